What follows belongs to an exercise in optimizing a design on an open flow for small area; a production flow would make more cautious choices.
Where RTL was checked, it was by simulation tests only, not by an equivalence proof against the original.
Runs are listed by start time; runs that overlapped did not see each other's results, and the first one shown may already differ from the original design.
Not every run is shown, and edits may drop behaviour that the tests do not exercise.
For runs 6 and 8, only the layout was checked, not whether the RTL still works.
No driver is modelled on the clock port, so clocking that relies on it looks cheaper here than on a real chip.
No activity file was given, so power comes from the tool's default toggle rates.

[design/flow/design.v]
module sd_cmd_fsm(
    in_sd_clk,
    in_soft_reset,
    hrst_n,
    in_longresponse,
    in_response,
    in_command_ready,
    in_sd_dat,
    in_sd_cmd,
    current_state,
    has_send_bit,
    has_receive_bit,
    end_command,
    end_command_and_response,
    response_timeout
);
input       in_sd_clk;
input       in_soft_reset;  
input       hrst_n;
input       in_longresponse;
input       in_response;
input       in_command_ready;
input [3:0] in_sd_dat;
input       in_sd_cmd;
output [2:0]    current_state;
output [5:0]    has_send_bit;
output [7:0]    has_receive_bit;
output          end_command;
output          end_command_and_response;
output          response_timeout;
reg [2:0]   current_state;
reg [2:0]   next_state;
reg         send_bit_counter_en;
reg [5:0]   has_send_bit;
reg         receive_bit_counter_en;
reg [7:0]   has_receive_bit;
reg         resp_time_counter_en;
reg [6:0]   resp_time;
reg         end_command;
reg         end_command_and_response;
reg         response_timeout;
wire [7:0]  need_to_receive_bit;
wire        in_command_ready;
assign need_to_receive_bit = in_longresponse ? 8'd136 : 8'd47;   
always @(posedge in_sd_clk or negedge hrst_n) begin
    if(!hrst_n)
        current_state <= 3'd0;
    else if (!in_soft_reset)
        current_state <= 3'd0;
    else
        current_state <= next_state;
end
always @(*) begin
    case (current_state)
        3'd0:
            if (in_command_ready)
                next_state = 3'd1;
            else
                next_state = current_state;
        3'd1:
            if (in_sd_dat[0])
                next_state = 3'd2;
            else
                next_state = current_state;
        3'd2:
            if (has_send_bit != 47)
                next_state = 3'd2;
            else if (!in_response)
                next_state = 3'd0;
            else
                next_state = 3'd3;
        3'd3:
            if(resp_time == 7'b0111111)
                next_state = 3'd0;
            else if (!in_sd_cmd)
                next_state = 3'd4;
            else
                next_state = 3'd3;
        3'd4:
            if(has_receive_bit == (need_to_receive_bit - 1))
                next_state = 3'd0;
            else 
                next_state = 3'd4;
        default: next_state = 3'd0;
    endcase
end
always @(*) begin
    case (current_state)
        3'd0:
        begin
            send_bit_counter_en = 1'b0;
            receive_bit_counter_en = 1'b0;
            resp_time_counter_en = 1'b0;
            end_command_and_response = 1'b0;
            end_command = 1'b0;
            response_timeout =1'b0;
        end
        3'd1:
        begin
            send_bit_counter_en = 1'b0;
            receive_bit_counter_en = 1'b0;
            resp_time_counter_en = 1'b0;
            end_command_and_response = 1'b0;
            end_command = 1'b0;
            response_timeout =1'b0;
        end
        3'd2:
        begin
            send_bit_counter_en = 1'b1;
            receive_bit_counter_en = 1'b0;
            resp_time_counter_en = 1'b0;
            end_command_and_response = 1'b0;
            end_command = 1'b0;
            response_timeout =1'b0;
        end
        3'd3:
        begin
            end_command = 1'b1;
            send_bit_counter_en = 1'b0;
            receive_bit_counter_en = 1'b0;
            resp_time_counter_en = 1'b0;
            end_command_and_response = 1'b0;
            response_timeout =1'b0;
            if(resp_time == 7'b0111111)
                response_timeout = 1'b1;
            else if (!in_sd_cmd)
                resp_time_counter_en = 1'b0;
            else
                resp_time_counter_en = 1'b1;
        end
        3'd4:
        begin
            send_bit_counter_en = 1'b0;
            resp_time_counter_en = 1'b0;
            end_command = 1'b1;
            end_command_and_response = 1'b0;
            response_timeout = 1'b0;
            if(has_receive_bit == (need_to_receive_bit - 1))
                begin
                    end_command_and_response = 1'b1;
                    receive_bit_counter_en = 1'b0;
                end
            else
                receive_bit_counter_en = 1'b1;
        end
        default: 
        begin
            send_bit_counter_en = 1'b0;
            receive_bit_counter_en = 1'b0;
            resp_time_counter_en = 1'b0;
            end_command_and_response = 1'b0;
            end_command = 1'b0;
            response_timeout =1'b0;
        end
    endcase
end
always @(posedge in_sd_clk or negedge hrst_n) begin
    if(!hrst_n)
        has_send_bit <= 6'b0;
    else if(!in_soft_reset)
        has_send_bit <= 6'b0;
    else
    begin
        if(has_send_bit == 47)
            has_send_bit <= 6'b0;
        else if (send_bit_counter_en == 1'b1)
            has_send_bit <= has_send_bit + 1;
    end
end
always @(posedge in_sd_clk or negedge hrst_n) begin
    if(!hrst_n)
        has_receive_bit <= 8'b0;
    else if (!in_soft_reset)
        has_receive_bit <= 8'b0;
    else begin
        if(has_receive_bit == (need_to_receive_bit - 1))
            has_receive_bit <= 8'b0;
        else if (receive_bit_counter_en == 1'b1)
            has_receive_bit <= has_receive_bit + 1;
    end
end
always @(posedge in_sd_clk or negedge hrst_n) begin
    if(!hrst_n)
        resp_time <= 7'b0;
    else if (!in_soft_reset)
        resp_time <= 7'b0;
    else if( current_state == 3'd4)
            resp_time <= 7'b0;
    else if (resp_time == 63)
        resp_time <= 7'b0;
    else if (resp_time_counter_en == 1'b1)
        resp_time <= resp_time + 1;
end
endmodule
module sd_cmd_send_shift_regidter (
    in_sd_clk,               
    hrst_n,                  
    in_soft_reset,           
    in_current_state,        
    in_command_index,        
    in_command_argument,     
    in_has_send_bit,         
    out_sd_cmd,              
    out_cmd_dir              
);
input   in_sd_clk;
input   hrst_n;
input   in_soft_reset;
input [2:0]  in_current_state;
input [5:0]   in_command_index;
input [31:0]  in_command_argument;
input [5:0]  in_has_send_bit;
output   out_sd_cmd;
output   out_cmd_dir;
reg [7:0]   shift_r;
reg [6:0]   crc_reg;
reg [0:7]   cmd_for_send;
reg cmd_dir_pos;
reg sd_cmd_pos;
always @(posedge in_sd_clk or negedge hrst_n) begin
    if(!hrst_n)
        cmd_dir_pos <= 1'b0;
	else if (in_current_state == 3'd2)
		cmd_dir_pos <= 1'b1;
	else if (in_current_state == 3'd0)
		cmd_dir_pos <= 1'b0;
	else if (in_current_state == 3'd3)
		cmd_dir_pos <= 1'b0;
end
assign out_cmd_dir = cmd_dir_pos;
always @(*) begin
    cmd_for_send = 8'b0;
    if (in_current_state == 3'd2)
        begin
            case(in_has_send_bit)
                6'b0,6'b1,6'b10,6'b11,6'b100,6'b101,6'b110,6'b111:
                    cmd_for_send = {1'b0,1'b1,in_command_index};
                6'b001000,6'b001001,6'b001010,6'b001011,6'b001100,6'b001101,6'b001110,6'b001111:
                    cmd_for_send = {in_command_argument[31:24]};
                6'b010000,6'b010001,6'b010010,6'b010011,6'b010100,6'b010101,6'b010110,6'b010111:
                    cmd_for_send = {in_command_argument[23:16]};
                6'b011000,6'b011001,6'b011010,6'b011011,6'b011100,6'b011101,6'b011110,6'b011111:
                    cmd_for_send = {in_command_argument[15:8]};
                6'b100000,6'b100001,6'b100010,6'b100011,6'b100100,6'b100101,6'b100110,6'b100111:
                    cmd_for_send = {in_command_argument[7:0]};
            endcase
        end
end
always @(posedge in_sd_clk or negedge hrst_n) begin
    if(!hrst_n)
        begin
            sd_cmd_pos <= 1'b1;
            shift_r <= 8'b0;
        end
    else if(!in_soft_reset)
        begin
            sd_cmd_pos <= 1'b1;
            shift_r <= 8'b0;
        end
    else
        begin
            if(in_current_state == 3'd2)
                begin
                    if(in_has_send_bit[2:0] == 3'b0)
                        begin
                            case(in_has_send_bit)
                                6'b000000:
                                    {sd_cmd_pos,shift_r} <= {1'b0,1'b1,in_command_index,1'b0};
                                6'b001000:
                                    {sd_cmd_pos,shift_r} <= {in_command_argument[31:24],1'b0};
                                6'b010000:
                                    {sd_cmd_pos,shift_r} <= {in_command_argument[23:16],1'b0};
                                6'b011000:
                                    {sd_cmd_pos,shift_r} <= {in_command_argument[15:8],1'b0};
                                6'b100000:
                                    {sd_cmd_pos,shift_r} <= {in_command_argument[7:0],1'b0};
								6'b101000:
                                    {sd_cmd_pos,shift_r} <= {crc_reg,1'b1,1'b0};
                            endcase
                        end
                    else
                        {sd_cmd_pos,shift_r} <= {shift_r,1'b0};
                end
        end
end
assign out_sd_cmd = sd_cmd_pos;
always @(posedge in_sd_clk or negedge hrst_n) begin
    if(!hrst_n)
        crc_reg <= 7'b0;
    else if (!in_soft_reset)
        crc_reg <= 7'b0;
    else
        if((in_current_state == 3'd2) &&
            (in_has_send_bit >= 6'b0)            &&
            (in_has_send_bit < 6'd40))
        begin
            crc_reg[0] <= cmd_for_send[in_has_send_bit[2:0]]^crc_reg[6];
            crc_reg[1] <= crc_reg[0];
            crc_reg[2] <= crc_reg[1];
            crc_reg[3] <= cmd_for_send[in_has_send_bit[2:0]]^crc_reg[6]^crc_reg[2];
            crc_reg[4] <= crc_reg[3];
            crc_reg[5] <= crc_reg[4];
            crc_reg[6] <= crc_reg[5];
        end
        else
            crc_reg <= 7'b0;
end
endmodule
module sd_cmd_receive_shift_register(
    in_sd_clk           ,
    hrst_n              ,
    in_soft_reset       ,
    in_current_state    ,
    in_serial_cmd       ,
    in_has_receive_bit  ,
    in_long_response    ,
    out_cmd_receive_crc_error,
    response0   ,
    response1   ,
    response2   ,
    response3
);
input       in_sd_clk                  ;
input       hrst_n                     ;
input       in_soft_reset              ;
input [2:0] in_current_state           ;
input       in_serial_cmd              ;
input [7:0] in_has_receive_bit         ;
input       in_long_response           ;
output       out_cmd_receive_crc_error  ;
output [31:0] response0  ;
output [31:0] response1  ;
output [31:0] response2  ;
output [31:0] response3  ;
reg [31:0]  response0;
reg [31:0]  response1;
reg [31:0]  response2;
reg [31:0]  response3;
reg [6:0]   receive_crc_reg;
reg [6:0]   generate_crc_reg;
reg         out_cmd_receive_crc_error;
always @(posedge in_sd_clk or negedge hrst_n) begin
    if(!hrst_n)
        begin
            response0 <= 32'b0; 
            response1 <= 32'b0; 
            response2 <= 32'b0; 
            response3 <= 32'b0;
        end
    else if (!in_soft_reset)
        begin
            response0 <= 32'b0; 
            response1 <= 32'b0; 
            response2 <= 32'b0; 
            response3 <= 32'b0;
        end
    else if (in_current_state == 3'd2)
        begin
            response0 <= 32'b0; 
            response1 <= 32'b0; 
            response2 <= 32'b0; 
            response3 <= 32'b0;
        end
    else if (in_current_state == 3'd4)
        begin
            if(in_long_response)
                begin
                    if((in_has_receive_bit >= 7) && (in_has_receive_bit <=30))
                        response3 <= {response3[30:0],in_serial_cmd};
                    else if((in_has_receive_bit >= 31) && (in_has_receive_bit <= 62))
                        response2 <= {response2[30:0],in_serial_cmd};
                    else if((in_has_receive_bit >= 63) && (in_has_receive_bit <= 94))
                        response1 <= {response1[30:0],in_serial_cmd};
                    else if((in_has_receive_bit >= 95) && (in_has_receive_bit <= 126))
                        response0 <= {response0[30:0],in_serial_cmd};
                end
            else if((in_has_receive_bit >= 7) && (in_has_receive_bit <= 38))
                response0 <= {response0[30:0],in_serial_cmd};
        end
end
always @(posedge in_sd_clk or negedge hrst_n) begin
    if(!hrst_n)
        receive_crc_reg <= 7'b0;
    else if (!in_soft_reset)
        receive_crc_reg <= 7'b0;
    else if (in_current_state == 3'd2)
        receive_crc_reg <= 7'b0;
    else if (in_current_state == 3'd4)
        begin
            if (in_long_response)
                begin
                    if((in_has_receive_bit >= 127) && (in_has_receive_bit <= 133))
                        receive_crc_reg <= {receive_crc_reg[5:0],in_serial_cmd};
                end
            else begin
                 if((in_has_receive_bit >= 39) && (in_has_receive_bit <= 45))
                     receive_crc_reg <= {receive_crc_reg[5:0],in_serial_cmd};
             end
         end
end
always @(posedge in_sd_clk or negedge hrst_n) begin
    if(!hrst_n)
        generate_crc_reg <= 7'b0;
    else if (!in_soft_reset)
        generate_crc_reg <= 7'b0;
    else if(in_current_state == 3'd2)
        generate_crc_reg <= 7'b0;
    else if (in_current_state == 3'd4)
        begin
            if(in_long_response)
                begin
                    if((in_has_receive_bit >= 7) && (in_has_receive_bit <=126))
                        begin
                            generate_crc_reg[0] <= in_serial_cmd^generate_crc_reg[6];
                            generate_crc_reg[1] <= generate_crc_reg[0];
                            generate_crc_reg[2] <= generate_crc_reg[1];
                            generate_crc_reg[3] <= in_serial_cmd^generate_crc_reg[6]^generate_crc_reg[2];
                            generate_crc_reg[4] <= generate_crc_reg[3];
                            generate_crc_reg[5] <= generate_crc_reg[4];
                            generate_crc_reg[6] <= generate_crc_reg[5];
                        end
                end
            else
                begin
                    if((in_has_receive_bit >= 0) && (in_has_receive_bit <=38))
                        begin
                            generate_crc_reg[0] <= in_serial_cmd^generate_crc_reg[6];
                            generate_crc_reg[1] <= generate_crc_reg[0];
                            generate_crc_reg[2] <= generate_crc_reg[1];
                            generate_crc_reg[3] <= in_serial_cmd^generate_crc_reg[6]^generate_crc_reg[2];
                            generate_crc_reg[4] <= generate_crc_reg[3];
                            generate_crc_reg[5] <= generate_crc_reg[4];
                            generate_crc_reg[6] <= generate_crc_reg[5];
                        end
                end
        end
end
always @(posedge in_sd_clk or negedge hrst_n) begin
    if (!hrst_n)
        out_cmd_receive_crc_error <= 1'b0;
    else if (!in_soft_reset)
        out_cmd_receive_crc_error <= 1'b0;
    else if (in_current_state == 3'd2)
        out_cmd_receive_crc_error <= 1'b0;
    else if (in_current_state == 3'd4)
        begin
            if (in_long_response)
                begin 
                    if(in_has_receive_bit == 134)
                        out_cmd_receive_crc_error <= !(generate_crc_reg == receive_crc_reg);
                end
            else if (in_has_receive_bit == 46)
                out_cmd_receive_crc_error <= !(generate_crc_reg == receive_crc_reg);
        end
end
endmodule
module sd_cmd_engine (
    input         clk,
    input         rst_n,
    input         soft_rst_n,
    input         command_ready,
    input         response_expected,
    input         long_response,
    input  [5:0]  command_index,
    input  [31:0] command_argument,
    input         sd_cmd_in,
    input         sd_dat0_in,
    output        sd_cmd_out,
    output        sd_cmd_oe,
    output        cmd_sending,
    output [31:0] response0,
    output [31:0] response1,
    output [31:0] response2,
    output [31:0] response3,
    output        resp_crc_err,
    output        end_command,
    output        end_command_and_response,
    output        response_timeout
);
wire [2:0] current_state;
wire [5:0] has_send_bit;
wire [7:0] has_receive_bit;
assign cmd_sending = (current_state == 3'd2);
sd_cmd_fsm u_fsm (
    .in_sd_clk                (clk),
    .in_soft_reset            (soft_rst_n),
    .hrst_n                   (rst_n),
    .in_longresponse          (long_response),
    .in_response              (response_expected),
    .in_command_ready         (command_ready),
    .in_sd_dat                ({3'b111, sd_dat0_in}),
    .in_sd_cmd                (sd_cmd_in),
    .current_state            (current_state),
    .has_send_bit             (has_send_bit),
    .has_receive_bit          (has_receive_bit),
    .end_command              (end_command),
    .end_command_and_response (end_command_and_response),
    .response_timeout         (response_timeout)
);
sd_cmd_send_shift_regidter u_send (
    .in_sd_clk           (clk),
    .hrst_n              (rst_n),
    .in_soft_reset       (soft_rst_n),
    .in_current_state    (current_state),
    .in_command_index    (command_index),
    .in_command_argument (command_argument),
    .in_has_send_bit     (has_send_bit),
    .out_sd_cmd          (sd_cmd_out),
    .out_cmd_dir         (sd_cmd_oe)
);
sd_cmd_receive_shift_register u_recv (
    .in_sd_clk                 (clk),
    .hrst_n                    (rst_n),
    .in_soft_reset             (soft_rst_n),
    .in_current_state          (current_state),
    .in_serial_cmd             (sd_cmd_in),
    .in_has_receive_bit        (has_receive_bit),
    .in_long_response          (long_response),
    .out_cmd_receive_crc_error (resp_crc_err),
    .response0                 (response0),
    .response1                 (response1),
    .response2                 (response2),
    .response3                 (response3)
);
endmodule
[design/flow/run.sh]
#!/bin/bash
# synth_recipe.tcl (not shown) runs the flow's synth.tcl, then flattens the netlist and writes it again
# the make line also repeats each setting of config.mk as NAME=value (left out here)
make -C /OpenROAD-flow-scripts/flow DESIGN_CONFIG=/design/flow/config.mk WORK_HOME=/design/flow/orfs CLKGATE_MAP_FILE= SYNTH_SCRIPT=/design/flow/synth_recipe.tcl finish
[design/flow/config.mk]
export PLATFORM = sky130hd
export DESIGN_NAME = sd_cmd_engine
export DESIGN_NICKNAME = sd_cmd_engine
export VERILOG_FILES = /design/flow/design.v
export SDC_FILE = /design/flow/constraint.sdc
export NUM_CORES = 4
export LEC_CHECK = 0
export CAP_MARGIN = 20
export CORE_MARGIN = 2
export CORE_UTILIZATION = 40
export PLACE_DENSITY = 0.6
export SLEW_MARGIN = 20
[design/flow/constraint.sdc]
create_clock -name core_clock -period 10.0 [get_ports {clk}]
set_input_delay 2.0000 -clock core_clock [delete_from_list [all_inputs] [get_ports {clk}]]
set_output_delay 2.0000 -clock core_clock [all_outputs]
set_load 0.01 [all_outputs]
==> results of run 1 <==
## worst min-delay path by stage
stage,to,startpoint
5_1_grt,u_send.sd_cmd_pos,u_send.sd_cmd_pos
2_1_floorplan,u_send.shift_r[1],u_send.shift_r[1]
4_1_cts,u_send.sd_cmd_pos,u_send.sd_cmd_pos
6_report,u_send.crc_reg[6],u_send.crc_reg[5]
3_5_place_dp,u_send.crc_reg[4],u_send.crc_reg[3]
3_3_place_gp,u_send.crc_reg[6],u_send.crc_reg[5]
## kinds of logic after synthesis
kind of cell | count (synthesis)
AND/OR/NAND/NOR | 382
AO/OA/AOI/OAI | 234
flip-flops | 183
buffers and inverters | 151
multiplexers | 27
XOR/XNOR | 23
adder cells (fa/ha/maj) | 9
## per-stage QoR
step / utilization / std cells
floorplan: - / 1009
global placement: 0.499 / 1411
detailed placement: 0.499 / 1411
CTS: 0.526 / 1443
global route: 0.528 / 1444
finish: 0.528 / 1444
## critical path, cell delays in order
cell             delay (ps)
clkdlybuf4s50_1         580
nor4bb_1                380
nand2_1                  80
o21ai_0                  80
nand3_1                 180
nor2_1                  130
clkdlybuf4s50_1         550
## Yosys cell counts, types with 4 or more instances
| cell | instances | share of area |
|---|---|---|
| a21bo_2 | 4 | 0.0045 |
| a21oi_1 | 51 | 0.029 |
| a22o_1 | 8 | 0.0079 |
| a31oi_1 | 6 | 0.0042 |
| and2_1 | 6 | 0.0042 |
| and3_1 | 6 | 0.0042 |
| buf_1 | 5 | 0.0021 |
| buf_2 | 13 | 0.0073 |
| clkbuf_1 | 50 | 0.021 |
| dfrtp_1 | 182 | 0.51 |
| ha_1 | 9 | 0.013 |
| inv_1 | 80 | 0.034 |
| mux2_2 | 11 | 0.014 |
| mux2i_1 | 16 | 0.018 |
| nand2_1 | 168 | 0.071 |
| nand2b_1 | 8 | 0.0056 |
| nand3_1 | 82 | 0.046 |
| nand3b_1 | 4 | 0.0034 |
| nand4_1 | 12 | 0.0084 |
| nor2_1 | 46 | 0.019 |
| nor2b_1 | 8 | 0.0056 |
| nor3_1 | 14 | 0.0079 |
| nor3b_1 | 4 | 0.0034 |
| o21ai_0 | 127 | 0.071 |
| o21ai_1 | 5 | 0.0028 |
| o221ai_1 | 4 | 0.0039 |
| or3_1 | 6 | 0.0042 |
| xnor2_1 | 10 | 0.0098 |
| xor2_1 | 13 | 0.013 |
## routing by layer
metal | GRT usage | vias to the layer above | wire (µm)
met2 | 0.276 | 202 | 9490
met5 | 0 | - | 0
li1 | - | 3701 | -
met4 | 0.0529 | 0 | 352
met1 | 0.276 | 3519 | 10500
met3 | 0.0590 | 23 | 1620
## power by group
part	internal, mW	total (mW)	switching, mW
clock	0.336	0.663	0.327
combinational	0.0807	0.221	0.141
sequential	0.762	0.784	0.0225
## cells in the final DEF (no fill, tap or decap), drive strengths merged, types with 3 or more instances in the layout
cell           instances
ha                     9
mux2i                 16
nor3b                  4
buf                   12
or3                    6
a221oi                 3
a21oi                 52
xnor2                 10
nand4                 12
nor3                  14
o21ai                132
a31oi                  6
a32oi                  3
clkinv                 9
nand3                 83
nand2                168
a21bo                  4
and2                   7
nand3b                 5
nor2b                  8
a22o                   8
and3                   6
clkbuf                19
or2                    4
mux2                  11
nand2b                 8
o221ai                 4
xor2                  13
clkdlybuf4s50        179
nor4                   3
nor2                  46
inv                   87
dfrtp                182
## final cells by class
class / count / area (µm²)
fill: 2021 / 10300
sequential: 183 / 4580
multi-input combinational: 675 / 3760
timing repair buffer: 192 / 1920
clock buffer: 18 / 429
tap: 280 / 350
inverter: 82 / 320
clock inverter: 14 / 155
==> impl_metrics.env, run 1 <==
export IMPL_hold_slack_ps=481
export IMPL_r2r_end="u_send.crc_reg[3]"
export IMPL_p_total_mw=1.67
export IMPL_layout_drive_gt1_share=0.0627
export IMPL_setup_violations=0
export IMPL_reg2reg_from="u_fsm.has_send_bit[4]"
export IMPL_chipHeight_um=153
export IMPL_grt_max_degree=108
export IMPL_track_usage=0.191
export IMPL_start_util=0.408
export IMPL_post_cts_resized=0
export IMPL_synth_simple_gate_area_frac=0.201
export IMPL_startpoint="long_response"
export IMPL_first_global_vias=7041
export IMPL_wl_um=22000
export IMPL_rsz0062_at_grt="false"
export IMPL_synthMuxAreaShare=0.0319
export IMPL_maxCapViolations=0
export IMPL_path_class="in -> out"
export IMPL_cts_tree="yes"
export IMPL_core_um2=21800
export IMPL_synthArstFlopShare=1.00
export IMPL_num_rows=54
export IMPL_die_area_um2=23500
export IMPL_overflow=0
export IMPL_port_buffers=180
export IMPL_syn_avg_cell_area_um2=8.83
export IMPL_vias_per_cell=5.16
export IMPL_r2r_worst_path_cells=8
export IMPL_ant_nets=0
export IMPL_vdd_drop_max_v=0.000123
export IMPL_tightest_slew_ps=1010
export IMPL_drcViolationCount=0
export IMPL_grt_pass1_wl_um=37000
export IMPL_yosys_warnings=3
export IMPL_synthXorXnorAreaFrac=0.0226
export IMPL_synth_edf_count=0
export IMPL_ys_seq_elements=183
export IMPL_cts_buffer_depth=2
export IMPL_vias=7445
export IMPL_antenna_found_initial=0
export IMPL_skew_ps=20.5
export IMPL_worst_setup_path_end_kind="primary output"
export IMPL_period_share=0.597
export IMPL_cp_start_kind="primary input"
export IMPL_endpoint="end_command_and_response"
export IMPL_avgRoutedWirePerCell_um=15.2
export IMPL_reg2reg_setup_slack_ps=6790
export IMPL_cp_required_ps=8000
export IMPL_cts_htree_levels=4
export IMPL_clockRootBuffer="clkbuf_16"
export IMPL_dr_first_iter_drc_count=462
export IMPL_cts_sinks=183
export IMPL_powerDensity_nw_per_um2=145
export IMPL_seq_area_frac_synth=0.514
export IMPL_slew_viol_final=0
export IMPL_nNetsFinal=1206
export IMPL_holdCritPathClass="reg -> reg"
export IMPL_maxSlewHeadroom=0.330
export IMPL_synth_top_family_by_area="simple AND/OR/NAND/NOR gates"
export IMPL_clk_pin_slew_worst_paths_ps=70
export IMPL_status="timing/DRC/antenna clean"
export IMPL_setup_slack_ps=4030
export IMPL_post_cts_hold_buffer_count=0
export IMPL_cts_buffers=17
export IMPL_crit_arrival_ps=3970
export IMPL_hpwl_um=14500
export IMPL_max_freq_mhz=168
export IMPL_synth_compound_area_frac=0.150
export IMPL_hold_violations=0
export IMPL_clock_latency_ps=430
export IMPL_fin_tns_setup_ps=0
export IMPL_first_pass_iters=4
export IMPL_fin_crit_ps=5970
export IMPL_synthToLayoutAreaGrowth_pct=29.2
export IMPL_design_area_um2=11500
export IMPL_synthesis_area_um2=8910
export IMPL_p_leak_nw=4.66
export IMPL_die_width_um=153
export IMPL_place_ws_ps=4040
export IMPL_crit_fanout=7
export IMPL_ys_types=65
export IMPL_synth_ff_type="dfrtp_1"
export IMPL_num_io_pins=181
export IMPL_antennaDiodeCount=0
export IMPL_synth_cells=1009
export IMPL_postCtsSetupBuffers=0
export IMPL_dpl_cell_area_um2=10900
export IMPL_synthAdderAreaFrac=0.0126
export IMPL_globalplace_congestion=0.845
export IMPL_hold_depth=1
==> inputs of run 2 (changes only) <==
==> design/flow/design.v (replaced) <==
module sd_cmd_engine (
    input         clk,
    input         rst_n,
    input         soft_rst_n,
    input         command_ready,
    input         response_expected,
    input         long_response,
    input  [5:0]  command_index,
    input  [31:0] command_argument,
    input         sd_cmd_in,
    input         sd_dat0_in,
    output        sd_cmd_out,
    output        sd_cmd_oe,
    output        cmd_sending,
    output [31:0] response0,
    output [31:0] response1,
    output [31:0] response2,
    output [31:0] response3,
    output        resp_crc_err,
    output        end_command,
    output        end_command_and_response,
    output        response_timeout
);
reg        st_send, st_resp, st_c;
reg        oe;
reg  [7:0] cnt;
reg  [6:0] crc;
reg [119:0] resp;
wire idle      = !st_send && !st_resp;
wire wait_send = idle && st_c;
wire wait_recv = st_resp && !st_c;
wire receiving = st_resp && st_c;
wire send_last = (cnt[5:0] == 6'd47);
wire timeout   = wait_recv && (cnt[5:0] == 6'd63);
wire recv_last = long_response ? (cnt == 8'd135) : (cnt == 8'd46);
always @(posedge clk or negedge rst_n) begin
    if (!rst_n) begin
        st_send <= 1'b0;
        st_resp <= 1'b0;
        st_c    <= 1'b0;
    end else if (!soft_rst_n) begin
        st_send <= 1'b0;
        st_resp <= 1'b0;
        st_c    <= 1'b0;
    end else if (st_send) begin
        if (send_last) begin
            st_send <= 1'b0;
            st_resp <= response_expected;
        end
    end else if (!st_resp) begin
        if (!st_c) begin
            st_c <= command_ready;
        end else if (sd_dat0_in) begin
            st_c    <= 1'b0;
            st_send <= 1'b1;
        end
    end else if (!st_c) begin
        if (timeout)
            st_resp <= 1'b0;
        else if (!sd_cmd_in)
            st_c <= 1'b1;
    end else if (recv_last) begin
        st_resp <= 1'b0;
        st_c    <= 1'b0;
    end
end
always @(posedge clk or negedge rst_n) begin
    if (!rst_n)
        oe <= 1'b0;
    else
        oe <= st_send;
end
always @(posedge clk) begin
    if (idle || (st_send && send_last) || (wait_recv && !sd_cmd_in))
        cnt <= 8'd0;
    else
        cnt <= cnt + 8'd1;
end
wire [39:0] frame = {2'b01, command_index, command_argument};
wire        send_bit = (cnt[5:0] >= 6'd1 && cnt[5:0] <= 6'd40) ? frame[6'd40 - cnt[5:0]] : crc[6];
assign sd_cmd_out  = !st_send || send_bit;
assign sd_cmd_oe   = oe;
assign cmd_sending = st_send;
wire recv_crc_win = long_response ? (cnt >= 8'd7 && cnt <= 8'd133) : (cnt <= 8'd45);
wire crc_in  = st_send ? send_bit : sd_cmd_in;
wire crc_fb  = crc_in ^ crc[6];
always @(posedge clk) begin
    if (wait_send)
        crc <= 7'd0;
    else if (st_send || (receiving && recv_crc_win))
        crc <= {crc[5:3], crc[2] ^ crc_fb, crc[1:0], crc_fb};
end
assign resp_crc_err = |crc;
wire shift_en = receiving && (cnt >= 8'd7) && (long_response ? (cnt <= 8'd126) : (cnt <= 8'd38));
always @(posedge clk) begin
    if (shift_en)
        resp <= {resp[118:96], resp[95] & long_response,
                 resp[94:64],  resp[63] & long_response,
                 resp[62:32],  resp[31] & long_response,
                 resp[30:0],   sd_cmd_in};
end
assign response0 = resp[31:0];
assign response1 = resp[63:32];
assign response2 = resp[95:64];
assign response3 = {8'd0, resp[119:96]};
assign end_command              = st_resp;
assign end_command_and_response = receiving && recv_last;
assign response_timeout         = timeout;
endmodule
==> run 2 against run 1 <==
  * Still clean
  * Power fell by 14%
  * Clock skew decreased by 14 ps
  * Worst setup slack got worse by 390 ps
  * Worst hold slack lost 37 ps
  * Cell count fell by 52%
  * Largest power group is now the clock network
  * Highest routed layer unchanged
==> impl_metrics.env, run 2 <==
export IMPL_ys_seq_elements=139
export IMPL_cts_sinks=139
export IMPL_hpwl_um=7980
export IMPL_yosys_warnings=1
export IMPL_rsz0062_at_grt="false"
export IMPL_largest_registers="resp: 120 flops, cnt: 8 flops, crc: 7 flops"
export IMPL_cp_slowest_stage_delay_ps=540
export IMPL_clk_pin_slew_worst_paths_ps=60
export IMPL_slew_viol_final=0
export IMPL_maxSlewHeadroom=0.414
export IMPL_hold_violations=0
export IMPL_num_rows=42
export IMPL_ant_nets=0
export IMPL_wl_um=11000
export IMPL_final_common_cell="clkdlybuf4s50_1"
export IMPL_cts_buffer_depth=2
export IMPL_largest_register_ffs=120
export IMPL_synth_top_area_cell="edfxtp_1"
export IMPL_cts_tree="yes"
export IMPL_holdCritPathClass="reg -> reg"
export IMPL_worst_path_max_delay_cell="clkdlybuf4s50_1"
export IMPL_crit_path_cell_trace="clkdlybuf4s50_1 > mux4_1 > mux2_4 > o311a_4 > a211oi_1 > o21ai_0 > clkdlybuf4s50_1"
export IMPL_ys_types=59
export IMPL_postCtsSetupBuffers=0
export IMPL_antennaDiodeCount=0
export IMPL_tightest_slew_ps=880
export IMPL_powerDensity_nw_per_um2=183
export IMPL_grtUsageMet2=0.242
export IMPL_synthAdderAreaFrac=0.00946
export IMPL_cp_start_kind="primary input"
export IMPL_synth_simple_gate_area_frac=0.0845
export IMPL_clock_latency_ps=410
export IMPL_synthToLayoutAreaGrowth_pct=47.8
export IMPL_max_freq_mhz=157
export IMPL_synth_compound_area_frac=0.0520
export IMPL_start_util=0.404
export IMPL_dpl_cell_area_um2=7170
export IMPL_design_area_um2=7820
export IMPL_p_leak_nw=2.71
export IMPL_vias_per_cell=4.89
export IMPL_vias=3367
export IMPL_cts_buffers=17
export IMPL_setup_violations=0
export IMPL_seq_area_frac_synth=0.757
export IMPL_status="timing/DRC/antenna clean"
export IMPL_critPathTopFamily="buffers and inverters"
export IMPL_nNetsFinal=550
export IMPL_top_register="resp"
export IMPL_skew_ps=6.97
export IMPL_core_um2=13100
export IMPL_crit_fanout=3
export IMPL_grt_busiest_layer="met2"
export IMPL_globalplace_congestion=0.756
export IMPL_period_share=0.636
export IMPL_synth_edf_count=120
export IMPL_crit_arrival_ps=4360
export IMPL_synthArstFlopShare=0.0288
export IMPL_path_common_cell="clkdlybuf4s50_1"
export IMPL_final_cell_mix="172 x clkdlybuf4s50_1, 120 x edfxtp_1, 23 x nor2_1"
export IMPL_first_pass_iters=6
export IMPL_synth_top_family_by_area="simple AND/OR/NAND/NOR gates"
export IMPL_avgRoutedWirePerCell_um=16.0
export IMPL_die_area_um2=14200
export IMPL_post_cts_hold_buffer_count=0
export IMPL_cp_buffers_inverters=2
export IMPL_first_global_vias=3169
export IMPL_drcViolationCount=0
export IMPL_synthTopCellsByArea="edfxtp_1 68%, dfxtp_1 5.7%, mux4_2 3.0%, dfrtp_1 1.9%, nor2_1 1.6%"
export IMPL_fin_crit_ps=6360
export IMPL_synthMuxAreaShare=0.0577
export IMPL_layout_drive_gt1_share=0.0975
export IMPL_yosys_top_cells_count="120 x edfxtp_1, 23 x nor2_1, 17 x nand2_1"
export IMPL_fin_tns_setup_ps=0
export IMPL_track_usage=0.159
export IMPL_post_cts_resized=0
export IMPL_syn_avg_cell_area_um2=16.6
export IMPL_synth_most_common_cell="edfxtp_1"
export IMPL_grt_pass1_wl_um=17000
export IMPL_worst_setup_path_end_kind="primary output"
export IMPL_synth_cells=318
export IMPL_num_io_pins=181
export IMPL_port_buffers=172
export IMPL_clockRootBuffer="clkbuf_16"
export IMPL_synth_ff_type="edfxtp_1"
export IMPL_yosysTopAreaCellShare=0.681
export IMPL_postLayoutCoreUtil=0.598
export IMPL_synthesis_area_um2=5290
export IMPL_vdd_drop_max_v=0.000116
export IMPL_cp_required_ps=8000
export IMPL_maxCapViolations=0
export IMPL_antenna_found_initial=0
export IMPL_gr_usage_met3=0.0603
export IMPL_grtUsageMet1=0.211
export IMPL_path_class="in -> out"
export IMPL_cts_htree_levels=4
export IMPL_dr_first_iter_drc_count=243
export IMPL_dp_cells=657
export IMPL_grt_max_degree=73
export IMPL_n_fill_cell=1018
export IMPL_synthXorXnorAreaFrac=0.0132
export IMPL_die_width_um=119
export IMPL_stdcell_count=689
export IMPL_chipHeight_um=119
export IMPL_overflow=0
==> run 2: changes by cell type in the layout (fill, tap and decap cells not counted), moves of 9 or more <==
| cell | change |
|---|---|
| a21oi_1 | -42 |
| inv_1 | -75 |
| dfxtp_1 | +15 |
| edfxtp_1 | +120 |
| nand2_1 | -151 |
| nand3_1 | -75 |
| nor2_1 | -22 |
| o21ai_0 | -121 |
| buf_4 | -9 |
| dfrtp_1 | -178 |
| nand4_1 | -10 |
| mux2_2 | -11 |
==> run 2: worst reg2reg max path, cell delays in order (launching register included) <==
cell      delay (ps)
dfxtp_1          820
ha_1             370
nand2_1          120
a311oi_1         300
nand2_1          120
a21oi_4          120
buf_4            510
buf_4            800
==> run 2: worst paths after layout <==
kind | startpoint | end | slack, ps | cells past startpoint
max | command_argument[13] | sd_cmd_out | 3640 | 7
min | resp[107] | resp[108] | 440 | 0
max reg2reg | cnt[0] | resp[67] | 6420 | 7
min reg2reg | resp[107] | resp[108] | 440 | 0
max in group asynchronous | rst_n | st_send | 8020 | 1
min in group asynchronous | rst_n | oe | 1800 | 1
==> run 2: logic make-up after synthesis <==
group / count (synthesis)
adder cells (fa/ha/maj): 4
other: 1
buffers and inverters: 24
XOR/XNOR: 8
flip-flops: 139
AO/OA/AOI/OAI: 38
multiplexers: 18
AND/OR/NAND/NOR: 86
==> run 2: metrics by stage <==
stage,hold slack (ps),setup WS [ps],power (mW)
after global routing,455,3540,1.49
after CTS,447,3630,1.45
after detailed placement,433,3640,0.778
final,445,3640,1.43
after global placement,432,3650,0.777
after floorplan,433,1360,0.737
==> run 2: power breakdown <==
part           total (mW)  switching [mW]  internal [mW]
registers           0.647          0.0162          0.631
clock network       0.670           0.226          0.444
logic               0.117          0.0489         0.0677
total                1.43           0.291           1.14
==> run 2: final cells by class <==
type	count	area, µm²	area share
flip-flops and latches	139	4000	0.512
repair buffers	174	1740	0.222
multi-input cells	162	1190	0.152
clock buffers	22	484	0.0619
well taps	176	220	0.0282
clock inverters	10	163	0.0208
inverters	6	22.5	0.00288
==> run 2: routing by layer <==
layer  share of wire  routed length, µm
met2            0.46               5110
met5               0                  0
met3           0.071                785
met4           0.010                115
met1            0.46               5030
==> inputs of run 3 (changes only) <==
--- a/design/flow/design.v
+++ b/design/flow/design.v
@@ -76,8 +76,17 @@
     else
         cnt <= cnt + 8'd1;
 end
-wire [39:0] frame = {2'b01, command_index, command_argument};
-wire        send_bit = (cnt[5:0] >= 6'd1 && cnt[5:0] <= 6'd40) ? frame[6'd40 - cnt[5:0]] : crc[6];
+wire [63:0] line = {{16{crc[6]}}, {7{crc[6]}}, command_argument[0], command_argument[1], command_argument[2],
+                    command_argument[3], command_argument[4], command_argument[5], command_argument[6],
+                    command_argument[7], command_argument[8], command_argument[9], command_argument[10],
+                    command_argument[11], command_argument[12], command_argument[13], command_argument[14],
+                    command_argument[15], command_argument[16], command_argument[17], command_argument[18],
+                    command_argument[19], command_argument[20], command_argument[21], command_argument[22],
+                    command_argument[23], command_argument[24], command_argument[25], command_argument[26],
+                    command_argument[27], command_argument[28], command_argument[29], command_argument[30],
+                    command_argument[31], command_index[0], command_index[1], command_index[2],
+                    command_index[3], command_index[4], command_index[5], 1'b1, 1'b0, crc[6]};
+wire        send_bit = line[cnt[5:0]];
 assign sd_cmd_out  = !st_send || send_bit;
 assign sd_cmd_oe   = oe;
 assign cmd_sending = st_send;
--- a/design/flow/config.mk
+++ b/design/flow/config.mk
@@ -7,6 +7,7 @@
 export LEC_CHECK = 0
 export CAP_MARGIN = 20
 export CORE_MARGIN = 2
-export CORE_UTILIZATION = 40
-export PLACE_DENSITY = 0.6
+export CORE_UTILIZATION = 60
+export CTS_BUF_LIST = sky130_fd_sc_hd__clkbuf_4
+export PLACE_DENSITY = 0.75
 export SLEW_MARGIN = 20
==> run 3 against run 2 <==
  * Sequential share of layout area grew 3.1 points
  * Worst setup slack got worse by 71 ps
  * Sequential power is 2% lower
  * Cell count down 12%
  * Area after synthesis down 0.62%
  * Fmax shrank 1.1%
  * Synthesized cell count shrank 1.9%
==> impl_metrics.env, run 3 <==
export IMPL_status="timing/DRC/antenna clean"
export IMPL_largest_registers="resp: 120 flops, cnt: 8 flops, crc: 7 flops"
export IMPL_cts_htree_levels=4
export IMPL_drcViolationCount=0
export IMPL_top_register="resp"
export IMPL_fin_tns_setup_ps=0
export IMPL_gr_usage_met3=0.0712
export IMPL_worst_path_max_delay_cell="clkdlybuf4s50_1"
export IMPL_vias=3479
export IMPL_synth_cells=312
export IMPL_postCtsSetupBuffers=0
export IMPL_cp_slowest_stage_delay_ps=490
export IMPL_cp_start_kind="primary input"
export IMPL_synth_ff_type="edfxtp_1"
export IMPL_first_pass_iters=4
export IMPL_crit_arrival_ps=4430
export IMPL_cts_buffer_depth=2
export IMPL_cts_buffers=17
export IMPL_avgRoutedWirePerCell_um=20.2
export IMPL_post_cts_resized=0
export IMPL_final_cell_mix="172 x clkdlybuf4s50_1, 120 x edfxtp_1, 26 x nor2_1"
export IMPL_wl_um=12300
export IMPL_synth_edf_count=120
export IMPL_slew_viol_final=0
export IMPL_nNetsFinal=538
export IMPL_crit_path_cell_trace="clkdlybuf4s50_1 > mux4_2 > and2_1 > a2111oi_0 > a311oi_1 > a211o_1 > clkdlybuf4s50_1"
export IMPL_track_usage=0.259
export IMPL_yosysTopAreaCellShare=0.686
export IMPL_clock_latency_ps=530
export IMPL_largest_register_ffs=120
export IMPL_synth_top_area_cell="edfxtp_1"
export IMPL_multi_input_area_um2=1130
export IMPL_overflow=0
export IMPL_num_rows=34
export IMPL_synthTopCellsByArea="edfxtp_1 69%, dfxtp_1 5.7%, mux4_2 2.1%, dfrtp_1 1.9%, nor2_1 1.9%"
export IMPL_die_width_um=97.6
export IMPL_n_fill_cell=413
export IMPL_yosys_warnings=1
export IMPL_synthesis_area_um2=5260
export IMPL_powerDensity_nw_per_um2=149
export IMPL_grtUsageMet1=0.346
export IMPL_period_share=0.643
export IMPL_grtUsageMet2=0.417
export IMPL_yosys_top_cells_count="120 x edfxtp_1, 26 x nor2_1, 15 x dfxtp_1"
export IMPL_final_common_cell="clkdlybuf4s50_1"
export IMPL_rsz0062_at_grt="false"
export IMPL_die_area_um2=9520
export IMPL_ys_types=55
export IMPL_antenna_found_initial=0
export IMPL_layout_drive_gt1_share=0.100
export IMPL_hold_violations=0
export IMPL_skew_ps=19.0
export IMPL_synth_most_common_cell="edfxtp_1"
export IMPL_clk_pin_slew_worst_paths_ps=130
export IMPL_num_io_pins=181
export IMPL_setup_violations=0
export IMPL_cp_required_ps=8000
export IMPL_hpwl_um=8060
export IMPL_tightest_slew_ps=826
export IMPL_max_freq_mhz=156
export IMPL_ant_nets=0
export IMPL_holdCritPathClass="reg -> reg"
export IMPL_fin_crit_ps=6430
export IMPL_dr_first_iter_drc_count=338
export IMPL_cts_tree="yes"
export IMPL_synthArstFlopShare=0.0288
export IMPL_vias_per_cell=5.72
export IMPL_ys_seq_elements=139
export IMPL_port_buffers=172
export IMPL_globalplace_congestion=0.853
export IMPL_antennaDiodeCount=0
export IMPL_grt_pass1_wl_um=18500
export IMPL_crit_fanout=2
export IMPL_grt_max_degree=62
export IMPL_first_global_vias=3289
export IMPL_seq_area_um2=4000
export IMPL_hold_slack_ps=455
export IMPL_cts_sinks=139
export IMPL_vdd_drop_max_v=0.000126
export IMPL_start_util=0.612
export IMPL_postLayoutCoreUtil=0.857
export IMPL_core_um2=8590
export IMPL_post_cts_hold_buffer_count=0
export IMPL_path_common_cell="clkdlybuf4s50_1"
export IMPL_chipHeight_um=97.6
export IMPL_synthToLayoutAreaGrowth_pct=40.2
export IMPL_seq_area_frac_synth=0.762
export IMPL_worst_setup_path_end_kind="primary output"
export IMPL_clockRootBuffer="clkbuf_4"
export IMPL_path_class="in -> out"
export IMPL_syn_avg_cell_area_um2=16.8
export IMPL_maxSlewHeadroom=0.449
export IMPL_grt_busiest_layer="met2"
export IMPL_p_leak_nw=2.49
export IMPL_maxCapViolations=0
[run 3: changes by cell type in the layout (fill, tap and decap cells not counted), moves of 3 or more]
cell | previous run | this run
nand4_1 | 2 | 5
nor4_1 | 4 | 1
clkbuf_4 | 0 | 18
inv_1 | 5 | 8
mux2_2 | 0 | 4
clkinv_4 | 1 | 4
clkbuf_8 | 4 | 0
nor2_1 | 23 | 26
clkbuf_16 | 17 | 0
nand3_1 | 7 | 4
nand2_1 | 17 | 6
xor2_1 | 6 | 2
[run 3: where the power goes]
group | internal [mW] | switching, mW
sequential | 0.624 | 0.00736
combinational | 0.0347 | 0.0208
clock | 0.202 | 0.208
[run 3: critical path: cells and delay by family]
kind | cells | cell delay (ps)
AO/OA/AOI/OAI | 3 | 900
buffers and inverters | 2 | 910
multiplexers | 1 | 450
AND/OR/NAND/NOR | 1 | 170
[run 3: cells by family after synthesis]
family / count (synthesis) / share of synthesized area
compound gates: 38 / 0.0517
xor+xnor: 6 / 0.0100
fa+ha+maj: 4 / 0.00952
buf+inv: 32 / 0.0321
flops: 139 / 0.762
mux: 21 / 0.0628
other cells: 1 / 0.000713
simple gates: 71 / 0.0714
[run 3: metal layers]
layer | share of wire | wire length [µm]
met1 | 0.40 | 4920
met2 | 0.51 | 6220
met3 | 0.077 | 945
met4 | 0.016 | 202
met5 | 0 | 0
[run 3: metrics by stage]
stage / setup slack, ps / instances / total power, mW / area [µm²]
floorplan: 2880 / 319 / 0.672 / 5300
global route: 3440 / 608 / 1.13 / 7370
CTS: 3560 / 608 / 1.10 / 7360
finish: 3570 / 608 / 1.10 / 7370
global placement: 3640 / 577 / 0.697 / 7030
detailed placement: 3570 / 577 / 0.699 / 7030
[run 3: cell type report]
class / instances / area share
sequential: 139 / 0.543
timing repair buffer: 174 / 0.236
inverter: 8 / 0.00408
clock buffer: 18 / 0.0183
tap: 108 / 0.0183
clock inverter: 13 / 0.0262
multi-input combinational: 148 / 0.154
[run 3: worst paths after layout]
| check | endpoint | from | cells after the start | slack, ps |
|---|---|---|---|---|
| worst max-delay path | sd_cmd_out | command_argument[22] | 7 | 3570 |
| worst min-delay path | resp[73] | resp[72] | 0 | 460 |
| worst max register to register | resp[26] | cnt[1] | 5 | 6420 |
| worst min register to register | resp[73] | resp[72] | 0 | 460 |
| max in group asynchronous | st_resp | rst_n | 1 | 8160 |
| min in group asynchronous | st_c | rst_n | 1 | 1660 |
==> inputs of run 4 (changes only) <==
--- a/design/flow/design.v
+++ b/design/flow/design.v
@@ -21,18 +21,20 @@
     output        end_command_and_response,
     output        response_timeout
 );
-reg        st_send, st_resp, st_c;
-reg        oe;
-reg  [7:0] cnt;
-reg  [6:0] crc;
+reg         st_send, st_resp, st_c;
+reg         oe;
+reg   [7:0] cnt;
+reg   [6:0] crc;
 reg [119:0] resp;
 wire idle      = !st_send && !st_resp;
 wire wait_send = idle && st_c;
 wire wait_recv = st_resp && !st_c;
 wire receiving = st_resp && st_c;
-wire send_last = (cnt[5:0] == 6'd47);
-wire timeout   = wait_recv && (cnt[5:0] == 6'd63);
-wire recv_last = long_response ? (cnt == 8'd135) : (cnt == 8'd46);
+wire send_last  = cnt[5] && cnt[4];
+wire timeout    = wait_recv && cnt[6];
+wire short_last = cnt[5] && (&cnt[3:0]);
+wire long_last  = cnt[7] && cnt[3];
+wire recv_last  = long_response ? long_last : short_last;
 always @(posedge clk or negedge rst_n) begin
     if (!rst_n) begin
         st_send <= 1'b0;
@@ -55,7 +57,7 @@
             st_send <= 1'b1;
         end
     end else if (!st_c) begin
-        if (timeout)
+        if (cnt[6])
             st_resp <= 1'b0;
         else if (!sd_cmd_in)
             st_c <= 1'b1;
@@ -72,11 +74,11 @@
 end
 always @(posedge clk) begin
     if (idle || (st_send && send_last) || (wait_recv && !sd_cmd_in))
-        cnt <= 8'd0;
+        cnt <= 8'd1;
     else
         cnt <= cnt + 8'd1;
 end
-wire [63:0] line = {{16{crc[6]}}, {7{crc[6]}}, command_argument[0], command_argument[1], command_argument[2],
+wire [63:0] line = {{22{crc[6]}}, command_argument[0], command_argument[1], command_argument[2],
                     command_argument[3], command_argument[4], command_argument[5], command_argument[6],
                     command_argument[7], command_argument[8], command_argument[9], command_argument[10],
                     command_argument[11], command_argument[12], command_argument[13], command_argument[14],
@@ -85,22 +87,22 @@
                     command_argument[23], command_argument[24], command_argument[25], command_argument[26],
                     command_argument[27], command_argument[28], command_argument[29], command_argument[30],
                     command_argument[31], command_index[0], command_index[1], command_index[2],
-                    command_index[3], command_index[4], command_index[5], 1'b1, 1'b0, crc[6]};
-wire        send_bit = line[cnt[5:0]];
+                    command_index[3], command_index[4], command_index[5], 1'b1, 1'b0, crc[6], crc[6]};
+wire send_bit = line[cnt[5:0]];
 assign sd_cmd_out  = !st_send || send_bit;
 assign sd_cmd_oe   = oe;
 assign cmd_sending = st_send;
-wire recv_crc_win = long_response ? (cnt >= 8'd7 && cnt <= 8'd133) : (cnt <= 8'd45);
+wire crc_win = long_response ? ((|cnt[7:3]) && !(cnt[7] && (cnt[3] || (&cnt[2:0])))) : !short_last;
 wire crc_in  = st_send ? send_bit : sd_cmd_in;
 wire crc_fb  = crc_in ^ crc[6];
 always @(posedge clk) begin
     if (wait_send)
         crc <= 7'd0;
-    else if (st_send || (receiving && recv_crc_win))
+    else if (st_send || (receiving && crc_win))
         crc <= {crc[5:3], crc[2] ^ crc_fb, crc[1:0], crc_fb};
 end
 assign resp_crc_err = |crc;
-wire shift_en = receiving && (cnt >= 8'd7) && (long_response ? (cnt <= 8'd126) : (cnt <= 8'd38));
+wire shift_en = receiving && !cnt[7] && (|cnt[6:3]) && !(!long_response && cnt[5] && cnt[3]);
 always @(posedge clk) begin
     if (shift_en)
         resp <= {resp[118:96], resp[95] & long_response,
==> design/flow/flow/run.sh (new file) <==
#!/bin/bash
# Layout flow: the standard flow (standard.sh, unchanged synthesis), with
#  - port buffers of the smallest buffer cell (buf_1) instead of buffer_ports' default pick,
#  - clock tree built from clkbuf_4 cells and without dummy balancing loads.
# make's full output goes to make_finish.log; each ORFS step keeps its own log under orfs/logs/.
set -euo pipefail
export BUFFER_PORTS_ARGS="-buffer_cell sky130_fd_sc_hd__buf_1"
export CTS_ARGS="-sink_clustering_enable -repair_clock_nets -dont_use_dummy_load -buf_list \"sky130_fd_sc_hd__clkbuf_4 sky130_fd_sc_hd__clkbuf_8\""
bash standard.sh finish > make_finish.log 2>&1
==> design/flow/standard.sh (new file) <==
#!/bin/bash
# synth_recipe.tcl (not shown) runs the flow's synth.tcl, then flattens the netlist and writes it again
# the make line also repeats each setting of config.mk as NAME=value (left out here)
make -C /OpenROAD-flow-scripts/flow DESIGN_CONFIG=/design/flow/config.mk WORK_HOME=/design/flow/orfs CLKGATE_MAP_FILE= SYNTH_SCRIPT=/design/flow/synth_recipe.tcl "${@:-finish}"
--- a/design/flow/config.mk
+++ b/design/flow/config.mk
@@ -8,6 +8,5 @@
 export CAP_MARGIN = 20
 export CORE_MARGIN = 2
 export CORE_UTILIZATION = 60
-export CTS_BUF_LIST = sky130_fd_sc_hd__clkbuf_4
 export PLACE_DENSITY = 0.75
 export SLEW_MARGIN = 20
removed: design/flow/run.sh
==> run 4 against run 3 <==
  * Largest power group unchanged
  * Sequential share of layout area is 12 points higher
  * Worst hold slack worse by 20 ps
  * Non-clock buffer count stayed put
  * Die area is 3.4% lower
  * Via count is 13% lower
  * Area after synthesis is 3.6% lower
  * Still clean
  * Power is 11% lower
==> impl_metrics.env, run 4 <==
export IMPL_status="timing/DRC/antenna clean"
export IMPL_skew_ps=28.4
export IMPL_die_area_um2=9200
export IMPL_fin_tns_setup_ps=0
export IMPL_cp_start_kind="primary input"
export IMPL_avgRoutedWirePerCell_um=17.0
export IMPL_ant_nets=0
export IMPL_synth_most_common_cell="edfxtp_1"
export IMPL_holdPathEnd="resp[89]"
export IMPL_r2r_worst_path_cells=5
export IMPL_rsz0062_at_grt="false"
export IMPL_num_rows=33
export IMPL_hold_depth=0
export IMPL_layout_drive_gt1_share=0.0784
export IMPL_drcViolationCount=0
export IMPL_hold_violations=0
export IMPL_largest_registers="resp: 120 flops, cnt: 8 flops, crc: 7 flops"
export IMPL_yosysTopAreaCellShare=0.711
export IMPL_hpwl_um=6950
export IMPL_final_cell_mix="172 x buf_1, 120 x edfxtp_1, 18 x nor2_1"
export IMPL_globalplace_congestion=0.742
export IMPL_clock_latency_ps=430
export IMPL_fin_crit_ps=5440
export IMPL_holdCritPathClass="reg -> reg"
export IMPL_setup_violations=0
export IMPL_worst_setup_path_end_kind="primary output"
export IMPL_maxCapViolations=0
export IMPL_wl_um=9560
export IMPL_vdd_drop_max_v=0.000120
export IMPL_syn_avg_cell_area_um2=18.1
export IMPL_cts_tree="yes"
export IMPL_p_leak_nw=1.96
export IMPL_synthToLayoutAreaGrowth_pct=18.6
export IMPL_multi_input_area_um2=967
export IMPL_ys_types=52
export IMPL_first_pass_iters=4
export IMPL_yosys_warnings=1
export IMPL_cp_required_ps=8000
export IMPL_overflow=0
export IMPL_synth_top_area_cell="edfxtp_1"
export IMPL_port_buffers=172
export IMPL_core_um2=8220
export IMPL_reg2reg_setup_slack_ps=7160
export IMPL_antennaDiodeCount=0
export IMPL_first_global_vias=2699
export IMPL_synth_cells=280
export IMPL_crit_arrival_ps=3440
export IMPL_seq_area_um2=4000
export IMPL_crit_fanout=3
export IMPL_synth_edf_count=120
export IMPL_min_from="resp[88]"
export IMPL_synth_ff_type="edfxtp_1"
export IMPL_tightest_slew_ps=942
export IMPL_cts_buffers=17
export IMPL_track_usage=0.210
export IMPL_hold_slack_ps=435
export IMPL_ys_seq_elements=139
export IMPL_slew_viol_final=0
export IMPL_max_freq_mhz=184
export IMPL_n_fill_cell=545
export IMPL_seq_area_frac_synth=0.790
export IMPL_grt_max_degree=81
export IMPL_grt_pass1_wl_um=13800
export IMPL_nNetsFinal=509
export IMPL_cts_htree_levels=4
export IMPL_cts_sinks=139
export IMPL_maxSlewHeadroom=0.372
export IMPL_post_cts_hold_buffer_count=0
export IMPL_period_share=0.544
export IMPL_largest_register_ffs=120
export IMPL_final_common_cell="buf_1"
export IMPL_synthTopCellsByArea="edfxtp_1 71%, dfxtp_1 5.9%, dfrtp_1 2.0%, mux2_2 1.8%, mux4_2 1.8%"
export IMPL_path_class="in -> out"
export IMPL_clk_pin_slew_worst_paths_ps=60
export IMPL_cts_buffer_depth=2
export IMPL_dr_first_iter_drc_count=152
export IMPL_postCtsSetupBuffers=0
export IMPL_antenna_found_initial=0
export IMPL_top_register="resp"
export IMPL_num_io_pins=181
export IMPL_powerDensity_nw_per_um2=163
export IMPL_clockRootBuffer="clkbuf_8"
export IMPL_synthArstFlopShare=0.0288
export IMPL_synthesis_area_um2=5070
export IMPL_startpoint="command_argument[28]"
export IMPL_r2r_end="resp[25]"
export IMPL_yosys_top_cells_count="120 x edfxtp_1, 18 x nor2_1, 15 x dfxtp_1"
export IMPL_reg2reg_from="cnt[3]"
export IMPL_chipHeight_um=95.9
export IMPL_vias=3014
export IMPL_vias_per_cell=5.34
export IMPL_start_util=0.617
export IMPL_post_cts_resized=0
export IMPL_die_width_um=95.9
-- run 4: cell count changes after synthesis, moves of 4 or more --
cell     change
nor2_1       -8
a21oi_1      -6
nand2_1      +6
inv_1        -5
nand4_1      -5
o21ai_0      -5
mux2_2       +4
-- run 4: cells by family after synthesis --
logic type,Yosys count,share of synthesized area
adders and majority gates,2,0.00494
other,1,0.000740
DFF,139,0.790
buffers and inverters,22,0.0267
and+or+nand+nor,55,0.0536
xor gates and xnor gates,10,0.0173
AOI/OAI and AO/OA,29,0.0449
muxes,22,0.0617
-- run 4: routing by layer --
| layer | vias up | wire [µm] | global-route usage |
|---|---|---|---|
| met5 | - | 0 | 0 |
| met2 | 122 | 4640 | 0.330 |
| met1 | 1479 | 4100 | 0.281 |
| met4 | 0 | 139 | 0.0857 |
| met3 | 15 | 683 | 0.0572 |
| li1 | 1398 | - | - |
-- run 4: through the flow --
stage | setup WS (ps) | std cells | utilization | instance area [µm²] | total power [mW]
2_1_floorplan | 2530 | 287 | - | 5100 | 0.667
3_3_place_gp | 4580 | 547 | 0.703 | 5770 | 0.674
3_5_place_dp | 4550 | 547 | 0.703 | 5770 | 0.676
4_1_cts | 4550 | 564 | 0.731 | 6010 | 0.989
5_1_grt | 4470 | 564 | 0.731 | 6010 | 1.01
6_report | 4560 | 564 | 0.731 | 6010 | 0.978
-- run 4: how the worst max path moves through the flow --
stage / to / slack, ps
floorplan: resp[0] / 2530
global placement: sd_cmd_out / 4580
detailed placement: sd_cmd_out / 4550
CTS: sd_cmd_out / 4550
global route: sd_cmd_out / 4470
finish: sd_cmd_out / 4560
-- run 4: final cells by class --
cell class / instances / area share
flip-flops and latches: 139 / 0.666
multi-input cells: 126 / 0.161
repair buffers: 174 / 0.110
clock buffers: 17 / 0.0389
well taps: 105 / 0.0219
inverters: 3 / 0.00187
-- run 4: worst max-delay path: stages --
cell and delay, ps:
buf_1 70, mux4_1 490, mux2i_1 170, o21bai_1 120, o31ai_4 340, nand2_1 110, buf_1 140
-- run 4: power breakdown --
group / switching, mW / total (mW) / internal, mW
registers: 0.00611 / 0.629 / 0.623
clock network: 0.166 / 0.315 / 0.149
logic: 0.0159 / 0.0341 / 0.0182
total: 0.188 / 0.978 / 0.791
==> inputs of run 5 (changes only) <==
--- a/design/flow/flow/run.sh
+++ b/design/flow/flow/run.sh
@@ -5,5 +5,5 @@
 # make's full output goes to make_finish.log; each ORFS step keeps its own log under orfs/logs/.
 set -euo pipefail
 export BUFFER_PORTS_ARGS="-buffer_cell sky130_fd_sc_hd__buf_1"
-export CTS_ARGS="-sink_clustering_enable -repair_clock_nets -dont_use_dummy_load -buf_list \"sky130_fd_sc_hd__clkbuf_4 sky130_fd_sc_hd__clkbuf_8\""
+export CTS_ARGS="-sink_clustering_enable -repair_clock_nets -dont_use_dummy_load -buf_list sky130_fd_sc_hd__clkbuf_4 -sink_clustering_size 10"
 bash standard.sh finish > make_finish.log 2>&1
==> run 5 against run 4 <==
  * Via count decreased by 0.40%
  * Register-to-register slack about the same
  * Cell count unchanged
  * Sequential cell count unchanged
  * Sequential share of layout area increased by 1.2 points
  * Largest cell class unchanged
  * Combinational power about the same
  * Critical path depth unchanged
  * Non-clock buffer count unchanged
  * Sequential power about the same
  * Global-route usage about the same
  * Clock power decreased by 26%
  * Die area unchanged
==> impl_metrics.env, run 5 <==
export IMPL_crit_fanout=3
export IMPL_synth_ff_type="edfxtp_1"
export IMPL_largest_registers="resp: 120 flops, cnt: 8 flops, crc: 7 flops"
export IMPL_synthToLayoutAreaGrowth_pct=16.5
export IMPL_skew_ps=41.1
export IMPL_layout_drive_gt1_share=0.0784
export IMPL_hold_violations=0
export IMPL_fin_crit_ps=5440
export IMPL_dr_first_iter_drc_count=121
export IMPL_setup_violations=0
export IMPL_core_um2=8220
export IMPL_cp_required_ps=8000
export IMPL_crit_arrival_ps=3440
export IMPL_tightest_slew_ps=944
export IMPL_rsz0062_at_grt="false"
export IMPL_cts_tree="yes"
export IMPL_p_leak_nw=1.92
export IMPL_setup_slack_ps=4560
export IMPL_vias=3002
export IMPL_crit_path_cell_trace="buf_1 > mux4_1 > mux2i_1 > o21bai_1 > o31ai_4 > nand2_1 > buf_1"
export IMPL_fin_tns_setup_ps=0
export IMPL_track_usage=0.210
export IMPL_reg2reg_from="cnt[3]"
export IMPL_post_cts_hold_buffer_count=0
export IMPL_max_freq_mhz=184
export IMPL_maxCapViolations=0
export IMPL_start_util=0.617
export IMPL_wl_um=9540
export IMPL_maxSlewHeadroom=0.371
export IMPL_status="timing/DRC/antenna clean"
export IMPL_yosys_top_cells_count="120 x edfxtp_1, 18 x nor2_1, 15 x dfxtp_1"
export IMPL_cp_slowest_stage_delay_ps=490
export IMPL_cts_buffers=17
export IMPL_clk_pin_slew_worst_paths_ps=120
export IMPL_die_width_um=95.9
export IMPL_min_from="resp[61]"
export IMPL_final_common_cell="buf_1"
export IMPL_grt_max_degree=81
export IMPL_ys_types=52
export IMPL_vdd_drop_max_v=0.000118
export IMPL_p_total_uw=894
export IMPL_synthTopCellsByArea="edfxtp_1 71%, dfxtp_1 5.9%, dfrtp_1 2.0%, mux2_2 1.8%, mux4_2 1.8%"
export IMPL_antenna_found_initial=0
export IMPL_ys_seq_elements=139
export IMPL_synth_most_common_cell="edfxtp_1"
export IMPL_powerDensity_nw_per_um2=152
export IMPL_period_share=0.544
export IMPL_drcViolationCount=0
export IMPL_holdCritPathClass="reg -> reg"
export IMPL_globalplace_congestion=0.742
export IMPL_synthArstFlopShare=0.0288
export IMPL_overflow=0
export IMPL_antennaDiodeCount=0
export IMPL_cts_sinks=139
export IMPL_cp_start_kind="primary input"
export IMPL_grt_pass1_wl_um=13800
export IMPL_clock_latency_ps=500
export IMPL_port_buffers=172
export IMPL_yosysTopAreaCellShare=0.711
export IMPL_first_global_vias=2689
export IMPL_num_rows=33
export IMPL_avgRoutedWirePerCell_um=16.9
export IMPL_die_area_um2=9200
export IMPL_syn_avg_cell_area_um2=18.1
export IMPL_top_register="resp"
export IMPL_synth_edf_count=120
export IMPL_startpoint="command_argument[28]"
export IMPL_cts_buffer_depth=2
export IMPL_post_cts_resized=0
export IMPL_place_ws_ps=4550
export IMPL_cts_htree_levels=4
export IMPL_seq_area_frac_synth=0.790
export IMPL_stdcell_count=564
export IMPL_clockRootBuffer="clkbuf_4"
export IMPL_largest_register_ffs=120
export IMPL_yosys_warnings=1
export IMPL_final_cell_mix="172 x buf_1, 120 x edfxtp_1, 18 x nor2_1"
export IMPL_first_pass_iters=4
export IMPL_postCtsSetupBuffers=0
export IMPL_path_common_cell="buf_1"
export IMPL_chipHeight_um=95.9
export IMPL_path_class="in -> out"
export IMPL_slew_viol_final=0
export IMPL_num_io_pins=181
export IMPL_worst_setup_path_end_kind="primary output"
export IMPL_hold_slack_ps=431
export IMPL_hpwl_um=6950
export IMPL_synth_top_area_cell="edfxtp_1"
export IMPL_nNetsFinal=509
export IMPL_worst_path_max_delay_cell="mux4_1"
export IMPL_ant_nets=0
export IMPL_vias_per_cell=5.32
export IMPL_dp_cells=547
export IMPL_synthesis_area_um2=5070
export IMPL_synth_cells=280
## run 5: cell counts after synthesis
Identical to the previous run, type by type.
## run 5: cell type report
class	count	area (µm²)
Inverter	3	11.3
Sequential cell	139	4000
Tap cell	105	131
Multi-Input combinational cell	126	967
Clock buffer	17	128
Fill cell	563	2310
Timing Repair Buffer	174	661
## run 5: worst paths after layout
kind,end,slack (ps),cells after the start
worst max-delay path,sd_cmd_out,4560,7
worst min-delay path,resp[62],430,0
worst max register to register,resp[110],7150,5
worst min register to register,resp[62],430,0
max in group asynchronous,oe,8440,1
min in group asynchronous,st_resp,1330,1
## run 5: cells by family (layout without fill, tap and decap cells)
family / Yosys count / after routing / share of synthesized area
compound gates: 29 / 29 / 0.0449
xor+xnor: 10 / 10 / 0.0173
fa+ha+maj: 2 / 2 / 0.00494
buf+inv: 22 / 194 / 0.0267
flops: 139 / 139 / 0.790
mux: 22 / 22 / 0.0617
other cells: 1 / 8 / 0.000740
simple gates: 55 / 55 / 0.0536
## run 5: critical path, delay by kind of cell
family | cells | cell delay, ps
compound gates | 2 | 460
simple gates | 1 | 110
buf+inv | 2 | 210
mux | 2 | 670
## run 5: layer usage
metal	routed length, µm	share of wire	track usage	up-vias
li1	-	-	-	1407
met1	4020	0.42	0.280	1459
met2	4690	0.49	0.329	130
met3	774	0.081	0.0720	6
met4	58	0.0061	0.0679	0
met5	0	0	0	-
## run 5: power breakdown
part	internal, mW	switching [mW]	leakage (nW)
Clock	0.0779	0.154	0.0782
Combinational	0.0182	0.0159	0.588
Sequential	0.622	0.00609	1.25
Total	0.718	0.176	1.92
## run 5: stage by stage
step,util,instance area (µm²)
5_1_grt,0.718,5900
6_report,0.718,5900
4_1_cts,0.718,5900
2_1_floorplan,-,5100
3_5_place_dp,0.703,5770
3_3_place_gp,0.703,5770
==> inputs of run 6 (changes only) <==
--- a/design/flow/design.v
+++ b/design/flow/design.v
@@ -1,3 +1,38 @@
+module sd_send_mux (
+    input  [5:0]  c,
+    input  [39:0] f,
+    input         crc6,
+    output        y
+);
+wire [12:0] g;
+wire [2:0]  h;
+sd_and2 u_g0 (.a(c[1]), .b(c[0]), .y(g[0]));           
+genvar k;
+generate
+    for (k = 1; k <= 9; k = k + 1) begin : l1
+        sd_mux4 u (.d({f[41-4*k-3], f[41-4*k-2], f[41-4*k-1], f[41-4*k]}), .s(c[1:0]), .y(g[k]));
+    end
+endgenerate
+sd_mux4 u_g10 (.d({crc6, crc6, f[0], f[1]}), .s(c[1:0]), .y(g[10]));
+sd_mux4 u_h0 (.d(g[3:0]), .s(c[3:2]), .y(h[0]));
+sd_mux4 u_h1 (.d(g[7:4]), .s(c[3:2]), .y(h[1]));
+sd_mux4 u_h2 (.d({crc6, g[10:8]}), .s(c[3:2]), .y(h[2]));
+sd_mux4 u_y  (.d({crc6, h[2:0]}), .s(c[5:4]), .y(y));
+endmodule
+module sd_mux4 (
+    input  [3:0] d,
+    input  [1:0] s,
+    output       y
+);
+assign y = d[s];
+endmodule
+module sd_and2 (
+    input  a,
+    input  b,
+    output y
+);
+assign y = a & b;
+endmodule
 module sd_cmd_engine (
     input         clk,
     input         rst_n,
@@ -78,17 +113,8 @@
     else
         cnt <= cnt + 8'd1;
 end
-wire [63:0] line = {{22{crc[6]}}, command_argument[0], command_argument[1], command_argument[2],
-                    command_argument[3], command_argument[4], command_argument[5], command_argument[6],
-                    command_argument[7], command_argument[8], command_argument[9], command_argument[10],
-                    command_argument[11], command_argument[12], command_argument[13], command_argument[14],
-                    command_argument[15], command_argument[16], command_argument[17], command_argument[18],
-                    command_argument[19], command_argument[20], command_argument[21], command_argument[22],
-                    command_argument[23], command_argument[24], command_argument[25], command_argument[26],
-                    command_argument[27], command_argument[28], command_argument[29], command_argument[30],
-                    command_argument[31], command_index[0], command_index[1], command_index[2],
-                    command_index[3], command_index[4], command_index[5], 1'b1, 1'b0, crc[6], crc[6]};
-wire send_bit = line[cnt[5:0]];
+wire send_bit;
+sd_send_mux u_mux (.c(cnt[5:0]), .f({2'b01, command_index, command_argument}), .crc6(crc[6]), .y(send_bit));
 assign sd_cmd_out  = !st_send || send_bit;
 assign sd_cmd_oe   = oe;
 assign cmd_sending = st_send;
--- a/design/flow/flow/run.sh
+++ b/design/flow/flow/run.sh
@@ -5,5 +5,5 @@
 # make's full output goes to make_finish.log; each ORFS step keeps its own log under orfs/logs/.
 set -euo pipefail
 export BUFFER_PORTS_ARGS="-buffer_cell sky130_fd_sc_hd__buf_1"
-export CTS_ARGS="-sink_clustering_enable -repair_clock_nets -dont_use_dummy_load -buf_list sky130_fd_sc_hd__clkbuf_4 -sink_clustering_size 10"
+export CTS_ARGS="-sink_clustering_enable -repair_clock_nets -dont_use_dummy_load -buf_list sky130_fd_sc_hd__clkbuf_8 -sink_clustering_size 25 -sink_clustering_max_diameter 100"
 bash standard.sh finish > make_finish.log 2>&1
--- a/design/flow/config.mk
+++ b/design/flow/config.mk
@@ -10,3 +10,5 @@
 export CORE_UTILIZATION = 60
 export PLACE_DENSITY = 0.75
 export SLEW_MARGIN = 20
+export SYNTH_HIERARCHICAL = 1
+export SYNTH_MINIMUM_KEEP_SIZE = 0
==> run 6 against run 5 <==
  * Still clean on timing, DRC and antenna
  * Non-clock buffer count did not move
  * Die area shrank 2.1%
  * Synthesized cell count fell by 14%
  * Clock-buffer cell count unchanged
  * Worst setup slack got worse by 350 ps
  * Sequential cell count unchanged
  * Wire length decreased by 0.69%
  * Cell count shrank 5.7%
  * Via count down 5.2%
==> impl_metrics.env, run 6 <==
export IMPL_status="timing/DRC/antenna clean"
export IMPL_worst_path_max_delay_cell="mux4_2"
export IMPL_worst_setup_path_end_kind="primary output"
export IMPL_hpwl_um=6740
export IMPL_skew_ps=31.6
export IMPL_clk_pin_slew_worst_paths_ps=80
export IMPL_antenna_found_initial=0
export IMPL_vias=2846
export IMPL_antennaDiodeCount=0
export IMPL_synthToLayoutAreaGrowth_pct=19.6
export IMPL_vdd_drop_max_v=0.0000840
export IMPL_final_cell_mix="172 x buf_1, 120 x edfxtp_1, 17 x clkbuf_8"
export IMPL_crit_path_cell_trace="buf_1 > mux4_2 > mux4_2 > mux4_2 > nand2b_1 > buf_1"
export IMPL_start_util=0.612
export IMPL_syn_avg_cell_area_um2=20.6
export IMPL_maxSlewHeadroom=0.453
export IMPL_grt_max_degree=70
export IMPL_top_register="resp"
export IMPL_largest_registers="resp: 120 flops, cnt: 8 flops, crc: 7 flops"
export IMPL_clock_latency_ps=430
export IMPL_chipHeight_um=94.9
export IMPL_fin_crit_ps=5780
export IMPL_die_area_um2=9000
export IMPL_cp_required_ps=8000
export IMPL_p_leak_nw=1.87
export IMPL_path_depth=6
export IMPL_reg2reg_setup_slack_ps=6860
export IMPL_p_sw_uw=190
export IMPL_min_from="resp[1]"
export IMPL_cp_start_kind="primary input"
export IMPL_num_io_pins=181
export IMPL_crit_arrival_ps=3780
export IMPL_nNetsFinal=477
export IMPL_final_common_cell="buf_1"
export IMPL_multi_input_area_um2=888
export IMPL_cts_htree_levels=4
export IMPL_hold_violations=0
export IMPL_r2r_end="crc[3]"
export IMPL_layout_drive_gt1_share=0.0984
export IMPL_track_usage=0.214
export IMPL_hold_depth=0
export IMPL_grt_pass1_wl_um=13800
export IMPL_seq_area_um2=4000
export IMPL_tightest_slew_ps=821
export IMPL_cts_buffers=17
export IMPL_ant_nets=0
export IMPL_globalplace_congestion=0.759
export IMPL_port_buffers=172
export IMPL_powerDensity_nw_per_um2=166
export IMPL_post_cts_resized=0
export IMPL_n_fill_cell=547
export IMPL_synth_cells=241
export IMPL_overflow=0
export IMPL_rsz0062_at_grt="false"
export IMPL_netSwitchingFraction=0.193
export IMPL_seqPwrFrac=0.641
export IMPL_setup_violations=0
export IMPL_cp_slowest_stage_delay_ps=480
export IMPL_cts_tree="yes"
export IMPL_max_freq_mhz=173
export IMPL_stdcell_count=532
export IMPL_period_share=0.578
export IMPL_slew_viol_final=0
export IMPL_drcViolationCount=0
export IMPL_power_frac_clock=0.322
export IMPL_cts_sinks=139
export IMPL_fin_tns_setup_ps=0
export IMPL_cts_buffer_depth=2
export IMPL_p_int_uw=795
export IMPL_maxCapViolations=0
export IMPL_num_rows=33
export IMPL_avgRoutedWirePerCell_um=17.8
export IMPL_wl_um=9470
export IMPL_r2r_worst_path_cells=7
export IMPL_first_pass_iters=4
export IMPL_reg2reg_from="cnt[0]"
export IMPL_core_um2=8090
export IMPL_holdPathEnd="resp[2]"
export IMPL_path_common_cell="mux4_2"
export IMPL_crit_fanout=2
export IMPL_largest_register_ffs=120
export IMPL_dr_first_iter_drc_count=159
export IMPL_path_class="in -> out"
export IMPL_dp_cells=515
export IMPL_synthesis_area_um2=4960
export IMPL_combPwrFrac=0.037
export IMPL_first_global_vias=2677
export IMPL_yosys_warnings=7
export IMPL_holdCritPathClass="reg -> reg"
export IMPL_postCtsSetupBuffers=0
export IMPL_post_cts_hold_buffer_count=0
export IMPL_critPathTopFamily="multiplexers"
export IMPL_die_width_um=94.9
export IMPL_vias_per_cell=5.35
export IMPL_clockRootBuffer="clkbuf_8"
export IMPL_cp_buffers_inverters=2
[run 6: worst max-delay path by stage]
stage	slack (ps)	to	start
after floorplan	2710	resp[0]	long_response
after global placement	4220	sd_cmd_out	command_argument[11]
after detailed placement	4210	sd_cmd_out	command_argument[11]
after CTS	4210	sd_cmd_out	command_argument[11]
after global routing	4160	sd_cmd_out	command_argument[22]
final	4220	sd_cmd_out	command_argument[14]
[run 6: final cells by class]
class,count,share of cell area
Clock buffer,17,0.0395
Tap cell,105,0.0222
Multi-Input combinational cell,94,0.150
Inverter,3,0.00190
Sequential cell,139,0.675
Timing Repair Buffer,174,0.111
[run 6: power groups by stage]
stage,registers (mW),clock network [mW],logic (mW)
4_1_cts,0.631,0.326,0.0368
2_1_floorplan,0.641,0,0.0292
5_1_grt,0.631,0.350,0.0406
3_5_place_dp,0.643,0,0.0365
6_report,0.631,0.317,0.0367
3_3_place_gp,0.643,0,0.0358
[run 6: per-layer routing]
metal	global-route usage	up-vias	part of all wire
met5	0	-	0
met4	0.0737	0	0.0097
met3	0.0742	12	0.088
met2	0.319	134	0.48
met1	0.300	1396	0.42
li1	-	1304	-
[run 6: per-stage QoR]
step	util	power, mW	area [µm²]	hold slack [ps]	setup slack, ps
floorplan	-	0.670	4990	465	2710
global placement	0.704	0.679	5700	429	4220
detailed placement	0.704	0.680	5700	431	4210
CTS	0.733	0.994	5930	436	4210
global route	0.733	1.02	5930	448	4160
finish	0.733	0.984	5930	439	4220
==> inputs of run 7 (changes only) <==
--- a/design/flow/design.v
+++ b/design/flow/design.v
@@ -1,3 +1,47 @@
+module sd_cnt_next (
+    input  [7:0] c,
+    input        clr_n,
+    output [7:0] n
+);
+wire [7:0] t;    
+wire [7:0] s;    
+assign t[1] = c[0];
+genvar i;
+generate
+    for (i = 1; i < 7; i = i + 1) begin : ha
+        sd_ha u (.a(c[i]), .b(t[i]), .s(s[i]), .co(t[i+1]));
+    end
+endgenerate
+sd_xor2 u_x7 (.a(c[7]), .b(t[7]), .y(s[7]));
+sd_nand2 u_n0 (.a(clr_n), .b(c[0]), .y(n[0]));
+generate
+    for (i = 1; i < 8; i = i + 1) begin : clr
+        sd_and2 u (.a(clr_n), .b(s[i]), .y(n[i]));
+    end
+endgenerate
+endmodule
+module sd_ha (
+    input  a,
+    input  b,
+    output s,
+    output co
+);
+assign {co, s} = a + b;
+endmodule
+module sd_xor2 (
+    input  a,
+    input  b,
+    output y
+);
+assign y = a ^ b;
+endmodule
+module sd_nand2 (
+    input  a,
+    input  b,
+    output y
+);
+assign y = !(a & b);
+endmodule
 module sd_send_mux (
     input  [5:0]  c,
     input  [39:0] f,
@@ -32,6 +76,44 @@
     output y
 );
 assign y = a & b;
+endmodule
+module sd_crc_next (
+    input  [6:0] r,
+    input        sel,
+    input        d1,
+    input        d0,
+    input        shift,
+    input        hold,
+    output [6:0] n
+);
+wire din, fb, f3;
+sd_mux2 u_in (.a0(d0), .a1(d1), .s(sel), .y(din));
+sd_xor2 u_fb (.a(din), .b(r[6]), .y(fb));
+sd_xor2 u_f3 (.a(r[2]), .b(fb), .y(f3));
+sd_a22o u_n0 (.a1(shift), .a2(fb),   .b1(hold), .b2(r[0]), .y(n[0]));
+sd_a22o u_n1 (.a1(shift), .a2(r[0]), .b1(hold), .b2(r[1]), .y(n[1]));
+sd_a22o u_n2 (.a1(shift), .a2(r[1]), .b1(hold), .b2(r[2]), .y(n[2]));
+sd_a22o u_n3 (.a1(shift), .a2(f3),   .b1(hold), .b2(r[3]), .y(n[3]));
+sd_a22o u_n4 (.a1(shift), .a2(r[3]), .b1(hold), .b2(r[4]), .y(n[4]));
+sd_a22o u_n5 (.a1(shift), .a2(r[4]), .b1(hold), .b2(r[5]), .y(n[5]));
+sd_a22o u_n6 (.a1(shift), .a2(r[5]), .b1(hold), .b2(r[6]), .y(n[6]));
+endmodule
+module sd_mux2 (
+    input  a0,
+    input  a1,
+    input  s,
+    output y
+);
+assign y = s ? a1 : a0;
+endmodule
+module sd_a22o (
+    input  a1,
+    input  a2,
+    input  b1,
+    input  b2,
+    output y
+);
+assign y = (a1 & a2) | (b1 & b2);
 endmodule
 module sd_cmd_engine (
     input         clk,
@@ -107,26 +189,24 @@
     else
         oe <= st_send;
 end
-always @(posedge clk) begin
-    if (idle || (st_send && send_last) || (wait_recv && !sd_cmd_in))
-        cnt <= 8'd1;
-    else
-        cnt <= cnt + 8'd1;
-end
+wire       cnt_clr_n = !(idle || (st_send && send_last) || (wait_recv && !sd_cmd_in));
+wire [7:0] cnt_next;
+sd_cnt_next u_cnt (.c(cnt), .clr_n(cnt_clr_n), .n(cnt_next));
+always @(posedge clk)
+    cnt <= cnt_next;
 wire send_bit;
 sd_send_mux u_mux (.c(cnt[5:0]), .f({2'b01, command_index, command_argument}), .crc6(crc[6]), .y(send_bit));
 assign sd_cmd_out  = !st_send || send_bit;
 assign sd_cmd_oe   = oe;
 assign cmd_sending = st_send;
 wire crc_win = long_response ? ((|cnt[7:3]) && !(cnt[7] && (cnt[3] || (&cnt[2:0])))) : !short_last;
-wire crc_in  = st_send ? send_bit : sd_cmd_in;
-wire crc_fb  = crc_in ^ crc[6];
-always @(posedge clk) begin
-    if (wait_send)
-        crc <= 7'd0;
-    else if (st_send || (receiving && crc_win))
-        crc <= {crc[5:3], crc[2] ^ crc_fb, crc[1:0], crc_fb};
-end
+wire       crc_shift = st_send || (receiving && crc_win);
+wire       crc_hold  = !crc_shift && !wait_send;
+wire [6:0] crc_next;
+sd_crc_next u_crc (.r(crc), .sel(st_send), .d1(send_bit), .d0(sd_cmd_in),
+                   .shift(crc_shift), .hold(crc_hold), .n(crc_next));
+always @(posedge clk)
+    crc <= crc_next;
 assign resp_crc_err = |crc;
 wire shift_en = receiving && !cnt[7] && (|cnt[6:3]) && !(!long_response && cnt[5] && cnt[3]);
 always @(posedge clk) begin
==> design/flow/flow/run.sh (replaced) <==
#!/bin/bash
# Layout flow: the standard flow (standard.sh, unchanged synthesis), with
#  - port buffers of the smallest buffer cell (buf_1) instead of buffer_ports' default pick,
#  - one tie cell for the constant outputs (no per-pin tie copies),
#  - a clock tree of clkbuf_4 cells without dummy balancing loads; after CTS,
#    cts_fix.tcl upsizes the clock buffers whose loads see a high slew.
# make's full output goes to make_finish.log; each ORFS step keeps its own log under orfs/logs/.
set -euo pipefail
here=$(pwd)
export BUFFER_PORTS_ARGS="-buffer_cell sky130_fd_sc_hd__buf_1"
export SKIP_REPAIR_TIE_FANOUT=1
export CTS_ARGS="-sink_clustering_enable -repair_clock_nets -dont_use_dummy_load -buf_list sky130_fd_sc_hd__clkbuf_4"
export POST_CTS_TCL="$here/flow/cts_fix.tcl"
bash standard.sh finish > make_finish.log 2>&1
==> design/flow/flow/cts_fix.tcl (new file) <==
# Upsize clock-tree buffers whose output slew (placement estimate) is high,
# so every flip-flop clock pin stays well inside the slew limit.
estimate_parasitics -placement
set n_up 0
foreach inst [get_cells *] {
  if {[get_property $inst ref_name] eq "sky130_fd_sc_hd__clkbuf_4"} {
    set worst 0
    foreach pin [get_pins -of_objects [get_nets -of_objects [get_pins -of_objects $inst -filter "direction == output"]]] {
      set s [get_property $pin slew_max]
      if {$s > $worst} { set worst $s }
    }
    if {$worst > 0.105} {
      replace_cell $inst [get_lib_cells */sky130_fd_sc_hd__clkbuf_8]
      incr n_up
    }
  }
}
puts "clock buffers upsized: $n_up"
detailed_placement
check_placement -verbose
==> run 7 against run 6 <==
  * Still clean
  * Via count fell by 2.5%
  * Power fell by 7.4%
  * Worst hold slack got worse by 11 ps
  * Clock-buffer cell count did not move
  * Non-clock buffer count did not move
  * Combinational power rose by 9.0%
  * Sequential power barely moved
  * Global-route usage fell by 1.5 points
  * Synthesized cell count fell by 2.5%
  * Die area fell by 0.61%
  * Largest cell class unchanged
  * Largest power group unchanged
  * Highest routed layer unchanged
==> impl_metrics.env, run 7 <==
export IMPL_status="timing/DRC/antenna clean"
export IMPL_synthesis_area_um2=4920
export IMPL_hpwl_um=6220
export IMPL_ant_nets=0
export IMPL_crit_fanout=2
export IMPL_first_global_vias=2452
export IMPL_p_leak_nw=1.88
export IMPL_worst_path_max_delay_cell="mux4_2"
export IMPL_track_usage=0.198
export IMPL_p_int_uw=736
export IMPL_place_ws_ps=4220
export IMPL_vdd_drop_max_v=0.000101
export IMPL_setup_violations=0
export IMPL_clk_pin_slew_worst_paths_ps=100
export IMPL_antennaDiodeCount=0
export IMPL_final_cell_mix="172 x buf_1, 120 x edfxtp_1, 15 x clkbuf_4, 15 x dfxtp_1, 14 x mux4_2"
export IMPL_overflow=0
export IMPL_nNetsFinal=469
export IMPL_met2_length_um=3880
export IMPL_period_share=0.579
export IMPL_design_area_um2=5780
export IMPL_largest_register_ffs=120
export IMPL_clock_latency_ps=390
export IMPL_synthToLayoutAreaGrowth_pct=17.3
export IMPL_cts_tree="yes"
export IMPL_maxSlewHeadroom=0.426
export IMPL_combPwrFrac=0.044
export IMPL_first_pass_iters=4
export IMPL_n_fill_cell=563
export IMPL_netSwitchingFraction=0.193
export IMPL_cp_required_ps=8000
export IMPL_skew_ps=21.4
export IMPL_fin_crit_ps=5790
export IMPL_maxCapViolations=0
export IMPL_worst_setup_path_end_kind="primary output"
export IMPL_grt_max_degree=74
export IMPL_chipHeight_um=94.6
export IMPL_largest_registers="resp: 120 flops, cnt: 8 flops, crc: 7 flops"
export IMPL_cts_sinks=139
export IMPL_slew_viol_final=0
export IMPL_globalplace_congestion=0.810
export IMPL_start_util=0.609
export IMPL_tightest_slew_ps=862
export IMPL_num_rows=33
export IMPL_port_buffers=172
export IMPL_max_freq_mhz=173
export IMPL_synth_cells=235
export IMPL_cp_slowest_stage_delay_ps=480
export IMPL_cp_start_kind="primary input"
export IMPL_avgRoutedWirePerCell_um=16.6
export IMPL_dr_max_layer_used="met4"
export IMPL_core_um2=8090
export IMPL_holdCritPathClass="reg -> reg"
export IMPL_setup_slack_ps=4210
export IMPL_die_width_um=94.6
export IMPL_antenna_found_initial=0
export IMPL_grt_pass1_wl_um=12800
export IMPL_final_common_cell="buf_1"
export IMPL_drcViolationCount=0
export IMPL_powerDensity_nw_per_um2=158
export IMPL_crit_arrival_ps=3790
export IMPL_path_common_cell="mux4_2"
export IMPL_crit_path_cell_trace="buf_1 > mux4_2 > mux4_2 > mux4_2 > nand2b_1 > buf_1"
export IMPL_wl_met1_um=3940
export IMPL_dr_first_iter_drc_count=93
export IMPL_top_register="resp"
export IMPL_met3_length_um=768
export IMPL_hold_violations=0
export IMPL_seqPwrFrac=0.695
export IMPL_yosys_warnings=7
export IMPL_path_class="in -> out"
export IMPL_syn_avg_cell_area_um2=21.0
export IMPL_vias=2775
export IMPL_power_frac_clock=0.261
export IMPL_rsz0062_at_grt="false"
export IMPL_vias_per_cell=5.34
export IMPL_layout_drive_gt1_share=0.0916
export IMPL_hold_slack_ps=427
export IMPL_wl_um=8660
export IMPL_num_io_pins=181
export IMPL_p_total_uw=911
export IMPL_p_sw_uw=175
export IMPL_dpl_cell_area_um2=5640
export IMPL_fin_tns_setup_ps=0
export IMPL_die_area_um2=8950
==> run 7: cell count changes in the layout (fill, tap and decap cells not counted), moves of 3 or more <==
| cell | delta |
|---|---|
| clkbuf_4 | +15 |
| nor2_1 | -9 |
| inv_1 | -3 |
| ha_1 | +4 |
| conb_1 | -7 |
| a21oi_1 | +4 |
| xnor2_1 | -4 |
| clkbuf_8 | -15 |
| and2_1 | +7 |
==> run 7: metal layers <==
metal  vias up  GRT usage
li1       1291          -
met1      1342      0.290
met3         6     0.0774
met5         -          0
met2       136      0.280
met4         0     0.0652
==> run 7: power groups by stage <==
stage / Combinational (mW) / Clock [mW] / Sequential [mW]
3_5_place_dp: 0.0401 / 0 / 0.646
2_1_floorplan: 0.0321 / 0 / 0.643
5_1_grt: 0.0443 / 0.272 / 0.634
6_report: 0.0400 / 0.238 / 0.633
3_3_place_gp: 0.0391 / 0 / 0.646
==> run 7: metrics by stage <==
stage	instances	util
after floorplan	235	-
after global placement	503	0.696
after detailed placement	503	0.696
after global routing	520	0.714
final	520	0.714
==> run 7: layout make-up <==
class | count | area [µm²] | area share
clock buffers | 17 | 140 | 0.0243
multi-input cells | 85 | 840 | 0.145
flip-flops and latches | 139 | 4000 | 0.693
well taps | 105 | 131 | 0.0227
repair buffers | 174 | 661 | 0.114
==> run 7: final timing paths <==
path	from	to	slack, ps	cells past startpoint
setup / recovery	command_argument[10]	sd_cmd_out	4210	6
min in group asynchronous	rst_n	st_send	1420	1
setup reg to reg	cnt[0]	crc[3]	6700	7
hold / removal	resp[49]	resp[50]	430	0
max in group asynchronous	rst_n	st_resp	8380	1
hold reg to reg	resp[49]	resp[50]	430	0
==> run 7: worst max-delay path, delay by kind of cell <==
family	cells	cell delay, ps
buffers and inverters	2	220
and+or+nand+nor	1	160
muxes	3	1410
==> inputs of run 8 (changes only) <==
--- a/design/flow/design.v
+++ b/design/flow/design.v
@@ -86,9 +86,9 @@
     input        hold,
     output [6:0] n
 );
-wire din, fb, f3;
-sd_mux2 u_in (.a0(d0), .a1(d1), .s(sel), .y(din));
-sd_xor2 u_fb (.a(din), .b(r[6]), .y(fb));
+wire din_n, fb, f3;
+sd_mux2i u_in (.a0(d0), .a1(d1), .s(sel), .y(din_n));
+sd_xnor2 u_fb (.a(din_n), .b(r[6]), .y(fb));
 sd_xor2 u_f3 (.a(r[2]), .b(fb), .y(f3));
 sd_a22o u_n0 (.a1(shift), .a2(fb),   .b1(hold), .b2(r[0]), .y(n[0]));
 sd_a22o u_n1 (.a1(shift), .a2(r[0]), .b1(hold), .b2(r[1]), .y(n[1]));
@@ -98,13 +98,20 @@
 sd_a22o u_n5 (.a1(shift), .a2(r[4]), .b1(hold), .b2(r[5]), .y(n[5]));
 sd_a22o u_n6 (.a1(shift), .a2(r[5]), .b1(hold), .b2(r[6]), .y(n[6]));
 endmodule
-module sd_mux2 (
+module sd_mux2i (
     input  a0,
     input  a1,
     input  s,
     output y
 );
-assign y = s ? a1 : a0;
+assign y = !(s ? a1 : a0);
+endmodule
+module sd_xnor2 (
+    input  a,
+    input  b,
+    output y
+);
+assign y = !(a ^ b);
 endmodule
 module sd_a22o (
     input  a1,
@@ -166,10 +173,10 @@
             st_send <= 1'b0;
             st_resp <= response_expected;
         end
+    end else if (command_ready) begin
+        st_c <= 1'b1;
     end else if (!st_resp) begin
-        if (!st_c) begin
-            st_c <= command_ready;
-        end else if (sd_dat0_in) begin
+        if (st_c && sd_dat0_in) begin
             st_c    <= 1'b0;
             st_send <= 1'b1;
         end
==> run 8 against run 7 <==
  * Clock-buffer cell count unchanged
  * Via count up 1.7%
  * Register-to-register slack better by 100 ps
  * Area after synthesis down 0.46%
  * Combinational power up 31%
  * Fmax down 0.28%
  * Sequential share of layout area down 0.12 points
  * Clock power up 5%
  * Sequential power up 0.6%
  * Critical path depth unchanged
  * Critical endpoint unchanged
==> impl_metrics.env, run 8 <==
export IMPL_status="timing/DRC/antenna clean"
export IMPL_seq_area_um2=4000
export IMPL_track_usage=0.215
export IMPL_overflow=0
export IMPL_maxSlewHeadroom=0.416
export IMPL_max_freq_mhz=172
export IMPL_rsz0062_at_grt="false"
export IMPL_synthesis_area_um2=4900
export IMPL_reg2reg_from="cnt[0]"
export IMPL_setup_violations=0
export IMPL_layout_drive_gt1_share=0.0995
export IMPL_setup_slack_ps=4190
export IMPL_core_um2=7810
export IMPL_synthToLayoutAreaGrowth_pct=18.0
export IMPL_period_share=0.581
export IMPL_port_buffers=172
export IMPL_dr_first_iter_drc_count=168
export IMPL_num_io_pins=181
export IMPL_start_util=0.628
export IMPL_final_common_cell="buf_1"
export IMPL_drcViolationCount=0
export IMPL_dp_cells=497
export IMPL_path_class="in -> out"
export IMPL_crit_path_cell_trace="buf_1 > mux4_2 > mux4_2 > mux4_2 > nand2b_1 > buf_1"
export IMPL_wl_um=9260
export IMPL_startpoint="command_argument[10]"
export IMPL_nNetsFinal=466
export IMPL_hold_slack_ps=430
export IMPL_clock_latency_ps=390
export IMPL_n_fill_cell=526
export IMPL_place_ws_ps=4200
export IMPL_antenna_found_initial=0
export IMPL_chipHeight_um=94.4
export IMPL_gr_usage_met3=0.0790
export IMPL_cp_required_ps=8000
export IMPL_grt_max_degree=76
export IMPL_syn_avg_cell_area_um2=21.1
export IMPL_first_pass_iters=4
export IMPL_cts_tree="yes"
export IMPL_slew_viol_final=0
export IMPL_top_register="resp"
export IMPL_die_width_um=94.4
export IMPL_p_leak_nw=1.88
export IMPL_yosys_warnings=7
export IMPL_final_cell_mix="172 x buf_1, 120 x edfxtp_1, 15 x dfxtp_1"
export IMPL_worst_setup_path_end_kind="primary output"
export IMPL_clk_pin_slew_worst_paths_ps=90
export IMPL_largest_register_ffs=120
export IMPL_antennaDiodeCount=0
export IMPL_cp_start_kind="primary input"
export IMPL_holdCritPathClass="reg -> reg"
export IMPL_grt_pass1_wl_um=13700
export IMPL_fin_crit_ps=5810
export IMPL_avgRoutedWirePerCell_um=18.0
export IMPL_vdd_drop_max_v=0.0000956
export IMPL_critPathTopFamily="multiplexers"
export IMPL_num_rows=32
export IMPL_crit_fanout=2
export IMPL_skew_ps=27.6
export IMPL_stdcell_count=514
export IMPL_p_total_uw=938
export IMPL_tightest_slew_ps=876
export IMPL_grt_busiest_layer="met1"
export IMPL_vias_per_cell=5.49
export IMPL_powerDensity_nw_per_um2=162
export IMPL_cp_buffers_inverters=2
export IMPL_cp_slowest_stage_delay_ps=490
export IMPL_globalplace_congestion=0.737
export IMPL_crit_arrival_ps=3810
export IMPL_hpwl_um=6690
export IMPL_die_area_um2=8910
export IMPL_cts_sinks=139
export IMPL_maxCapViolations=0
export IMPL_ant_nets=0
export IMPL_first_global_vias=2616
export IMPL_grtUsageMet1=0.314
export IMPL_fin_tns_setup_ps=0
export IMPL_multi_input_area_um2=833
export IMPL_vias=2821
export IMPL_min_from="resp[15]"
export IMPL_hold_violations=0
export IMPL_synth_cells=232
export IMPL_largest_registers="resp: 120 flops, cnt: 8 flops, crc: 7 flops"
export IMPL_worst_path_max_delay_cell="mux4_2"
export IMPL_grtUsageMet2=0.313
export IMPL_path_common_cell="mux4_2"
==> run 8: per-stage QoR <==
stage | area (µm²) | utilization
finish | 5790 | 0.741
global route | 5790 | 0.741
detailed placement | 5630 | 0.721
global placement | 5630 | 0.721
floorplan | 4910 | -
==> run 8: final cells by class <==
| cell class | count | area share |
|---|---|---|
| clock buffers | 17 | 0.0264 |
| inverters | 2 | 0.00130 |
| multi-input cells | 80 | 0.144 |
| flip-flops and latches | 139 | 0.692 |
| well taps | 102 | 0.0221 |
| repair buffers | 174 | 0.114 |
==> run 8: layer usage <==
metal	vias to the layer above	wire, µm
li1	1288	-
met1	1402	4120
met2	127	4440
met3	4	658
met4	0	38
met5	-	0
==> run 8: path summary, 6_finish.rpt <==
kind,endpoint,slack (ps),cells past startpoint
max,sd_cmd_out,4190,6
min in group asynchronous,st_send,1430,1
max reg2reg,crc[3],6800,7
min reg2reg,resp[16],430,0
min,resp[16],430,0
max in group asynchronous,st_resp,8380,1
==> run 8: power breakdown <==
part           total (mW)  switching [mW]  internal (mW)
clock network       0.249           0.153         0.0962
logic              0.0526          0.0200         0.0327
registers           0.637          0.0123          0.624
total               0.938           0.185          0.753
==> inputs of run 9 (changes only) <==
--- a/design/flow/design.v
+++ b/design/flow/design.v
@@ -173,10 +173,10 @@
             st_send <= 1'b0;
             st_resp <= response_expected;
         end
-    end else if (command_ready) begin
-        st_c <= 1'b1;
     end else if (!st_resp) begin
-        if (st_c && sd_dat0_in) begin
+        if (!st_c) begin
+            st_c <= command_ready;
+        end else if (sd_dat0_in) begin
             st_c    <= 1'b0;
             st_send <= 1'b1;
         end
==> design/flow/flow/run.sh (replaced) <==
#!/bin/bash
# Layout flow: the standard flow (standard.sh, unchanged synthesis), with
#  - port buffers of the smallest buffer cell (buf_1) instead of buffer_ports' default pick,
#  - one tie cell for the constant outputs (no per-pin tie copies),
#  - a clock tree of clkbuf_4 cells without dummy balancing loads; after CTS
#    (post_cts.tcl), downsize.tcl gives logic cells the smallest drive that keeps timing, and
#    cts_fix.tcl upsizes the clock buffers whose loads see a high slew.
# make's full output goes to make_finish.log; each ORFS step keeps its own log under orfs/logs/.
set -euo pipefail
here=$(pwd)
export BUFFER_PORTS_ARGS="-buffer_cell sky130_fd_sc_hd__buf_1"
export SKIP_REPAIR_TIE_FANOUT=1
export CTS_ARGS="-sink_clustering_enable -repair_clock_nets -dont_use_dummy_load -buf_list sky130_fd_sc_hd__clkbuf_4"
export POST_CTS_TCL="$here/flow/post_cts.tcl"
bash standard.sh finish > make_finish.log 2>&1
==> design/flow/flow/downsize.tcl (new file) <==
# Downsize logic cells: replace each combinational cell by the smallest-area
# cell of the same function (sky130hd drive variants) that keeps every slew
# and capacitance limit, load slews under max_load_slew, setup slack above
# min_setup and hold slack above min_hold. Clock buffers, flip-flops, port
# buffers and physical cells are left alone.
set max_load_slew 0.75
set min_setup 2.0e-9
set min_hold 0.05e-9
estimate_parasitics -placement
set lib_area {}
foreach lc [get_lib_cells */sky130_fd_sc_hd__*] {
  dict set lib_area [get_name $lc] [get_property $lc area]
}
proc variants {master} {
  global lib_area
  if {![regexp {^(sky130_fd_sc_hd__[a-z0-9]+)_[0-9]+$} $master -> base]} { return {} }
  set out {}
  dict for {name a} $lib_area {
    if {[regexp "^${base}_\[0-9\]+\$" $name]} { lappend out [list $name $a] }
  }
  return [lsort -real -index 1 $out]
}
proc load_slew_ok {inst} {
  global max_load_slew
  foreach opin [get_pins -of_objects $inst -filter "direction == output"] {
    set net [get_nets -of_objects $opin]
    if {$net eq ""} { continue }
    foreach pin [get_pins -of_objects $net -filter "direction == input"] {
      if {[get_property $pin slew_max] > $max_load_slew} { return 0 }
    }
  }
  return 1
}
proc design_ok {} {
  global min_setup min_hold
  if {[sta::max_slew_violation_count] > 0} { return 0 }
  if {[sta::max_capacitance_violation_count] > 0} { return 0 }
  if {[sta::worst_slack_cmd max] < $min_setup} { return 0 }
  if {[sta::worst_slack_cmd min] < $min_hold} { return 0 }
  return 1
}
set saved 0.0
foreach inst [get_cells *] {
  set master [get_property $inst ref_name]
  if {[regexp {clkbuf|clkinv|df|dl|tap|fill|decap|conb} $master]} { continue }
  if {[string match "sky130_fd_sc_hd__buf_1" $master]} { continue }
  set cur_area [dict get $lib_area $master]
  foreach v [variants $master] {
    lassign $v name a
    if {$a >= $cur_area} { break }
    replace_cell $inst [get_lib_cells */$name]
    if {[load_slew_ok $inst] && [design_ok]} {
      set saved [expr {$saved + $cur_area - $a}]
      puts "downsized [get_full_name $inst]: $master -> $name"
      break
    }
    replace_cell $inst [get_lib_cells */$master]
  }
}
puts "downsizing saved $saved um2"
detailed_placement
check_placement -verbose
==> design/flow/flow/post_cts.tcl (new file) <==
# After CTS: upsize clock buffers whose flip-flops see a high clock slew, then
# downsize the logic cells to the smallest drive that keeps timing and slews.
set here [file dirname [info script]]
source $here/cts_fix.tcl
source $here/downsize.tcl
==> run 9 against run 8 <==
  * The flow now stops in clock tree synthesis
  * Synthesized cell count up 1.3%
  * Area after synthesis up 0.36%
==> impl_metrics.env, run 9 <==
export IMPL_die_width_um=94.6
export IMPL_num_rows=33
export IMPL_dpl_cell_area_um2=5630
export IMPL_chipHeight_um=94.6
export IMPL_hpwl_um=6270
export IMPL_status="stopped before the end"
export IMPL_start_util=0.608
export IMPL_cts_sinks=139
export IMPL_port_buffers=172
export IMPL_firstError="Error: cts.tcl, 90 can't read \"lib_area\": no such variable"
export IMPL_globalplace_congestion=0.815
export IMPL_num_io_pins=181
export IMPL_yosys_warnings=7
export IMPL_syn_avg_cell_area_um2=20.9
export IMPL_synthesis_area_um2=4920
export IMPL_synth_cells=235
export IMPL_stop_stage="clock tree synthesis"
[run 9: power by group through the flow]
stage               sequential (mW)  clock [mW]  combinational [mW]
detailed placement            0.646           0              0.0398
floorplan                     0.643           0              0.0319
global placement              0.646           0              0.0385
[run 9: how the worst min path moves through the flow]
stage / cells after the start / end
3_5_place_dp: 0 / resp[65]
3_3_place_gp: 0 / resp[21]
2_1_floorplan: 1 / crc[5]
[run 9: stage by stage]
step,hold slack [ps],setup slack [ps],power [mW],std cells
3_3_place_gp,429,4230,0.685,503
2_1_floorplan,463,2680,0.675,235
3_5_place_dp,431,4220,0.686,503
==> inputs of run 10 (changes only) <==
==> design/flow/flow/downsize.tcl (replaced) <==
# Downsize logic cells: replace each combinational cell by the smallest-area
# cell of the same function (sky130hd drive variants) that keeps every slew
# and capacitance limit, load slews under max_load_slew, setup slack above
# min_setup and hold slack above min_hold. Clock buffers, flip-flops, port
# buffers and physical cells are left alone.
set ::max_load_slew 0.75
set ::min_setup 2.0e-9
set ::min_hold 0.05e-9
estimate_parasitics -placement
set ::lib_area {}
foreach lc [get_lib_cells */sky130_fd_sc_hd__*] {
  dict set ::lib_area [get_name $lc] [get_property $lc area]
}
proc variants {master} {
    if {![regexp {^(sky130_fd_sc_hd__[a-z0-9]+)_[0-9]+$} $master -> base]} { return {} }
  set out {}
  dict for {name a} $::lib_area {
    if {[regexp "^${base}_\[0-9\]+\$" $name]} { lappend out [list $name $a] }
  }
  return [lsort -real -index 1 $out]
}
proc load_slew_ok {inst} {
    foreach opin [get_pins -of_objects $inst -filter "direction == output"] {
    set net [get_nets -of_objects $opin]
    if {$net eq ""} { continue }
    foreach pin [get_pins -of_objects $net -filter "direction == input"] {
      if {[get_property $pin slew_max] > $::max_load_slew} { return 0 }
    }
  }
  return 1
}
proc design_ok {} {
  if {[sta::max_slew_violation_count] > 0} { return 0 }
  if {[sta::max_capacitance_violation_count] > 0} { return 0 }
  if {[sta::worst_slack_cmd max] < $::min_setup} { return 0 }
  if {[sta::worst_slack_cmd min] < $::min_hold} { return 0 }
  return 1
}
set saved 0.0
foreach inst [get_cells *] {
  set master [get_property $inst ref_name]
  if {[regexp {clkbuf|clkinv|df|dl|tap|fill|decap|conb} $master]} { continue }
  if {[string match "sky130_fd_sc_hd__buf_1" $master]} { continue }
  set cur_area [dict get $::lib_area $master]
  foreach v [variants $master] {
    lassign $v name a
    if {$a >= $cur_area} { break }
    replace_cell $inst [get_lib_cells */$name]
    if {[load_slew_ok $inst] && [design_ok]} {
      set saved [expr {$saved + $cur_area - $a}]
      puts "downsized [get_full_name $inst]: $master -> $name"
      break
    }
    replace_cell $inst [get_lib_cells */$master]
  }
}
puts "downsizing saved $saved um2"
detailed_placement
check_placement -verbose
==> run 10 against run 9 <==
  * Now clean on timing, DRC and antenna
  * Synthesized cell count did not move
  * Area after synthesis did not move
==> impl_metrics.env, run 10 <==
export IMPL_period_share=0.579
export IMPL_r2r_end="crc[3]"
export IMPL_hold_depth=0
export IMPL_crit_path_cell_trace="buf_1 > mux4_2 > mux4_2 > mux4_2 > nand2b_1 > buf_1"
export IMPL_rsz0062_at_grt="false"
export IMPL_fin_crit_ps=5790
export IMPL_num_rows=33
export IMPL_tightest_slew_ps=1030
export IMPL_track_usage=0.204
export IMPL_chipHeight_um=94.6
export IMPL_max_freq_mhz=173
export IMPL_first_pass_iters=4
export IMPL_die_area_um2=8940
export IMPL_slew_viol_final=0
export IMPL_vias_per_cell=5.38
export IMPL_powerDensity_nw_per_um2=161
export IMPL_vdd_drop_max_v=0.000111
export IMPL_syn_avg_cell_area_um2=20.9
export IMPL_cp_required_ps=8000
export IMPL_final_common_cell="buf_1"
export IMPL_cp_buffers_inverters=2
export IMPL_largest_register_ffs=120
export IMPL_synthToLayoutAreaGrowth_pct=17.2
export IMPL_antenna_found_initial=0
export IMPL_largest_registers="resp: 120 flops, cnt: 8 flops, crc: 7 flops"
export IMPL_crit_fanout=2
export IMPL_num_io_pins=181
export IMPL_grt_pass1_wl_um=13100
export IMPL_reg2reg_from="cnt[0]"
export IMPL_synthesis_area_um2=4920
export IMPL_r2r_worst_path_cells=7
export IMPL_clock_latency_ps=400
export IMPL_layout_drive_gt1_share=0.0819
export IMPL_maxSlewHeadroom=0.315
export IMPL_drcViolationCount=0
export IMPL_critPathTopFamily="multiplexers"
export IMPL_yosys_warnings=7
export IMPL_setup_violations=0
export IMPL_path_depth=6
export IMPL_cp_start_kind="primary input"
export IMPL_dr_first_iter_drc_count=130
export IMPL_globalplace_congestion=0.815
export IMPL_min_from="resp[74]"
export IMPL_path_common_cell="mux4_2"
export IMPL_cp_slowest_stage_delay_ps=470
export IMPL_avgRoutedWirePerCell_um=17.1
export IMPL_holdCritPathClass="reg -> reg"
export IMPL_overflow=0
export IMPL_nNetsFinal=469
export IMPL_grt_max_degree=88
export IMPL_p_leak_nw=1.88
export IMPL_crit_arrival_ps=3790
export IMPL_clk_pin_slew_worst_paths_ps=100
export IMPL_worst_path_max_delay_cell="mux4_2"
export IMPL_n_fill_cell=571
export IMPL_holdPathEnd="resp[75]"
export IMPL_reg2reg_setup_slack_ps=6850
export IMPL_hold_violations=0
export IMPL_antennaDiodeCount=0
export IMPL_final_cell_mix="172 x buf_1, 120 x edfxtp_1, 15 x dfxtp_1"
export IMPL_vias=2798
export IMPL_synth_cells=235
export IMPL_top_register="resp"
export IMPL_wl_um=8870
export IMPL_first_global_vias=2552
export IMPL_ant_nets=0
export IMPL_cts_tree="yes"
export IMPL_hpwl_um=6270
export IMPL_path_class="in -> out"
export IMPL_die_width_um=94.6
export IMPL_port_buffers=172
export IMPL_worst_setup_path_end_kind="primary output"
export IMPL_fin_tns_setup_ps=0
export IMPL_skew_ps=36.4
export IMPL_core_um2=8090
export IMPL_start_util=0.608
export IMPL_status="timing/DRC/antenna clean"
export IMPL_p_total_uw=928
export IMPL_maxCapViolations=0
export IMPL_cts_sinks=139
## run 10: final cells by class
type | count | area (µm²) | area share
clock buffer | 17 | 159 | 0.0276
multi-input combinational | 85 | 815 | 0.141
sequential | 139 | 4000 | 0.694
timing repair buffer | 174 | 658 | 0.114
tap | 105 | 131 | 0.0228
## run 10: stage by stage
| stage | instance area, µm² | std cells | util | setup WS, ps | hold WS (ps) |
|---|---|---|---|---|---|
| global placement | 5630 | 503 | 0.696 | 4230 | 429 |
| detailed placement | 5630 | 503 | 0.696 | 4220 | 431 |
| finish | 5770 | 520 | 0.713 | 4210 | 434 |
| global route | 5770 | 520 | 0.713 | 4160 | 434 |
| floorplan | 4920 | 235 | - | 2680 | 463 |
## run 10: worst reg2reg max path, cell delays in order, from the launching register on
cell and delay (ps):
dfxtp_1 800, mux4_2 590, mux4_2 480, mux4_2 480, mux2i_1 210, xnor2_1 130, xor2_1 180, a22o_1 200
## run 10: worst max path at each step
| stage | from | to | slack (ps) |
|---|---|---|---|
| after global placement | command_argument[6] | sd_cmd_out | 4230 |
| after detailed placement | command_argument[30] | sd_cmd_out | 4220 |
| after floorplan | long_response | resp[0] | 2680 |
| after global routing | command_argument[6] | sd_cmd_out | 4160 |
| final | command_argument[22] | sd_cmd_out | 4210 |
## run 10: routing by layer
layer / vias up / routed length, µm / track usage / part of all wire
li1: 1283 / - / - / -
met1: 1350 / 3710 / 0.275 / 0.42
met2: 156 / 4210 / 0.315 / 0.47
met3: 9 / 869 / 0.0742 / 0.098
met4: 0 / 80 / 0.0676 / 0.0090
met5: - / 0 / 0 / 0
## run 10: power by group
group	internal [mW]	total (mW)	leakage, nW	switching (mW)
clock	0.100	0.255	0.0912	0.155
combinational	0.0233	0.0397	0.530	0.0163
sequential	0.625	0.633	1.25	0.00849
total	0.748	0.928	1.88	0.180
==> inputs of run 11 (changes only) <==
--- a/design/flow/config.mk
+++ b/design/flow/config.mk
@@ -7,8 +7,8 @@
 export LEC_CHECK = 0
 export CAP_MARGIN = 20
 export CORE_MARGIN = 2
-export CORE_UTILIZATION = 60
-export PLACE_DENSITY = 0.75
+export CORE_UTILIZATION = 75
+export PLACE_DENSITY = 0.88
 export SLEW_MARGIN = 20
 export SYNTH_HIERARCHICAL = 1
 export SYNTH_MINIMUM_KEEP_SIZE = 0
==> run 11 against run 10 <==
  * Wire length rose by 13%
  * Combinational power is 2% higher
  * Global-route usage increased by 8.0 points
  * Clock skew is 1.3 ps higher
  * Non-clock buffer count unchanged
  * Largest cell class unchanged
  * Highest routed layer unchanged
==> impl_metrics.env, run 11 <==
export IMPL_first_global_vias=2785
export IMPL_dr_first_iter_drc_count=269
export IMPL_wl_um=10000
export IMPL_hold_slack_ps=422
export IMPL_layout_drive_gt1_share=0.0819
export IMPL_vdd_drop_max_v=0.000129
export IMPL_netSwitchingFraction=0.198
export IMPL_clock_latency_ps=400
export IMPL_hpwl_um=7320
export IMPL_vias_per_cell=5.94
export IMPL_combPwrFrac=0.044
export IMPL_ant_nets=0
export IMPL_tightest_slew_ps=1010
export IMPL_power_frac_clock=0.273
export IMPL_holdCritPathClass="reg -> reg"
export IMPL_antennaDiodeCount=0
export IMPL_num_io_pins=181
export IMPL_syn_avg_cell_area_um2=20.9
export IMPL_period_share=0.580
export IMPL_synthToLayoutAreaGrowth_pct=16.4
export IMPL_seqPwrFrac=0.683
export IMPL_cp_start_kind="primary input"
export IMPL_n_fill_cell=240
export IMPL_worst_setup_path_end_kind="primary output"
export IMPL_hold_violations=0
export IMPL_die_width_um=85.0
export IMPL_p_leak_nw=1.87
export IMPL_antenna_found_initial=0
export IMPL_rsz0062_at_grt="false"
export IMPL_status="timing/DRC/antenna clean"
export IMPL_synth_cells=235
export IMPL_skew_ps=37.8
export IMPL_vias=2924
export IMPL_core_um2=6350
export IMPL_multi_input_area_um2=815
export IMPL_port_buffers=172
export IMPL_slew_viol_final=0
export IMPL_nNetsFinal=469
export IMPL_path_class="in -> out"
export IMPL_maxSlewHeadroom=0.325
export IMPL_setup_violations=0
export IMPL_seq_area_um2=4000
export IMPL_globalplace_congestion=0.795
export IMPL_cp_required_ps=8000
export IMPL_start_util=0.775
export IMPL_num_rows=29
export IMPL_largest_register_ffs=120
export IMPL_crit_fanout=2
export IMPL_drcViolationCount=0
export IMPL_overflow=0
export IMPL_fin_tns_setup_ps=0
export IMPL_die_area_um2=7220
export IMPL_max_freq_mhz=172
export IMPL_grt_pass1_wl_um=14800
export IMPL_final_common_cell="buf_1"
export IMPL_p_int_uw=744
export IMPL_final_cell_mix="172 x buf_1, 120 x edfxtp_1, 15 x dfxtp_1"
export IMPL_first_pass_iters=5
export IMPL_chipHeight_um=85.0
export IMPL_grt_max_degree=88
export IMPL_yosys_warnings=7
export IMPL_cts_tree="yes"
export IMPL_maxCapViolations=0
export IMPL_clk_pin_slew_worst_paths_ps=110
export IMPL_fin_crit_ps=5800
export IMPL_synthesis_area_um2=4920
export IMPL_p_sw_uw=183
export IMPL_crit_arrival_ps=3800
export IMPL_powerDensity_nw_per_um2=162
export IMPL_track_usage=0.284
export IMPL_cts_sinks=139
export IMPL_largest_registers="resp: 120 flops, cnt: 8 flops, crc: 7 flops"
export IMPL_avgRoutedWirePerCell_um=20.4
export IMPL_p_total_uw=927
export IMPL_top_register="resp"
==> run 11: changes by cell type in the layout (fill, tap and decap cells not counted) <==
cell      change
clkbuf_4      +1
clkbuf_8      -1
==> run 11: power by group through the flow <==
| stage | clock network, mW | registers, mW | logic (mW) |
|---|---|---|---|
| floorplan | 0 | 0.643 | 0.0319 |
| global placement | 0 | 0.646 | 0.0385 |
| detailed placement | 0 | 0.646 | 0.0402 |
| global route | 0.279 | 0.635 | 0.0441 |
| finish | 0.253 | 0.633 | 0.0404 |
==> run 11: area by class of cell <==
class,count,area share
repair buffers,174,0.115
flip-flops and latches,139,0.699
well taps,77,0.0168
multi-input cells,85,0.142
clock buffers,17,0.0267
==> run 11: worst max-delay path, cell delays in order <==
cell and delay, ps:
buf_1 70, mux4_2 460, mux4_2 490, mux4_2 470
nand2b_1 160, buf_1 140
==> run 11: metal layers <==
metal | vias to the layer above | global-route usage | wire length (µm) | part of all wire
met3 | 11 | 0.0982 | 971 | 0.097
met4 | 0 | 0.0895 | 133 | 0.013
met1 | 1421 | 0.358 | 3670 | 0.37
met2 | 208 | 0.472 | 5260 | 0.52
li1 | 1284 | - | - | -
met5 | - | 0 | 0 | 0
==> run 11: per-stage QoR <==
step | area, µm² | setup WS [ps] | instances | utilization
floorplan | 4920 | 2680 | 235 | -
global placement | 5600 | 4230 | 475 | 0.881
detailed placement | 5600 | 4190 | 475 | 0.881
global route | 5730 | 4150 | 492 | 0.902
finish | 5730 | 4200 | 492 | 0.902
==> run 11: worst paths after layout <==
path / cells past startpoint / endpoint / from / slack [ps]
min reg2reg: 0 / resp[74] / resp[73] / 420
max reg2reg: 7 / crc[3] / cnt[0] / 6830
min in group asynchronous: 1 / oe / rst_n / 1430
max in group asynchronous: 1 / st_resp / rst_n / 8360
max: 6 / sd_cmd_out / command_argument[26] / 4200
min: 0 / resp[74] / resp[73] / 420
==> inputs of run 12 (changes only) <==
--- a/design/flow/flow/run.sh
+++ b/design/flow/flow/run.sh
@@ -4,7 +4,8 @@
 #  - one tie cell for the constant outputs (no per-pin tie copies),
 #  - a clock tree of clkbuf_4 cells without dummy balancing loads; after CTS
 #    (post_cts.tcl), downsize.tcl gives logic cells the smallest drive that keeps timing, and
-#    cts_fix.tcl upsizes the clock buffers whose loads see a high slew.
+#    cts_fix.tcl sizes each leaf clock buffer to the smallest clkbuf that keeps the
+#    flip-flop clock slew low.
 # make's full output goes to make_finish.log; each ORFS step keeps its own log under orfs/logs/.
 set -euo pipefail
 here=$(pwd)
==> design/flow/flow/cts_fix.tcl (replaced) <==
set ::slew_target 0.112
set ::leaf_sizes {sky130_fd_sc_hd__clkbuf_1 sky130_fd_sc_hd__clkbuf_2 sky130_fd_sc_hd__clkbuf_4 sky130_fd_sc_hd__clkbuf_8 sky130_fd_sc_hd__clkbuf_16}
proc clk_load_pins {inst} {
  return [get_pins -of_objects [get_nets -of_objects [get_pins -of_objects $inst -filter "direction == output"]] -filter "direction == input"]
}
proc clk_load_slew {inst} {
  set worst 0
  foreach pin [clk_load_pins $inst] {
    set s [get_property $pin slew_max]
    if {$s > $worst} { set worst $s }
  }
  return $worst
}
estimate_parasitics -placement
foreach inst [get_cells *] {
  if {![string match "sky130_fd_sc_hd__clkbuf_*" [get_property $inst ref_name]]} { continue }
  set leaf 1
  foreach pin [clk_load_pins $inst] {
    if {[string match "sky130_fd_sc_hd__clkbuf_*" [get_property [get_cells -of_objects $pin] ref_name]]} { set leaf 0 }
  }
  if {!$leaf} { continue }
  set orig [get_property $inst ref_name]
  foreach m $::leaf_sizes {
    replace_cell $inst [get_lib_cells */$m]
    if {[clk_load_slew $inst] <= $::slew_target} { break }
  }
  puts "leaf clock buffer [get_full_name $inst]: $orig -> [get_property $inst ref_name], load slew [clk_load_slew $inst]"
}
detailed_placement
check_placement -verbose
==> run 12 against run 11 <==
  * Still clean on timing, DRC and antenna
  * Sequential cell count unchanged
  * Critical path depth is the same
  * Synthesized cell count unchanged
  * Combinational power about the same
==> impl_metrics.env, run 12 <==
export IMPL_wl_um=10000
export IMPL_final_common_cell="buf_1"
export IMPL_path_depth=6
export IMPL_synthesis_area_um2=4920
export IMPL_ant_nets=0
export IMPL_n_fill_cell=246
export IMPL_overflow=0
export IMPL_synth_cells=235
export IMPL_grt_max_degree=88
export IMPL_syn_avg_cell_area_um2=20.9
export IMPL_critPathTopFamily="multiplexers"
export IMPL_avgRoutedWirePerCell_um=20.3
export IMPL_vdd_drop_max_v=0.000127
export IMPL_period_share=0.580
export IMPL_num_rows=29
export IMPL_largest_registers="resp: 120 flops, cnt: 8 flops, crc: 7 flops"
export IMPL_core_um2=6350
export IMPL_crit_fanout=2
export IMPL_holdCritPathClass="reg -> reg"
export IMPL_maxSlewHeadroom=0.317
export IMPL_crit_path_cell_trace="buf_1 > mux4_2 > mux4_2 > mux4_2 > nand2b_1 > buf_1"
export IMPL_power_frac_clock=0.252
export IMPL_hold_depth=0
export IMPL_clock_latency_ps=480
export IMPL_multi_input_area_um2=815
export IMPL_chipHeight_um=85.0
export IMPL_nNetsFinal=469
export IMPL_max_freq_mhz=172
export IMPL_vias=2955
export IMPL_dp_cells=475
export IMPL_drcViolationCount=0
export IMPL_p_sw_uw=179
export IMPL_seqPwrFrac=0.703
export IMPL_num_io_pins=181
export IMPL_cp_slowest_stage_delay_ps=490
export IMPL_clk_pin_slew_worst_paths_ps=100
export IMPL_dr_first_iter_drc_count=206
export IMPL_skew_ps=54.1
export IMPL_cp_buffers_inverters=2
export IMPL_fin_crit_ps=5800
export IMPL_p_int_uw=722
export IMPL_synthToLayoutAreaGrowth_pct=15.8
export IMPL_tightest_slew_ps=1030
export IMPL_path_class="in -> out"
export IMPL_cp_start_kind="primary input"
export IMPL_largest_register_ffs=120
export IMPL_antennaDiodeCount=0
export IMPL_combPwrFrac=0.045
export IMPL_netSwitchingFraction=0.199
export IMPL_first_pass_iters=4
export IMPL_top_register="resp"
export IMPL_r2r_worst_path_cells=7
export IMPL_grt_pass1_wl_um=14800
export IMPL_rsz0062_at_grt="false"
export IMPL_cts_sinks=139
export IMPL_path_common_cell="mux4_2"
export IMPL_seq_area_um2=4000
export IMPL_first_global_vias=2789
export IMPL_port_buffers=172
export IMPL_antenna_found_initial=0
export IMPL_hpwl_um=7320
export IMPL_cp_required_ps=8000
export IMPL_hold_violations=0
export IMPL_status="timing/DRC/antenna clean"
export IMPL_worst_setup_path_end_kind="primary output"
export IMPL_powerDensity_nw_per_um2=158
export IMPL_p_leak_nw=1.86
export IMPL_final_cell_mix="172 x buf_1, 120 x edfxtp_1, 15 x clkbuf_4, 15 x dfxtp_1, 14 x mux4_2"
export IMPL_crit_arrival_ps=3800
export IMPL_maxCapViolations=0
export IMPL_worst_path_max_delay_cell="mux4_2"
export IMPL_fin_tns_setup_ps=0
export IMPL_cts_tree="yes"
export IMPL_slew_viol_final=0
export IMPL_start_util=0.775
export IMPL_vias_per_cell=6.01
export IMPL_die_area_um2=7220
export IMPL_globalplace_congestion=0.795
export IMPL_stdcell_count=492
export IMPL_track_usage=0.284
export IMPL_setup_violations=0
export IMPL_layout_drive_gt1_share=0.0819
export IMPL_yosys_warnings=7
export IMPL_die_width_um=85.0
==> run 12: worst paths after layout <==
path | start | to | slack [ps]
setup / recovery | command_argument[26] | sd_cmd_out | 4200
hold / removal | resp[73] | resp[74] | 420
setup reg to reg | cnt[0] | crc[3] | 6870
hold reg to reg | resp[73] | resp[74] | 420
max in group asynchronous | rst_n | st_resp | 8430
min in group asynchronous | rst_n | oe | 1360
==> run 12: area by class of cell <==
class	count	area share
clock buffers	17	0.0215
multi-input cells	85	0.143
flip-flops and latches	139	0.703
well taps	77	0.0169
repair buffers	174	0.116
==> run 12: worst reg2reg max path, cell delays in order (launching register included) <==
cell and delay [ps]:
dfxtp_1 790, mux4_2 590, mux4_2 490, mux4_2 470, mux2i_1 190, xnor2_1 130, xor2_1 180, a22o_1 200
==> run 12: layer usage <==
layer,share of wire,GRT usage
met1,0.36,0.358
met2,0.52,0.469
met3,0.098,0.104
met4,0.016,0.0895
met5,0,0
==> run 12: power groups by stage <==
stage | clock [mW] | combinational, mW | sequential [mW]
after floorplan | 0 | 0.0319 | 0.643
after global placement | 0 | 0.0385 | 0.646
after detailed placement | 0 | 0.0402 | 0.646
after global routing | 0.255 | 0.0440 | 0.635
final | 0.227 | 0.0404 | 0.633
==> run 12: metrics by stage <==
step	utilization	hold slack, ps	area (µm²)	setup WS, ps	power [mW]
5_1_grt	0.897	440	5700	4150	0.934
2_1_floorplan	-	463	4920	2680	0.675
3_3_place_gp	0.881	427	5600	4230	0.685
6_report	0.897	422	5700	4200	0.901
3_5_place_dp	0.881	432	5600	4190	0.687
==> inputs of run 13 (changes only) <==
--- a/design/flow/design.v
+++ b/design/flow/design.v
@@ -217,11 +217,10 @@
 assign resp_crc_err = |crc;
 wire shift_en = receiving && !cnt[7] && (|cnt[6:3]) && !(!long_response && cnt[5] && cnt[3]);
 always @(posedge clk) begin
-    if (shift_en)
-        resp <= {resp[118:96], resp[95] & long_response,
-                 resp[94:64],  resp[63] & long_response,
-                 resp[62:32],  resp[31] & long_response,
-                 resp[30:0],   sd_cmd_in};
+    if (st_send || !soft_rst_n)
+        resp <= 120'd0;
+    else if (shift_en)
+        resp <= {resp[118:0], sd_cmd_in};
 end
 assign response0 = resp[31:0];
 assign response1 = resp[63:32];
==> run 13 against run 12 <==
  * Clock-buffer cell count unchanged
  * Fmax decreased by 0.21%
  * Still clean on timing, DRC and antenna
  * Highest routed layer unchanged
  * Largest power group unchanged
  * Combinational power increased by 23%
==> impl_metrics.env, run 13 <==
export IMPL_path_class="in -> out"
export IMPL_max_freq_mhz=172
export IMPL_powerDensity_nw_per_um2=138
export IMPL_globalplace_congestion=0.903
export IMPL_antenna_found_initial=0
export IMPL_crit_fanout=2
export IMPL_final_common_cell="buf_1"
export IMPL_reg2reg_setup_slack_ps=6780
export IMPL_tightest_slew_ps=856
export IMPL_yosys_warnings=7
export IMPL_drcViolationCount=0
export IMPL_hpwl_um=8350
export IMPL_cts_sinks=139
export IMPL_crit_arrival_ps=3810
export IMPL_syn_avg_cell_area_um2=11.0
export IMPL_cp_slowest_stage_delay_ps=490
export IMPL_first_global_vias=4207
export IMPL_holdCritPathClass="reg -> reg"
export IMPL_vias_per_cell=5.67
export IMPL_port_buffers=172
export IMPL_grt_max_degree=88
export IMPL_path_depth=6
export IMPL_cp_required_ps=8000
export IMPL_rsz0062_at_grt="false"
export IMPL_vias=4282
export IMPL_worst_setup_path_end_kind="primary output"
export IMPL_die_width_um=89.8
export IMPL_chipHeight_um=89.8
export IMPL_cp_start_kind="primary input"
export IMPL_hold_violations=0
export IMPL_avgRoutedWirePerCell_um=15.6
export IMPL_start_util=0.769
export IMPL_wl_um=11800
export IMPL_cp_buffers_inverters=2
export IMPL_track_usage=0.296
export IMPL_largest_register_ffs=120
export IMPL_place_ws_ps=4220
export IMPL_period_share=0.581
export IMPL_layout_drive_gt1_share=0.0534
export IMPL_setup_slack_ps=4190
export IMPL_top_register="resp"
export IMPL_antennaDiodeCount=0
export IMPL_ant_nets=0
export IMPL_synthToLayoutAreaGrowth_pct=12.7
export IMPL_slew_viol_final=0
export IMPL_nNetsFinal=710
export IMPL_largest_registers="resp: 120 flops, cnt: 8 flops, crc: 7 flops"
export IMPL_reg2reg_from="cnt[0]"
export IMPL_multi_input_area_um2=2470
export IMPL_n_fill_cell=393
export IMPL_synth_cells=500
export IMPL_grt_pass1_wl_um=19300
export IMPL_r2r_worst_path_cells=7
export IMPL_num_rows=31
export IMPL_num_io_pins=181
export IMPL_maxSlewHeadroom=0.429
export IMPL_crit_path_cell_trace="buf_1 > mux4_2 > mux4_2 > mux4_2 > nand2b_1 > buf_1"
export IMPL_first_pass_iters=5
export IMPL_path_common_cell="mux4_2"
export IMPL_core_um2=7180
export IMPL_status="timing/DRC/antenna clean"
export IMPL_critPathTopFamily="multiplexers"
export IMPL_cts_tree="yes"
export IMPL_overflow=0
export IMPL_clock_latency_ps=520
export IMPL_setup_violations=0
export IMPL_maxCapViolations=0
export IMPL_p_leak_nw=2.09
export IMPL_worst_path_max_delay_cell="mux4_2"
export IMPL_fin_tns_setup_ps=0
export IMPL_dr_first_iter_drc_count=163
export IMPL_clk_pin_slew_worst_paths_ps=100
export IMPL_vdd_drop_max_v=0.000138
export IMPL_r2r_end="crc[3]"
export IMPL_final_cell_mix="172 x buf_1, 135 x dfxtp_1, 126 x nand2_1"
export IMPL_synthesis_area_um2=5520
export IMPL_skew_ps=37.3
export IMPL_fin_crit_ps=5810
export IMPL_die_area_um2=8060
export IMPL_endpoint="sd_cmd_out"
export IMPL_startpoint="command_argument[6]"
export IMPL_seq_area_um2=2800
## run 13: routing by layer
metal / vias to the layer above / part of all wire / GRT usage / routed length, µm
li1: 2053 / - / - / -
met2: 179 / 0.51 / 0.520 / 6030
met3: 25 / 0.077 / 0.0805 / 910
met4: 0 / 0.023 / 0.105 / 275
met1: 2025 / 0.39 / 0.349 / 4550
met5: - / 0 / 0 / 0
## run 13: area by class of cell
| class | count | area share |
|---|---|---|
| Inverter | 4 | 0.00241 |
| Tap cell | 99 | 0.0199 |
| Multi-Input combinational cell | 321 | 0.397 |
| Clock buffer | 17 | 0.0223 |
| Timing Repair Buffer | 175 | 0.108 |
| Sequential cell | 139 | 0.451 |
## run 13: per-stage QoR
step / cell area (µm²) / power, mW / hold slack [ps] / std cells / utilization
finish: 6220 / 0.861 / 470 / 755 / 0.867
global route: 6220 / 0.889 / 494 / 755 / 0.867
detailed placement: 6090 / 0.626 / 463 / 738 / 0.849
global placement: 6090 / 0.624 / 445 / 738 / 0.849
floorplan: 5520 / 0.612 / 463 / 500 / -
## run 13: power breakdown
group | internal, mW | switching (mW)
combinational | 0.0220 | 0.0278
sequential | 0.557 | 0.00768
clock | 0.0845 | 0.162
total | 0.664 | 0.198
## run 13: worst min-delay path by stage
| stage | startpoint | endpoint | depth (start not counted) | slack (ps) |
|---|---|---|---|---|
| 2_1_floorplan | crc[5] | crc[5] | 1 | 460 |
| 3_3_place_gp | resp[119] | resp[119] | 2 | 450 |
| 3_5_place_dp | resp[119] | resp[119] | 2 | 460 |
| 5_1_grt | resp[96] | resp[97] | 2 | 490 |
| 6_report | resp[6] | resp[7] | 2 | 470 |
## run 13: tightest hold or removal path: cells and delay by family, from the launching register on
kind             cells  cell delay [ps]
flip-flops           1              310
AND/OR/NAND/NOR      1               70
multiplexers         1               60
==> inputs of run 14 (changes only) <==
--- a/design/flow/design.v
+++ b/design/flow/design.v
@@ -214,13 +214,33 @@
                    .shift(crc_shift), .hold(crc_hold), .n(crc_next));
 always @(posedge clk)
     crc <= crc_next;
-assign resp_crc_err = |crc;
-wire shift_en = receiving && !cnt[7] && (|cnt[6:3]) && !(!long_response && cnt[5] && cnt[3]);
+reg crc_err;
+wire crc_done = long_response ? (cnt[7] && (&cnt[2:0])) : short_last;
+always @(posedge clk or negedge rst_n) begin
+    if (!rst_n)
+        crc_err <= 1'b0;
+    else if (!soft_rst_n || st_send)
+        crc_err <= 1'b0;
+    else if (receiving && crc_done)
+        crc_err <= |crc;
+end
+assign resp_crc_err = crc_err;
+wire in_8_31 = !cnt[7] && !cnt[6] && !cnt[5] && (cnt[4] || cnt[3]);
+wire [3:0] word_en;
+assign word_en[3] = receiving && long_response && in_8_31;
+assign word_en[2] = receiving && long_response && (cnt[7:5] == 3'd1);
+assign word_en[1] = receiving && long_response && (cnt[7:5] == 3'd2);
+assign word_en[0] = receiving && (long_response ? (cnt[7:5] == 3'd3)
+                                                : (in_8_31 || (cnt[7:3] == 5'd4)));
 always @(posedge clk) begin
     if (st_send || !soft_rst_n)
         resp <= 120'd0;
-    else if (shift_en)
-        resp <= {resp[118:0], sd_cmd_in};
+    else begin
+        if (word_en[3]) resp[119:96] <= {resp[118:96], sd_cmd_in};
+        if (word_en[2]) resp[95:64]  <= {resp[94:64],  sd_cmd_in};
+        if (word_en[1]) resp[63:32]  <= {resp[62:32],  sd_cmd_in};
+        if (word_en[0]) resp[31:0]   <= {resp[30:0],   sd_cmd_in};
+    end
 end
 assign response0 = resp[31:0];
 assign response1 = resp[63:32];
==> run 14 against run 13 <==
  * Still clean on timing, DRC and antenna
  * Cell count is 14% higher
  * Sequential cell count grew 1
  * Sequential share of layout area is 0.086 points lower
  * Non-clock buffer count grew 3
  * Combinational power increased by 1%
  * Die area up 1.6%
  * Utilization about the same
  * Critical path type unchanged
  * Largest cell class unchanged
  * Highest routed layer unchanged
==> impl_metrics.env, run 14 <==
export IMPL_status="timing/DRC/antenna clean"
export IMPL_first_global_vias=4572
export IMPL_tightest_slew_ps=1010
export IMPL_die_area_um2=8190
export IMPL_clock_latency_ps=510
export IMPL_ant_nets=0
export IMPL_vias_per_cell=5.70
export IMPL_cp_start_kind="primary input"
export IMPL_skew_ps=41.2
export IMPL_maxSlewHeadroom=0.326
export IMPL_period_share=0.581
export IMPL_globalplace_congestion=0.834
export IMPL_crit_fanout=2
export IMPL_avgRoutedWirePerCell_um=14.8
export IMPL_track_usage=0.308
export IMPL_vdd_drop_max_v=0.0000954
export IMPL_cts_tree="yes"
export IMPL_holdCritPathClass="reg -> reg"
export IMPL_hpwl_um=8680
export IMPL_powerDensity_nw_per_um2=138
export IMPL_worst_setup_path_end_kind="primary output"
export IMPL_min_from="resp[45]"
export IMPL_grt_pass1_wl_um=20400
export IMPL_chipHeight_um=90.5
export IMPL_final_common_cell="nand2_1"
export IMPL_setup_slack_ps=4190
export IMPL_max_freq_mhz=172
export IMPL_antennaDiodeCount=0
export IMPL_maxCapViolations=0
export IMPL_num_rows=31
export IMPL_worst_path_max_delay_cell="mux4_2"
export IMPL_cp_slowest_stage_delay_ps=480
export IMPL_p_leak_nw=2.07
export IMPL_dr_first_iter_drc_count=236
export IMPL_cts_sinks=140
export IMPL_path_class="in -> out"
export IMPL_nNetsFinal=817
export IMPL_clk_pin_slew_worst_paths_ps=100
export IMPL_drcViolationCount=0
export IMPL_top_register="resp"
export IMPL_die_width_um=90.5
export IMPL_startpoint="command_argument[6]"
export IMPL_setup_violations=0
export IMPL_vias=4913
export IMPL_rsz0062_at_grt="false"
export IMPL_grt_max_degree=89
export IMPL_crit_arrival_ps=3810
export IMPL_synth_cells=615
export IMPL_slew_viol_final=0
export IMPL_layout_drive_gt1_share=0.0550
export IMPL_largest_registers="resp: 120 flops, cnt: 8 flops, crc: 7 flops"
export IMPL_num_io_pins=181
export IMPL_crit_path_cell_trace="buf_1 > mux4_2 > mux4_2 > mux4_2 > nand2b_1 > buf_1"
export IMPL_fin_tns_setup_ps=0
export IMPL_fin_crit_ps=5810
export IMPL_syn_avg_cell_area_um2=9.12
export IMPL_reg2reg_from="cnt[0]"
export IMPL_hold_violations=0
export IMPL_first_pass_iters=5
export IMPL_largest_register_ffs=120
export IMPL_cp_required_ps=8000
export IMPL_port_buffers=172
export IMPL_path_common_cell="mux4_2"
export IMPL_synthToLayoutAreaGrowth_pct=12.1
export IMPL_start_util=0.774
export IMPL_synthesis_area_um2=5610
export IMPL_core_um2=7250
export IMPL_overflow=0
export IMPL_p_total_uw=865
export IMPL_yosys_warnings=7
export IMPL_wl_um=12700
export IMPL_antenna_found_initial=0
export IMPL_place_ws_ps=4220
export IMPL_final_cell_mix="213 x nand2_1, 172 x buf_1, 135 x dfxtp_1"
[run 14: cell type report]
type                       instances  area (µm²)
timing repair buffer             178         707
tap                               99         124
inverter                           1        3.75
sequential                       140        2830
clock buffer                      17         135
fill                             392         965
multi-input combinational        427        2490
[run 14: layer usage]
metal  wire (µm)  track usage
met5           0            0
met3         831       0.0893
met1        4900        0.341
met2        6580        0.542
met4         418        0.145
[run 14: per-stage QoR]
stage | instance area [µm²] | instances | hold WS (ps) | util
after floorplan | 5610 | 615 | 463 | -
after global placement | 6140 | 841 | 440 | 0.846
after detailed placement | 6140 | 841 | 451 | 0.846
after global routing | 6290 | 862 | 478 | 0.867
final | 6290 | 862 | 454 | 0.867
[run 14: final timing paths]
kind                              endpoint  slack, ps  cells past startpoint
worst max-delay path            sd_cmd_out       4190                      6
worst min-delay path              resp[46]        450                      2
worst max register to register      crc[3]       6800                      7
worst min register to register    resp[46]        450                      2
max in group asynchronous          st_resp       8430                      1
min in group asynchronous          st_send       1350                      1
[run 14: power breakdown]
| part | internal, mW | switching (mW) | leakage [nW] |
|---|---|---|---|
| sequential | 0.562 | 0.00874 | 1.16 |
| combinational | 0.0229 | 0.0274 | 0.828 |
| clock | 0.0824 | 0.162 | 0.0825 |
[run 14: critical path: cells and delay by family]
family / cells / cell delay, ps
multiplexers: 3 / 1440
AND/OR/NAND/NOR: 1 / 150
buffers and inverters: 2 / 220

==> re-timing with driven ports <==
The results above use ideal ports. As a check the final layouts listed here were re-extracted and re-timed, cells and wires unchanged.
Step 1: set_driving_cell puts a clkbuf_16 on clk and a buf_2 on each other input, an assumption about the parent block.
Step 2 also shifts input and output timing later by t, the mid clock arrival at the registers, as if the neighbouring blocks saw the same clock.
Three values: ideal ports, drivers, drivers and shift; two values: the first two.
| run | t (ns) | slack for setup (ns) | latest minus earliest clock arrival (ns) | pins driven straight from the clock port |
|---|---|---|---|---|
| run 1 | 0.469 | 4.031 / 3.964 / 3.964 | 0.021 / 0.021 | 1 |
| run 2 | 0.442 | 3.644 / 3.615 / 3.615 | 0.007 / 0.007 | 1 |
| run 3 | 0.554 | 3.573 / 3.540 / 3.540 | 0.019 / 0.019 | 1 |
| run 4 | 0.442 | 4.561 / 4.541 / 4.541 | 0.030 / 0.031 | 1 |
| run 5 | 0.508 | 4.562 / 4.542 / 4.542 | 0.043 / 0.043 | 1 |
| run 6 | 0.444 | 4.216 / 4.194 / 4.194 | 0.032 / 0.032 | 1 |
| run 7 | 0.408 | 4.210 / 4.187 / 4.187 | 0.022 / 0.022 | 1 |
| run 8 | 0.406 | 4.194 / 4.167 / 4.167 | 0.028 / 0.028 | 1 |
| run 10 | 0.407 | 4.215 / 4.192 / 4.192 | 0.037 / 0.036 | 1 |
| run 11 | 0.412 | 4.200 / 4.178 / 4.178 | 0.038 / 0.039 | 1 |
| run 12 | 0.484 | 4.200 / 4.177 / 4.177 | 0.058 / 0.058 | 1 |
| run 13 | 0.531 | 4.188 / 4.148 / 4.148 | 0.037 / 0.038 | 1 |
| run 14 | 0.520 | 4.191 / 4.168 / 4.168 | 0.041 / 0.042 | 1 |
After both steps every run listed still meets setup and hold. The setup slack of run 1, which loses most, moves by -0.067 ns with the drivers and by -0.067 ns with both steps.
